What follows belongs to an exercise in optimizing a design on an open flow for small area, a short achievable clock period and few clock cycles; a production flow would make more cautious choices.
Function was checked by simulation only, so behaviour that the tests miss may differ from the original.
Order is by start time. A run may have started before the one above it ended, and the first run may already hold edits.
Some runs may be left out. An edit can pass the tests and still lose a function that they never use.
Power figures rest on the tool's default switching activity, not on a simulated workload.

$ cat flow/config.mk
export PLATFORM = sky130hd
export DESIGN_NAME = arm
export DESIGN_NICKNAME = arm
export VERILOG_FILES = /design/flow/design.v
export SDC_FILE = /design/flow/constraint.sdc
export NUM_CORES = 4
export LEC_CHECK = 0
export CAP_MARGIN = 20
export CORE_MARGIN = 2
export CORE_UTILIZATION = 40
export SLEW_MARGIN = 20
$ cat flow/constraint.sdc
create_clock -name core_clock -period 11.0 [get_ports {clk}]
set_input_delay 2.2000 -clock core_clock [delete_from_list [all_inputs] [get_ports {clk}]]
set_output_delay 2.2000 -clock core_clock [all_outputs]
set_load 0.01 [all_outputs]
$ cat flow/design.v
module ff_res #(parameter N = 8)
              (input clk, reset,
               input [N-1:0] d, 
               output reg [N-1:0] q);
always @(posedge clk, posedge reset)
    if (reset) q <= 0;
    else       q <= d;
endmodule
module ff_resen #(parameter N = 8)
                (input clk, reset, en,
                 input [N-1:0] d, 
                 output reg [N-1:0] q);
always @(posedge clk, posedge reset)
    if (reset)   
        q <= 0;
    else 
        if(en) 
            q <= d;
endmodule
module mux2 #(parameter N = 8)
             (input[N-1:0] a, b, 
              input sel, 
              output[N-1:0] y);
assign y = sel ? b : a; 
endmodule
module mux3 #(parameter WIDTH = 8)
             (input  [WIDTH-1:0] d0, d1, d2,
              input  [1:0]       sel, 
              output [WIDTH-1:0] y);
  assign y = sel[1] ? d2 : (sel[0] ? d1 : d0); 
endmodule
module alu(
    input [31:0] a, b,
    input [3:0] ctrl,
    output [31:0] res,
    output [3:0] flags  
);
wire [31:0] ares, lres;
wire [31:0] sumres, sb;
wire cout;
assign res = ctrl[2] ? lres : ares;
assign o1 = ~(ctrl[1] ^ (a[31] ^ b[31]));
assign o2 = (ares[31] ^ a[31]);
assign o3 = ~ctrl[2];
assign flags[0] = o1 & o2 & o3;
assign flags[1] = (~ctrl[2]) & cout;
assign flags[2] = ~(|res);
assign flags[3] = res[31];
assign sb = ctrl[1] ? ~b : b;
assign {cout, sumres} = a + sb + ctrl[1];
assign ares = ctrl[3] ? {31'b0, sumres[31]} : sumres;
assign lres = (ctrl[2:0] == 3'b100) ? a & b    :
              (ctrl[2:0] == 3'b101) ? a | b    :
              (ctrl[2:0] == 3'b110) ? a ^ b    :
              (ctrl[2:0] == 3'b111) ? ~(a | b) :
                                      32'b0    ;
endmodule
module extender(input  [23:0] x,
                input  [1:0]  src,
                output reg [31:0] y);
always @(*)
    case(src) 
        2'b00:   y = {24'b0, x[7:0]};  
        2'b01:   y = {20'b0, x[11:0]}; 
        2'b10:   y = {{6{x[23]}}, x[23:0], 2'b00}; 
        default: y = 32'bx;  
    endcase             
endmodule
module regs(input clk, reset, 
            input we3, 
            input  [3:0] ra1, ra2, wa3, 
            input  [31:0] wd3, r15,
            output [31:0] rd1, rd2);
reg [31:0] rf[14:0];
integer i;
always @(posedge clk, posedge reset)
  if (reset)   
    begin
      for(i = 0; i < 15; i=i+1) 
        begin
          rf[i] = 0;
        end
    end
  else if (we3) rf[wa3] <= wd3;	
assign rd1 = (ra1 == 4'b1111) ? r15 : rf[ra1];
assign rd2 = (ra2 == 4'b1111) ? r15 : rf[ra2];
endmodule
module datapath(input         clk, reset,
                output [31:0] Adr, WriteData,
                input  [31:0] ReadData,
                output [31:0] Instr,
                output [3:0]  ALUFlags,
                input         PCWrite, RegWrite,
                input         IRWrite,
                input         AdrSrc, 
                input  [1:0]  RegSrc, 
                input  [1:0]  ALUSrcA, ALUSrcB, ResultSrc,
                input  [1:0]  ImmSrc, 
                input  [3:0]  ALUControl);
    wire [31:0] PCNext, PC;
    wire [31:0] ExtImm, SrcA, SrcB, Result;
    wire [31:0] Data, RD1, RD2, A, ALUResult, ALUOut;
    wire [3:0]  RA1, RA2;
    ff_resen #(32) pcreg(.clk(clk), .reset(reset), .en(PCWrite), .d(Result), .q(PC));
    mux2 #(32)  pcmux(.a(PC), .b(Result), .sel(AdrSrc), .y(Adr));
    ff_resen #(32) instreg(.clk(clk), .reset(reset), .en(IRWrite), .d(ReadData), .q(Instr));
    ff_res #(32) datareg(.clk(clk), .reset(reset), .d(ReadData), .q(Data));
    mux2 #(4) ra1mux(.a(Instr[19:16]), .b(4'b1111), .sel(RegSrc[0]), .y(RA1));
    mux2 #(4) ra2mux(.a(Instr[3:0]), .b(Instr[15:12]), .sel(RegSrc[1]), .y(RA2));
    regs register_file(.clk(clk),
                       .reset(reset),
                       .we3(RegWrite),
                       .ra1(RA1),
                       .ra2(RA2),
                       .wa3(Instr[15:12]),
                       .wd3(Result),
                       .r15(Result),
                       .rd1(RD1),
                       .rd2(RD2));
    ff_res #(32) rd1reg(.clk(clk), .reset(reset), .d(RD1), .q(A));
    ff_res #(32) rd2reg(.clk(clk), .reset(reset), .d(RD2), .q(WriteData));
    extender ext(.x(Instr[23:0]), 
                 .src(ImmSrc), 
                 .y(ExtImm));
    mux3 #(32) alusrc1mux(.d0(A), 
                          .d1(PC), 
                          .d2(ALUOut), 
                          .sel(ALUSrcA), 
                          .y(SrcA));
    mux3 #(32) alusrc2mux(.d0(WriteData), 
                          .d1(ExtImm), 
                          .d2(32'd4), 
                          .sel(ALUSrcB), 
                          .y(SrcB));
    alu alu(.a(SrcA),  
            .b(SrcB),  
            .ctrl(ALUControl),  
            .res(ALUResult),  
            .flags(ALUFlags));  
    ff_res #(32) alureg(.clk(clk), .reset(reset), .d(ALUResult), .q(ALUOut));
    mux3 #(32) resmux(.d0(ALUOut), 
                          .d1(Data), 
                          .d2(ALUResult), 
                          .sel(ResultSrc), 
                          .y(Result));
endmodule
module condlogic(input        clk, reset,
                 input  [3:0] Cond,
                 input  [3:0] ALUFlags,
                 input  [1:0] FlagW,
                 input        PCS, NextPC, RegW, MemW,
                 output       PCWrite, RegWrite, MemWrite);
  wire [1:0] FlagWrite;
  wire [3:0] Flags;
  wire       CondEx, CondExR;
  assign FlagWrite = FlagW&{2{CondEx}};
  ff_resen #(2)flagreg1(.clk(clk), 
                       .reset(reset), 
                       .en(FlagWrite[1]), 
                       .d(ALUFlags[3:2]), 
                       .q(Flags[3:2]));
  ff_resen #(2)flagreg0(.clk(clk),
                       .reset(reset),
                       .en(FlagWrite[0]),
                       .d(ALUFlags[1:0]),
                       .q(Flags[1:0]));
  condcheck cc(Cond, Flags, CondEx);
  ff_res #(1)condexreg(clk, reset, CondEx, CondExR);
  assign RegWrite  = RegW   & CondExR;
  assign MemWrite  = MemW   & CondExR;
  assign PCWrite   = (PCS   & CondExR) | NextPC;
endmodule    
module condcheck(input  [3:0] Cond,
                 input  [3:0] Flags,
                 output reg   CondEx);
  wire neg, zero, carry, overflow, ge;
  assign {neg, zero, carry, overflow} = Flags;
  assign ge = (neg == overflow);
  always @(*)
    case(Cond)
      4'b0000: CondEx = zero;              
      4'b0001: CondEx = ~zero;             
      4'b0010: CondEx = carry;             
      4'b0011: CondEx = ~carry;            
      4'b0100: CondEx = neg;               
      4'b0101: CondEx = ~neg;              
      4'b0110: CondEx = overflow;          
      4'b0111: CondEx = ~overflow;         
      4'b1000: CondEx = carry & ~zero;     
      4'b1001: CondEx = ~(carry & ~zero);  
      4'b1010: CondEx = ge;                
      4'b1011: CondEx = ~ge;               
      4'b1100: CondEx = ~zero & ge;        
      4'b1101: CondEx = ~(~zero & ge);     
      4'b1110: CondEx = 1'b1;              
      default: CondEx = 1'bx;              
    endcase
endmodule
module mainfsm(input          clk,
               input          reset,
               input  [1:0]   Op,
               input  [5:0]   Funct,
               output         IRWrite,
               output         AdrSrc,
               output [1:0]   ALUSrcA, ALUSrcB, ResultSrc,
               output         NextPC, RegW, MemW, Branch, ALUOp);  
  localparam [3:0] FETCH = 4'd0,
                   DECODE = 4'd1,
                   MEMADR = 4'd2,
                   MEMRD = 4'd3,
                   MEMWB = 4'd4,
                   MEMWR = 4'd5,
                   EXECUTER = 4'd6,
                   EXECUTEI = 4'd7,
                   ALUWB = 4'd8,
                   BRANCH = 4'd9,
				   UNKNOWN = 4'd10;
  reg [3:0] state, nextstate;
  reg [12:0] controls;
  always @(posedge clk or posedge reset)
    if (reset) state <= FETCH;
    else state <= nextstate;
  always @(*)
    casex(state)
      FETCH:                    nextstate = DECODE;
      DECODE: case(Op)
                2'b00: 
                  if (Funct[5]) nextstate = EXECUTEI;
                  else          nextstate = EXECUTER;
                2'b01:          nextstate = MEMADR;
                2'b10:          nextstate = BRANCH;
                default:        nextstate = UNKNOWN;
              endcase
      EXECUTER:
                                nextstate = ALUWB;                  
      EXECUTEI:
                                nextstate = ALUWB;                  
      MEMADR: 
                if (Funct[0] == 1) 
                                nextstate = MEMRD;
                else
                                nextstate = MEMWR;
      MEMRD:
                                nextstate = MEMWB;                     
      default:                  nextstate = FETCH; 
    endcase
  always @(*)
    case(state)
      FETCH: 	controls = 13'b10001_010_01100; 
      DECODE:  	controls = 13'b00000_010_01100;      
      MEMADR:   controls = 13'b00000_000_00010;      
      MEMRD:    controls = 13'h0080;
      MEMWB:    controls = 13'h0220;
      MEMWR:    controls = 13'h0480;
      EXECUTER: controls = 13'h0001;
      EXECUTEI: controls = 13'h0003;
      ALUWB:    controls = 13'h0200;
      BRANCH:   controls = 13'h0852;
      default: 	controls = 13'bxxxxx_xxx_xxxxx;
    endcase
  assign {NextPC, Branch, MemW, RegW, IRWrite,
          AdrSrc, ResultSrc,   
          ALUSrcA, ALUSrcB, ALUOp} = controls;
endmodule
module decode(input        clk, reset,
              input  [1:0] Op,
              input  [5:0] Funct,
              input  [3:0] Rd,
              output reg [1:0] FlagW,
              output       PCS, NextPC, RegW, MemW,
              output       IRWrite, AdrSrc,
              output [1:0] ResultSrc, ALUSrcA, ALUSrcB, 
              output [1:0] ImmSrc, RegSrc, 
              output reg [3:0] ALUControl);
  wire Branch, ALUOp;
  mainfsm fsm(clk, reset, Op, Funct, 
              IRWrite, AdrSrc, 
              ALUSrcA, ALUSrcB, ResultSrc,
              NextPC, RegW, MemW, Branch, ALUOp);
  always @(*)
    if (ALUOp) begin                  
      case(Funct[4:1]) 
  	    4'b0100: ALUControl = 4'b0000;  
  	    4'b0010: ALUControl = 4'b0010;  
        4'b0000: ALUControl = 4'b0100;  
  	    4'b1100: ALUControl = 4'b0101;  
        4'b0001: ALUControl = 4'b0110;  
  	    default: ALUControl = 4'bx;   
      endcase
      FlagW[1] = Funct[0];  
      FlagW[0] = Funct[0] & 
                 (ALUControl == 4'b0000 | ALUControl == 4'b0010); 
    end else begin
      ALUControl = 4'b0000;  
      FlagW      = 2'b00;  
    end
  assign PCS = ((Rd == 4'b1111) & RegW) | Branch; 
  assign ImmSrc = Op;
  assign RegSrc = (Op == 2'b01) ? 2'b10 :
                  (Op == 2'b00) ? 2'b00 :
                                  2'b01 ;
endmodule
module controller(input          clk,
                  input          reset,
                  input  [31:12] Instr,
                  input  [3:0]   ALUFlags,
                  output         PCWrite,
                  output         MemWrite,
                  output         RegWrite,
                  output         IRWrite,
                  output         AdrSrc,
                  output [1:0]   RegSrc,
                  output [1:0]   ALUSrcA,
                  output [1:0]   ALUSrcB,
                  output [1:0]   ResultSrc,
                  output [1:0]   ImmSrc,
                  output [3:0]   ALUControl);
  wire [1:0] FlagW;
  wire       PCS, NextPC, RegW, MemW;
  decode dec(clk, reset, Instr[27:26], Instr[25:20], Instr[15:12],
             FlagW, PCS, NextPC, RegW, MemW,
             IRWrite, AdrSrc, ResultSrc, 
             ALUSrcA, ALUSrcB, ImmSrc, RegSrc, ALUControl);
  condlogic cl(clk, reset, Instr[31:28], ALUFlags,
               FlagW, PCS, NextPC, RegW, MemW,
               PCWrite, RegWrite, MemWrite);
endmodule
module arm(input         clk, reset,
           output        MemWrite,
           output [31:0] Adr, WriteData,
           input  [31:0] ReadData);
  wire [31:0] Instr;
  wire [3:0]  ALUFlags, ALUControl;
  wire        PCWrite, RegWrite, IRWrite;
  wire        AdrSrc;
  wire [1:0]  RegSrc, ALUSrcA, ALUSrcB, ImmSrc, ResultSrc;
  controller c(.clk(clk), 
               .reset(reset), 
               .Instr(Instr[31:12]), 
               .ALUFlags(ALUFlags), 
               .PCWrite(PCWrite), 
               .MemWrite(MemWrite), 
               .RegWrite(RegWrite), 
               .IRWrite(IRWrite), 
               .AdrSrc(AdrSrc), 
               .RegSrc(RegSrc), 
               .ALUSrcA(ALUSrcA), 
               .ALUSrcB(ALUSrcB), 
               .ResultSrc(ResultSrc), 
               .ImmSrc(ImmSrc), 
               .ALUControl(ALUControl));
  datapath dp(.clk(clk), 
              .reset(reset), 
              .Adr(Adr), 
              .WriteData(WriteData), 
              .ReadData(ReadData), 
              .Instr(Instr), 
              .ALUFlags(ALUFlags), 
              .PCWrite(PCWrite), 
              .RegWrite(RegWrite), 
              .IRWrite(IRWrite), 
              .AdrSrc(AdrSrc), 
              .RegSrc(RegSrc), 
              .ALUSrcA(ALUSrcA), 
              .ALUSrcB(ALUSrcB), 
              .ResultSrc(ResultSrc), 
              .ImmSrc(ImmSrc), 
              .ALUControl(ALUControl));
endmodule
$ cat flow/run.sh
#!/bin/bash
# synth_recipe.tcl (not shown) runs the flow's synth.tcl, then flattens the netlist and writes it again
# the make line also repeats each setting of config.mk as NAME=value (left out here)
make -C /OpenROAD-flow-scripts/flow DESIGN_CONFIG=/design/flow/config.mk WORK_HOME=/design/flow/orfs CLKGATE_MAP_FILE= SYNTH_SCRIPT=/design/flow/synth_recipe.tcl finish
==> results of run 1 <==
worst min-delay path, delay by kind of cell (launching register included):
family	cells	cell delay (ps)
AOI/OAI and AO/OA	1	60
DFF	1	350
and+or+nand+nor	1	50
worst max path at each step:
stage | startpoint | end | slack (ps) | depth (start not counted)
finish | dp.instreg.q[27]$_DFFE_PP0P_ | Adr[24] | 1440 | 22
global route | dp.instreg.q[27]$_DFFE_PP0P_ | Adr[24] | 1090 | 22
CTS | dp.instreg.q[27]$_DFFE_PP0P_ | Adr[24] | 1620 | 22
detailed placement | dp.instreg.q[27]$_DFFE_PP0P_ | Adr[24] | 2350 | 22
global placement | dp.instreg.q[27]$_DFFE_PP0P_ | Adr[24] | 2470 | 22
floorplan | reset | c.cl.condexreg.q$_DFF_PP0_ | -520 | 1
cells in the final DEF (no fill, tap or decap), drive strengths merged, types with 7 or more instances in the layout:
cell	n
o211ai	24
clkinv	9
a31oi	13
a22oi	265
o21a	37
mux2	29
nand2b	12
ha	102
o22ai	48
nand2	725
nor3	27
nand4b	13
or3	8
nand3	99
a22o	41
mux2i	68
nor2b	7
o22a	13
xnor2	42
buf	105
nand4	78
dfrtp	681
a222oi	42
a21o	15
or2	10
a221oi	55
bufinv	8
inv	90
xor2	12
a211oi	10
clkdlybuf4s50	98
o221ai	15
and3	12
clkbuf	107
nor2	106
a21oi	126
o31ai	9
o21ai	694
sequential cells by signal (all words and copies together) (netlist names):
name                 flops
c.cl.flagreg0.q          2
c.dec.fsm.state          4
c.cl.flagreg1.q          2
dp.instreg.q            32
dp.rd2reg.q             32
dp.datareg.q            32
dp.alureg.q             32
dp.pcreg.q              32
c.cl.condexreg.q         1
dp.rd1reg.q             32
dp.register_file.rf    480
through the flow:
stage	hold WS, ps	cells
floorplan	463	3930
global placement	480	4971
detailed placement	489	4971
CTS	501	5104
global route	532	5104
finish	501	5105
routing by layer:
metal | up-vias | GRT usage
li1 | 14200 | -
met1 | 15700 | 0.422
met2 | 1948 | 0.494
met3 | 501 | 0.0811
met4 | 6 | 0.145
met5 | - | 0
where the power goes:
part | internal, mW | leakage (nW) | switching [mW]
clock | 1.61 | 1.28 | 1.10
sequential | 3.49 | 9.01 | 0.900
combinational | 2.43 | 6.87 | 5.72
total | 7.53 | 17.2 | 7.72
final cells by class:
| cell class | count | share of cell area |
|---|---|---|
| clock buffer | 107 | 0.0552 |
| clock inverter | 26 | 0.00973 |
| multi-input combinational | 2835 | 0.426 |
| sequential | 681 | 0.421 |
| timing repair buffer | 203 | 0.0443 |
| inverter | 87 | 0.00816 |
| tap | 1165 | 0.0360 |
| antenna | 1 | 0.0000618 |
cells by family after synthesis:
| logic type | after synthesis | share of synthesized area |
|---|---|---|
| DFF | 681 | 0.479 |
| and+or+nand+nor | 1133 | 0.139 |
| muxes | 97 | 0.0283 |
| adders and majority gates | 103 | 0.0364 |
| buffers and inverters | 414 | 0.0451 |
| AOI/OAI and AO/OA | 1448 | 0.258 |
| xor gates and xnor gates | 54 | 0.0133 |
==> summary.txt, run 1 <==
Power
  • Total power after layout: 15.2 mW
  • Peak VDD IR: 0.237 mV
  • LEAKAGE: 17.2 nW
  • PwrDens: 376 mW/mm^2

Floorplanning
  • # IOs: 99
  • Die Span X: 302 um
  • Core ar.: 0.0882 mm^2
  • Row count: 109
  • Die Footprint: 0.0913 mm^2
  • Die height: 302 um
  • Starting Density: 0.403

Global route
  • First-pass GRT wire length: 215000 um
  • Number of global-route vias before repair: 31.2k
  • Total track usage: 0.319
  • Grt ovf: 0
  • Initial antenna violation count: 5
  • Largest net degree at the start of global routing: 170

Worst setup path
  • Critical Path Slowest Stage Cell: ha_1
  • Critical Path Start Type: register
  • WP buf/inv: 4
  • CP Data Required Time: 8800 ps
  • Arr. time, crit path: 7360 ps
  • Largest stage delay, worst path: 710 ps
  • Flop2flop setup slack: 4310 ps
  • CP max FO: 22
  • CP Class: reg2out
  • CP most frequent cell: nor2_1
  • Largest delay share family, worst path: compound AO/OA/AOI/OAI gates
  • FF-to-FF End: c.cl.flagreg1.q[0]$_DFFE_PP0P_
  • RR Startpoint: dp.instreg.q[27]$_DFFE_PP0P_
  • R2R depth: 21
  • Crit. End Element: primary output
  • Critical-path cell list: inv_1, ha_1, nand2b_1, a21boi_0, nor2_1, or2_1, inv_2, nor2_1, a21oi_1, fa_1, nand2b_1, a211o_1, a2111o_1, and3_1, nor2_1, a311oi_1, o21ai_1, nor2_1, a31oi_1, inv_1, o21ai_0, clkdlybuf4s50_1

Routing
  • Drt wl/cell: 28.8 um
  • DRT iter0 DRCs: 4316
  • DR pass1 iterations: 6
  • Number of nets with antenna violations after routing: 0
  • Wire length on met1: 58400 um
  • Routed wl met3: 15900 um
  • DR WL met2: 65200 um
  • Max Used Layer: met5
  • # DRC: 0
  • Final Routed Wirelength: 147000 um
  • Vias: 32.3k
  • DR vias/cell: 6.33

Logic synthesis
  • Gate Count Post-Synth: 3930
  • Dominant synthesized flop cell: dfrtp_1
  • Post-synth top area share: 0.479
  • Most frequent cells after synthesis: nand2_1 (725), dfrtp_1 (681), o21ai_0 (646)
  • Area leader, netlist: dfrtp_1
  • EDFF count, synth: 0
  • Mean Syn Cell Area: 9.05 um^2
  • Most area-consuming cells after synthesis: dfrtp_1 (48%), o21ai_0 (9.1%), nand2_1 (7.7%)
  • Number of synthesized register bits: 681
  • Synth Warn #: 13
  • Ys async rst share: 1.00
  • Unique masters post-synth: 83
  • Synthesized cell area: 0.0356 mm^2
  • Mapped Nets: 4067
  • Post-synthesis sequential area ratio: 0.479
  • Most common cell in the netlist: nand2_1

Placed design
  • I/O Buffers: 98
  • Area after DPL: 0.0379 mm^2
  • Dpl ws: 2350 ps
  • Hpwl dp: 87700 um
  • Gp weighted congestion: 0.978

Clock network
  • Hold Buf Count CTS: 0
  • H-tree levels: 3
  • Worst-skew pair later-pin latency: 640 ps
  • Cts repair resizes: 0
  • Setup Fix Bufs, Post-CTS: 0
  • Total CTS buffers: 73
  • CTS Root Cell: clkbuf_16
  • Clk buf depth: 3
  • CTS sink count: 681
  • Clock slew at reported path FFs: 70 ps
  • CTS tree: done

Final layout
  • Fillers: 8374
  • Final Util: 0.459
  • Layout cells sized above 1: 0.0904
  • Design Area, Final: 0.0405 mm^2
  • Multi-input logic area: 0.0172 mm^2
  • Fin nets: 4018
  • Area Growth Syn to Fin: 13.9%
  • Reg area: 0.0170 mm^2

STA
  • Worst Skew: 26.1 ps
  • Max Fclk: 105 MHz
  • Slew Limit Headroom: 0.239
  • Final hold violation count: 0
  • Pins Over Slew Limit: 0
  • Fin crit period: 9560 ps
  • RSZ-0062 raised after global routing: no
  • Crit share post-route: 0.869
  • Setup ws final: 1440 ps
  • Setup TNS: 0 ps
  • Worst Max-Slew Pin Slew: 1130 ps
  • Final setup viols: 0

Hold path
  • Hold crit path type: reg2reg
  • Hold Crit Depth: 2
  • Worst Hold Endpoint: dp.register_file.rf[0][5]$_DFFE_PP0P_
  • Hold Startpoint: dp.register_file.rf[0][5]$_DFFE_PP0P_

Run
  • Number of max-cap violations: 0

Outcome
  • Outcome: finished clean
Testbench counts, summed over its fixed seeds: cycles 87,193.
==> run 2: changes to the inputs <==
==> flow/design.v (replaced) <==
module arm(input         clk, reset,
           output        MemWrite,
           output [31:0] Adr, WriteData,
           input  [31:0] ReadData);
  reg  [31:2] pc;         
  reg  [31:0] ir;         
  reg         irv;        
  reg         mem;        
  reg         mst;        
  reg  [31:0] madr;       
  reg  [3:0]  mrd;        
  reg  [3:0]  flags;      
  wire [3:0] cond = ir[31:28];
  wire       n = flags[3], z = flags[2], c = flags[1], v = flags[0];
  wire       ge = (n == v);
  reg        condpass;
  always @(*)
    case (cond)
      4'b0000: condpass = z;
      4'b0001: condpass = ~z;
      4'b0010: condpass = c;
      4'b0011: condpass = ~c;
      4'b0100: condpass = n;
      4'b0101: condpass = ~n;
      4'b0110: condpass = v;
      4'b0111: condpass = ~v;
      4'b1000: condpass = c & ~z;
      4'b1001: condpass = ~(c & ~z);
      4'b1010: condpass = ge;
      4'b1011: condpass = ~ge;
      4'b1100: condpass = ~z & ge;
      4'b1101: condpass = ~(~z & ge);
      default: condpass = 1'b1;
    endcase
  wire ex    = irv & ~mem & condpass;
  wire isdp  = ~ir[27] & ~ir[26];
  wire ismem = ~ir[27] &  ir[26];
  wire isb   =  ir[27];
  wire [3:0] cmd = ir[24:21];
  wire       setf = ir[20];
  wire       ld   = ir[20];
  wire [3:0] rn = ir[19:16];
  wire [3:0] rd = ir[15:12];
  reg  [31:0] rf [0:14];
  wire [3:0]  ra1 = rn;
  wire [3:0]  ra2 = mem ? mrd : ir[3:0];
  wire [31:0] pc4 = {pc + 30'd1, 2'b00};    
  reg  [14:0] rv;
  wire [15:0] rv16 = {1'b0, rv};
  wire [31:0] rd1 = (ra1 == 4'd15) ? pc4 : rf[ra1] & {32{rv16[ra1]}};
  wire [31:0] rd2 = (ra2 == 4'd15) ? (mem ? {pc, 2'b00} : pc4) : rf[ra2] & {32{rv16[ra2]}};
  wire        useimm = ir[25] | ir[26];
  wire [31:0] b     = useimm ? {20'b0, ir[11:0]} : rd2;
  wire        sub   = ~ir[26] & cmd[1];
  wire        arith = ir[26] | (cmd[2] & ~cmd[3]) | cmd[1];
  wire [31:0] bx    = sub ? ~b : b;
  wire [32:0] sum   = {1'b0, rd1} + {1'b0, bx} + {32'b0, sub};
  wire [31:0] lres = cmd[3] ? (rd1 | b) : cmd[0] ? (rd1 ^ b) : (rd1 & b);
  wire [31:0] res   = arith ? sum[31:0] : lres;
  wire        fz    = ~|res;
  wire        fv    = (rd1[31] ^ b[31] ^ ~sub) & (sum[31] ^ rd1[31]);
  wire dpwr   = ex & isdp;
  wire jump   = dpwr & (rd == 4'd15);
  wire br     = ex & isb;
  wire memgo  = ex & ismem;
  wire ldpc   = mem & ~mst & (mrd == 4'd15);
  wire [31:2] brt = pc + 30'd1 + {{6{ir[23]}}, ir[23:0]};
  wire        we  = (mem & ~mst) | dpwr;
  wire [3:0]  wa  = mem ? mrd : rd;
  wire [31:0] wd  = mem ? ReadData : res;
  integer i;
  always @(posedge clk)
    for (i = 0; i < 15; i = i + 1)
      if (we && wa == i) rf[i] <= wd;
  always @(posedge clk, posedge reset)
    if (reset) rv <= 15'b0;
    else
      for (i = 0; i < 15; i = i + 1)
        if (we && wa == i) rv[i] <= 1'b1;
  always @(posedge clk, posedge reset)
    if (reset) flags <= 4'b0;
    else if (dpwr & setf) begin
      flags[3] <= res[31];
      flags[2] <= fz;
      if (arith) begin
        flags[1] <= sum[32];
        flags[0] <= fv;
      end
    end
  always @(posedge clk, posedge reset)
    if (reset) begin
      pc  <= 30'b0;
      irv <= 1'b0;
    end else if (mem) begin
      if (ldpc) begin
        pc  <= ReadData[31:2];
        irv <= 1'b0;
      end
    end else if (jump) begin
      pc  <= res[31:2];
      irv <= 1'b0;
    end else if (br) begin
      pc  <= brt;
      irv <= 1'b0;
    end else begin
      pc  <= pc + 30'd1;
      irv <= 1'b1;
    end
  always @(posedge clk)
    if (~mem) ir <= ReadData;
  always @(posedge clk, posedge reset)
    if (reset) begin
      mem <= 1'b0;
      mst <= 1'b0;
    end else begin
      mem <= memgo;
      mst <= memgo & ~ld;
    end
  always @(posedge clk)
    if (memgo) begin
      madr <= sum[31:0];
      mrd  <= rd;
    end
  assign Adr       = mem ? madr : {pc, 2'b00};
  assign MemWrite  = mst;
  assign WriteData = rd2;
endmodule
==> run 2 against run 1 <==
Net effect: still clean on timing, DRC and antenna; sequential cell count fell by 81; critical path depth rose by 2; cell area fell by 4.9%; worst hold slack got worse by 6.4 ps; largest cell class is now sequential cells; clock skew rose by 14 ps.
==> summary.txt, run 2 <==
Logic synthesis
  • Post-synth top area share: 0.488
  • Largest family of logic cells by synthesized area: compound AO/OA/AOI/OAI gates
  • Gate Count Post-Synth: 3043
  • Most frequent cells after synthesis: edfxtp_1 (548), a22oi_1 (296), nor2_1 (221)
  • Mean Syn Cell Area: 11.1 um^2
  • Post-synthesis sequential area ratio: 0.527
  • Ys async rst share: 0.0867
  • EDFF count, synth: 548
  • Most common cell in the netlist: edfxtp_1
  • Synth Warn #: 2
  • Adder-cell share of the synthesized area: 0.0476
  • Synthesized cell area: 0.0337 mm^2
  • Synth Area in Simple Gates: 0.111
  • Most area-consuming cells after synthesis: edfxtp_1 (49%), a22oi_1 (6.6%), ha_1 (4.6%)
  • Unique masters post-synth: 89
  • Synth Area in Compound Gates: 0.205
  • Number of synthesized register bits: 600
  • Mapped Nets: 3204
  • Dominant synthesized flop cell: edfxtp_1
  • Mux contribution to synthesized area: 0.0386
  • XOR/XNOR Fraction of Synth Area: 0.0314
  • Area leader, netlist: edfxtp_1

Hold path
  • Hold Startpoint: rv[6]$_DFFE_PP0P_
  • Hold crit path type: reg2reg
  • Hold Crit Depth: 1
  • Worst Hold Endpoint: rv[6]$_DFFE_PP0P_

Floorplanning
  • Die Span X: 294 um
  • Core ar.: 0.0836 mm^2
  • Starting Density: 0.404
  • Row count: 106
  • # IOs: 99
  • Die Footprint: 0.0866 mm^2
  • Die height: 294 um

Worst setup path
  • RR Startpoint: mem$_DFF_PP0_
  • Flop2flop setup slack: 1850 ps
  • CP max FO: 37
  • Critical Path Start Type: register
  • Arr. time, crit path: 9730 ps
  • CP Data Required Time: 11580 ps
  • CP Class: reg2reg
  • FF-to-FF End: flags[2]$_DFFE_PP0P_
  • R2R depth: 24
  • Crit. End Element: register

Final layout
  • Commonest non-fill, non-tap cells in the layout: edfxtp_1 (548), a22oi_1 (296), nor2_1 (176), nand2_1 (175), a21oi_1 (171)
  • Fillers: 7565
  • Largest regs: rf (480), ir (32), madr (32)
  • Max reg flops: 480
  • Commonest non-fill, non-tap cell in the layout: edfxtp_1
  • Area Growth Syn to Fin: 14.2%
  • Layout cells sized above 1: 0.115
  • Ant diodes: 0
  • Register with the most flip-flops: rf
  • Fin nets: 3250

STA
  • Setup TNS: 0 ps
  • Fin crit period: 9150 ps
  • Pins Over Slew Limit: 0
  • RSZ-0062 raised after global routing: no
  • Worst Skew: 40.0 ps
  • Max Fclk: 109 MHz
  • Slew Limit Headroom: 0.214
  • Crit share post-route: 0.832
  • Worst Max-Slew Pin Slew: 1160 ps
  • Final setup viols: 0
  • Final hold violation count: 0
  • Worst hold slack: 494 ps

Power
  • PwrDens: 303 mW/mm^2
  • LEAKAGE: 14.0 nW
  • Total power after layout: 11.7 mW
  • Peak VDD IR: 0.146 mV

Placed design
  • Gp weighted congestion: 0.995
  • Hpwl dp: 85500 um
  • I/O Buffers: 98

Clock network
  • CTS sink count: 600
  • CTS Root Cell: clkbuf_16
  • H-tree levels: 2
  • CTS tree: done
  • Clk buf depth: 3
  • Hold Buf Count CTS: 0
  • Total CTS buffers: 61
  • Worst-skew pair later-pin latency: 680 ps
  • Cts repair resizes: 0
  • Setup Fix Bufs, Post-CTS: 0
  • Clock slew at reported path FFs: 70 ps

Routing
  • Final Routed Wirelength: 135000 um
  • Drt wl/cell: 31.9 um
  • Vias: 28.8k
  • DR vias/cell: 6.82
  • Number of nets with antenna violations after routing: 0
  • DRT iter0 DRCs: 5199
  • # DRC: 0
  • DR pass1 iterations: 10

Run
  • Number of max-cap violations: 0

Outcome
  • Outcome: finished clean

Global route
  • Number of global-route vias before repair: 28.1k
  • Total track usage: 0.303
  • Grt ovf: 0
  • Initial antenna violation count: 2
  • First-pass GRT wire length: 192000 um
  • Largest net degree at the start of global routing: 70
==> run 2: cell count changes in the layout (fill, tap and decap cells not counted), sizes merged, moves of 45 or more <==
cell / before / now
o22ai: 48 / 3
edfxtp: 0 / 548
inv: 90 / 150
a21oi: 126 / 180
nand2: 725 / 175
nor2: 106 / 221
dfrtp: 681 / 52
a211oi: 10 / 66
o21ai: 694 / 86
==> run 2: cells by family (layout without fill, tap and decap cells) <==
kind of cell,after synthesis,in the layout
AND/OR/NAND/NOR,769,769
XOR/XNOR,121,121
buffers and inverters,353,452
multiplexers,117,117
flip-flops,600,600
adder cells (fa/ha/maj),127,127
AO/OA/AOI/OAI,956,956
==> run 2: area by class of cell <==
| class | instances | area, um^2 | share of cell area |
|---|---|---|---|
| Clock inverter | 47 | 556 | 0.0144 |
| Multi-Input combinational cell | 2090 | 15000 | 0.390 |
| Inverter | 149 | 563 | 0.0146 |
| Clock buffer | 69 | 1620 | 0.0421 |
| Tap cell | 1080 | 1350 | 0.0351 |
| Sequential cell | 600 | 17800 | 0.461 |
| Timing Repair Buffer | 187 | 1650 | 0.0428 |
==> run 2: through the flow <==
stage	setup slack, ps	cells	util	area, um^2
final	1850	4222	0.461	38500
after global routing	1680	4222	0.461	38500
after CTS	1870	4222	0.460	38500
after detailed placement	1860	4106	0.434	36300
after global placement	1960	4106	0.434	36300
after floorplan	5000	3043	-	33700
==> run 2: routing by layer <==
metal	share of wire	wire length, um	global-route usage	vias to the layer above
met1	0.37	49800	0.389	13800
met2	0.44	59200	0.468	2402
li1	-	-	-	12000
met4	0.062	8410	0.165	2
met3	0.13	17500	0.0790	616
met5	0.000074	10	0	-
==> run 2: critical path, cell delays in order (launching register included) <==
cell and delay [ps]:
dfrtp_4 670, buf_4 350, and3_1 200, a31oi_2 530
or2_2 300, nand2_1 440, buf_4 460, a2111oi_0 490
a31oi_1 230, a21oi_1 280, nor2_1 60, a21oi_1 270
xor2_1 140, ha_1 410, nand2_1 100, o21ai_0 440
nor2_1 150, nor3_1 840, nand3_1 240, o21a_1 290
o311ai_1 960, o2111ai_1 300, nor4_2 470, nand4_1 180
o31ai_2 240
==> run 2: report_power, final <==
group | switching (mW) | internal (mW) | total (mW)
clock | 0.962 | 1.28 | 2.25
combinational | 3.75 | 1.89 | 5.65
sequential | 0.307 | 3.46 | 3.77
==> run 2: worst max-delay path by stage <==
stage / startpoint / to / slack, ps / cells after the start
finish: mem$_DFF_PP0_ / flags[2]$_DFFE_PP0P_ / 1850 / 24
global route: mem$_DFF_PP0_ / flags[2]$_DFFE_PP0P_ / 1680 / 27
CTS: mem$_DFF_PP0_ / flags[2]$_DFFE_PP0P_ / 1870 / 24
detailed placement: mem$_DFF_PP0_ / flags[2]$_DFFE_PP0P_ / 1860 / 24
global placement: mem$_DFF_PP0_ / flags[2]$_DFFE_PP0P_ / 1960 / 24
floorplan: mrd[0]$_DFFE_PP_ / rf[0][30]$_DFFE_PP_ / 5000 / 27
Testbench counts for the RTL of run 2, summed over its fixed seeds: cycles 28,710.
==> run 3: changes to the inputs <==
--- a/flow/design.v
+++ b/flow/design.v
@@ -12,2 +12,3 @@
   reg  [3:0]  flags;      
+  reg  [3:0]  ra2;        
   wire [3:0] cond = ir[31:28];
@@ -45,3 +46,2 @@
   wire [3:0]  ra1 = rn;
-  wire [3:0]  ra2 = mem ? mrd : ir[3:0];
   wire [31:0] pc4 = {pc + 30'd1, 2'b00};    
@@ -49,8 +49,9 @@
   wire [15:0] rv16 = {1'b0, rv};
-  wire [31:0] rd1 = (ra1 == 4'd15) ? pc4 : rf[ra1] & {32{rv16[ra1]}};
+  wire [31:0] rd1 = (ra1 == 4'd15 || isb) ? pc4 : rf[ra1] & {32{rv16[ra1]}};
   wire [31:0] rd2 = (ra2 == 4'd15) ? (mem ? {pc, 2'b00} : pc4) : rf[ra2] & {32{rv16[ra2]}};
   wire        useimm = ir[25] | ir[26];
-  wire [31:0] b     = useimm ? {20'b0, ir[11:0]} : rd2;
-  wire        sub   = ~ir[26] & cmd[1];
-  wire        arith = ir[26] | (cmd[2] & ~cmd[3]) | cmd[1];
+  wire [31:0] b     = isb ? {{6{ir[23]}}, ir[23:0], 2'b00} :
+                      useimm ? {20'b0, ir[11:0]} : rd2;
+  wire        sub   = isdp & cmd[1];
+  wire        arith = ~isdp | (cmd[2] & ~cmd[3]) | cmd[1];
   wire [31:0] bx    = sub ? ~b : b;
@@ -59,3 +60,4 @@
   wire [31:0] res   = arith ? sum[31:0] : lres;
-  wire        fz    = ~|res;
+  wire [31:0] zk    = {rd1[30:0] | bx[30:0], sub};
+  wire        fz    = arith ? &(~(rd1 ^ bx ^ zk)) : ~|lres;
   wire        fv    = (rd1[31] ^ b[31] ^ ~sub) & (sum[31] ^ rd1[31]);
@@ -66,3 +68,2 @@
   wire ldpc   = mem & ~mst & (mrd == 4'd15);
-  wire [31:2] brt = pc + 30'd1 + {{6{ir[23]}}, ir[23:0]};
   wire        we  = (mem & ~mst) | dpwr;
@@ -98,7 +99,4 @@
       end
-    end else if (jump) begin
+    end else if (jump | br) begin
       pc  <= res[31:2];
-      irv <= 1'b0;
-    end else if (br) begin
-      pc  <= brt;
       irv <= 1'b0;
@@ -118,7 +116,7 @@
     end
-  always @(posedge clk)
-    if (memgo) begin
-      madr <= sum[31:0];
-      mrd  <= rd;
-    end
+  always @(posedge clk) begin
+    madr <= sum[31:0];
+    mrd  <= rd;
+    ra2  <= memgo ? rd : mem ? ir[3:0] : ReadData[3:0];
+  end
   assign Adr       = mem ? madr : {pc, 2'b00};
--- a/flow/config.mk
+++ b/flow/config.mk
@@ -7,2 +7,3 @@
 export LEC_CHECK = 0
+export ABC_CLOCK_PERIOD_IN_PS = 5000
 export CAP_MARGIN = 20
@@ -10,2 +11,3 @@
 export CORE_UTILIZATION = 40
+export SETUP_SLACK_MARGIN = 5
 export SLEW_MARGIN = 20
==> run 3 against run 2 <==
Net effect: still clean on timing, DRC and antenna; non-clock buffer count rose by 37; maximum frequency rose by 49%; critical path depth fell by 7; combinational power rose by 22%; cell count fell by 2.2%; count of clock-buffer cells in the layout rose by 10; total power rose by 14%; routed wire length rose by 3.4%; synthesized cell count fell by 3.4%; highest routed layer unchanged.
==> summary.txt, run 3 <==
Outcome
  • Outcome: finished clean

Final layout
  • Design Area, Final: 0.0387 mm^2
  • Max reg flops: 480
  • Largest regs: rf (480), ir (32), madr (32)
  • Area Growth Syn to Fin: 17.8%
  • Commonest non-fill, non-tap cells in the layout: edfxtp_1 (512), a22oi_1 (323), a21oi_1 (173), nand2_1 (153), nor2_1 (152)
  • Commonest non-fill, non-tap cell in the layout: edfxtp_1
  • Final instance count without filler cells: 4129
  • Fin nets: 3164
  • Layout cells sized above 1: 0.160
  • Final Util: 0.474
  • Register with the most flip-flops: rf

Floorplanning
  • Die Footprint: 0.0844 mm^2
  • Die Span X: 291 um
  • Starting Density: 0.402
  • Die height: 291 um
  • # IOs: 99
  • Core ar.: 0.0817 mm^2
  • Row count: 105

Routing
  • DR pass1 iterations: 11
  • DRT iter0 DRCs: 5341
  • Vias: 27.9k
  • Number of nets with antenna violations after routing: 0
  • # DRC: 0
  • Drt wl/cell: 33.8 um
  • Final Routed Wirelength: 139000 um
  • DR vias/cell: 6.75

Clock network
  • Hold Buf Count CTS: 0
  • Clock slew at reported path FFs: 60 ps
  • H-tree levels: 3
  • Clk buf depth: 3
  • Total CTS buffers: 67
  • CTS sink count: 604
  • Worst-skew pair later-pin latency: 640 ps
  • CTS tree: done
  • CTS Root Cell: clkbuf_16

STA
  • Worst Max-Slew Pin Slew: 1160 ps
  • Worst hold slack: 510 ps
  • Crit share post-route: 0.557
  • Pins Over Slew Limit: 0
  • Final setup viols: 0
  • RSZ-0062 raised after global routing: yes
  • Setup ws final: 4880 ps
  • Max Fclk: 163 MHz
  • Fin crit period: 6120 ps
  • Worst Skew: 37.2 ps
  • Setup TNS: 0 ps
  • Final hold violation count: 0
  • Slew Limit Headroom: 0.223

Logic synthesis
  • Mux contribution to synthesized area: 0.0292
  • Dominant synthesized flop cell: edfxtp_1
  • Post-synthesis sequential area ratio: 0.532
  • Mapped Nets: 3101
  • Most common cell in the netlist: edfxtp_1
  • Synth Area in Compound Gates: 0.195
  • Synth Warn #: 2
  • Most frequent cells after synthesis: edfxtp_1 (512), a22oi_1 (323), nor2_1 (190)
  • Largest family of logic cells by synthesized area: compound AO/OA/AOI/OAI gates
  • Synth Area in Simple Gates: 0.108
  • Post-synth top area share: 0.468
  • Unique masters post-synth: 95
  • XOR/XNOR Fraction of Synth Area: 0.0423
  • Mean Syn Cell Area: 11.2 um^2
  • Synthesized cell area: 0.0329 mm^2
  • Number of synthesized register bits: 604
  • Gate Count Post-Synth: 2939
  • Area leader, netlist: edfxtp_1
  • Most area-consuming cells after synthesis: edfxtp_1 (47%), a22oi_1 (7.4%), ha_1 (4.8%)
  • Adder-cell share of the synthesized area: 0.0490
  • EDFF count, synth: 512
  • Ys async rst share: 0.0861

Worst setup path
  • Critical-path cell list: buf_4, nand2b_1, nor3_4, buf_6, a22oi_1, nand4_1, nor2_1, o32ai_1, inv_1, ha_1, mux2_2, o21ai_0, nor4b_1, nand2_1, nor3_1, a31oi_1, o21ai_0
  • CP Class: reg2reg
  • Critical Path Slowest Stage Cell: nor4b_1
  • Largest stage delay, worst path: 770 ps
  • CP Data Required Time: 11540 ps
  • Crit. End Element: register
  • CP most frequent cell: o21ai_0
  • CP max FO: 26
  • Critical Path Start Type: register
  • WP buf/inv: 3
  • Largest delay share family, worst path: simple AND/OR/NAND/NOR gates
  • Arr. time, crit path: 6660 ps

Power
  • Total power after layout: 13.3 mW
  • Peak VDD IR: 0.180 mV
  • LEAKAGE: 13.5 nW
  • PwrDens: 344 mW/mm^2

Hold path
  • Hold crit path type: reg2reg

Run
  • Number of max-cap violations: 0

Global route
  • Total track usage: 0.317
  • First-pass GRT wire length: 194000 um
  • Initial antenna violation count: 6
  • Largest net degree at the start of global routing: 53
  • Number of global-route vias before repair: 26.6k
  • Grt ovf: 0

Placed design
  • Area after DPL: 0.0351 mm^2
  • I/O Buffers: 98
  • Dpl ws: 2820 ps
  • Placed cells: 3957
  • Gp weighted congestion: 1.02
  • Hpwl dp: 86400 um
==> run 3: area by class of cell <==
class,count,area [um^2]
clock inverter,44,644
clock buffer,79,1750
tap,1070,1340
antenna,3,7.51
fill,7217,43000
sequential,604,17500
inverter,123,467
multi-input combinational,1982,14900
timing repair buffer,224,2130
==> run 3: cells by family after synthesis <==
| family | after synthesis |
|---|---|
| mux | 85 |
| flops | 604 |
| buf+inv | 354 |
| fa+ha+maj | 128 |
| simple gates | 714 |
| compound gates | 897 |
| xor+xnor | 157 |
==> run 3: final timing paths <==
check                                  start                   end  slack [ps]  cells after the start
hold / removal             rv[1]$_DFFE_PP0P_     rv[1]$_DFFE_PP0P_         510                      1
min in group asynchronous              reset     pc[6]$_DFFE_PP0P_        2160                      3
setup reg to reg            ir[16]$_DFFE_PN_  flags[2]$_DFFE_PP0P_        4880                     17
max in group asynchronous              reset    pc[17]$_DFFE_PP0P_        8160                      3
hold reg to reg            rv[1]$_DFFE_PP0P_     rv[1]$_DFFE_PP0P_         510                      1
setup / recovery            ir[16]$_DFFE_PN_  flags[2]$_DFFE_PP0P_        4880                     17
==> run 3: routing by layer <==
layer	vias to the layer above	GRT usage	share of wire
li1	11500	-	-
met3	463	0.0853	0.13
met4	10	0.159	0.052
met2	2265	0.479	0.44
met1	13700	0.420	0.38
met5	-	0	0.00046
==> run 3: report_power, final <==
group	switching [mW]	leakage, nW	internal [mW]
sequential	0.312	5.60	3.67
clock	0.999	1.17	1.45
combinational	4.57	6.75	2.32
total	5.88	13.5	7.44
==> run 3: repair_timing <==
action / 4_1_cts / 5_1_grt
gates resized for setup: 83 / 90
buffers inserted: 23 / 19
cloned: 2 / 2
pin swaps: 13 / 19
endpoints found under the setup margin: 465 / 346
Testbench counts for the RTL of run 3, summed over its fixed seeds: cycles 28,710.
==> run 4: changes to the inputs <==
--- a/flow/config.mk
+++ b/flow/config.mk
@@ -7,3 +7,2 @@
 export LEC_CHECK = 0
-export ABC_CLOCK_PERIOD_IN_PS = 5000
 export CAP_MARGIN = 20
==> run 4 against run 3 <==
Net effect: highest routed layer unchanged; cell area is the same; worst hold slack unchanged; synthesized area stayed put; cell count did not move; utilization did not move; routed wire length stayed put; count of clock-buffer cells in the layout stayed put; setup slack unchanged; sequential power barely moved; sequential share of layout area unchanged; total power is the same; maximum frequency stayed put.
==> summary.txt, run 4 <==
Worst setup path
  • CP Launch Point: ir[16]$_DFFE_PN_
  • Critical Path Start Type: register
  • CP Class: reg2reg
  • FF-to-FF End: flags[2]$_DFFE_PP0P_
  • CP Capture Point: flags[2]$_DFFE_PP0P_
  • RR Startpoint: ir[16]$_DFFE_PN_
  • CP Data Required Time: 11540 ps
  • R2R depth: 17
  • Crit. End Element: register
  • Arr. time, crit path: 6660 ps
  • CP max FO: 26
  • Flop2flop setup slack: 4880 ps

Floorplanning
  • Die Span X: 291 um
  • Die Footprint: 0.0844 mm^2
  • Starting Density: 0.402
  • Core ar.: 0.0817 mm^2
  • Die height: 291 um
  • Row count: 105
  • # IOs: 99

Placed design
  • I/O Buffers: 98
  • Hpwl dp: 86400 um
  • Placed cells: 3957
  • Area after DPL: 0.0351 mm^2
  • Dpl ws: 2820 ps
  • Gp weighted congestion: 1.02

Global route
  • Total track usage: 0.317
  • Largest net degree at the start of global routing: 53
  • First-pass GRT wire length: 194000 um
  • Grt ovf: 0
  • Number of global-route vias before repair: 26.6k
  • Initial antenna violation count: 6

STA
  • Crit share post-route: 0.557
  • Max Fclk: 163 MHz
  • Worst Max-Slew Pin Slew: 1160 ps
  • Slew Limit Headroom: 0.223
  • Setup TNS: 0 ps
  • Final hold violation count: 0
  • Setup ws final: 4880 ps
  • RSZ-0062 raised after global routing: yes
  • Worst Skew: 37.2 ps
  • Final setup viols: 0
  • Pins Over Slew Limit: 0
  • Fin crit period: 6120 ps

Outcome
  • Outcome: finished clean

Logic synthesis
  • Post-synthesis sequential area ratio: 0.532
  • Synth Warn #: 2
  • Ys async rst share: 0.0861
  • Most common cell in the netlist: edfxtp_1
  • Area leader, netlist: edfxtp_1
  • Mapped Nets: 3101
  • Most area-consuming cells after synthesis: edfxtp_1 (47%), a22oi_1 (7.4%), ha_1 (4.8%)
  • Mean Syn Cell Area: 11.2 um^2
  • Synthesized cell area: 0.0329 mm^2
  • Dominant synthesized flop cell: edfxtp_1
  • EDFF count, synth: 512
  • Unique masters post-synth: 95
  • Gate Count Post-Synth: 2939
  • Most frequent cells after synthesis: edfxtp_1 (512), a22oi_1 (323), nor2_1 (190)
  • Number of synthesized register bits: 604
  • Post-synth top area share: 0.468

Clock network
  • CTS Root Cell: clkbuf_16
  • CTS sink count: 604
  • Clock slew at reported path FFs: 60 ps
  • Clk buf depth: 3
  • Total CTS buffers: 67
  • CTS tree: done
  • H-tree levels: 3
  • Worst-skew pair later-pin latency: 640 ps

Final layout
  • Register with the most flip-flops: rf
  • Layout cells sized above 1: 0.160
  • Commonest non-fill, non-tap cells in the layout: edfxtp_1 (512), a22oi_1 (323), a21oi_1 (173), nand2_1 (153), nor2_1 (152)
  • Area Growth Syn to Fin: 17.8%
  • Largest regs: rf (480), ir (32), madr (32)
  • Max reg flops: 480
  • Multi-input logic area: 0.0149 mm^2
  • Design Area, Final: 0.0387 mm^2
  • Fillers: 7217
  • Commonest non-fill, non-tap cell in the layout: edfxtp_1
  • Fin nets: 3164
  • Reg area: 0.0175 mm^2
  • Final instance count without filler cells: 4129

Power
  • Peak VDD IR: 0.180 mV
  • Pint: 7.44 mW
  • Reg power frac: 0.299
  • Logic pwr share: 0.517
  • LEAKAGE: 13.5 nW
  • PwrDens: 344 mW/mm^2
  • NetSw: 5.88 mW
  • Sw Share: 0.441
  • Clock network power share: 0.184

Routing
  • Final Routed Wirelength: 139000 um
  • DRT iter0 DRCs: 5341
  • Drt wl/cell: 33.8 um
  • DR vias/cell: 6.75
  • DR pass1 iterations: 11
  • # DRC: 0
  • Vias: 27.9k
  • Number of nets with antenna violations after routing: 0

Hold path
  • Hold crit path type: reg2reg

Run
  • Number of max-cap violations: 0
## run 4: cell counts in the layout (fill, tap and decap cells not counted)
No cell type changed its count.
## run 4: through the flow
step | hold slack, ps | power [mW] | utilization
after floorplan | 429 | 7.42 | -
after global placement | 488 | 9.95 | 0.430
after detailed placement | 490 | 10.0 | 0.430
after CTS | 502 | 12.7 | 0.466
after global routing | 519 | 13.8 | 0.474
final | 510 | 13.3 | 0.474
## run 4: layout make-up
cell class / instances / area share
Sequential cell: 604 / 0.452
Multi-Input combinational cell: 1982 / 0.384
Timing Repair Buffer: 224 / 0.0550
Clock buffer: 79 / 0.0453
Tap cell: 1070 / 0.0346
Clock inverter: 44 / 0.0166
Inverter: 123 / 0.0121
Antenna cell: 3 / 0.000194
## run 4: worst min-delay path by stage
stage | start | to | cells past startpoint | slack (ps)
after global routing | rv[1]$_DFFE_PP0P_ | rv[1]$_DFFE_PP0P_ | 1 | 520
after floorplan | ir[13]$_DFFE_PN_ | mrd[1]$_DFF_P_ | 0 | 430
after detailed placement | rv[1]$_DFFE_PP0P_ | rv[1]$_DFFE_PP0P_ | 1 | 490
after global placement | rv[7]$_DFFE_PP0P_ | rv[7]$_DFFE_PP0P_ | 1 | 490
final | rv[1]$_DFFE_PP0P_ | rv[1]$_DFFE_PP0P_ | 1 | 510
after CTS | rv[1]$_DFFE_PP0P_ | rv[1]$_DFFE_PP0P_ | 1 | 500
## run 4: kinds of logic after synthesis
| logic type | count (synthesis) | synth area share |
|---|---|---|
| xor gates and xnor gates | 157 | 0.0423 |
| and+or+nand+nor | 714 | 0.108 |
| muxes | 85 | 0.0292 |
| adders and majority gates | 128 | 0.0490 |
| buffers and inverters | 354 | 0.0439 |
| DFF | 604 | 0.532 |
| AOI/OAI and AO/OA | 897 | 0.195 |
## run 4: what timing repair did
action                     CTS  global route
gates resized for setup     83            90
hold buffers                 0             0
pin swaps                   13            19
setup endpoints to repair  465           346
setup buffers               23            19
cloned                       2             2
## run 4: power by group through the flow
stage | Sequential (mW) | Combinational (mW) | Clock, mW
floorplan | 3.83 | 3.58 | 0
CTS | 3.97 | 6.30 | 2.46
global placement | 4.02 | 5.93 | 0
finish | 3.98 | 6.89 | 2.45
detailed placement | 4.02 | 6.02 | 0
global route | 4.00 | 7.20 | 2.56
## run 4: metal layers
layer | vias up | part of all wire | GRT usage
li1 | 11500 | - | -
met5 | - | 0.00046 | 0
met1 | 13700 | 0.38 | 0.420
met4 | 10 | 0.052 | 0.159
met3 | 463 | 0.13 | 0.0853
met2 | 2265 | 0.44 | 0.479
## run 4: critical path, cell delays in order, from the launching register on
cell and delay, ps:
edfxtp_1 360, buf_4 260, nand2b_1 360, nor3_4 450, buf_6 420, a22oi_1 150
nand4_1 140, nor2_1 140, o32ai_1 720, inv_1 160, ha_1 320, mux2_2 260
o21ai_0 740, nor4b_1 770, nand2_1 110, nor3_1 220, a31oi_1 160, o21ai_0 250
==> run 5: changes to the inputs <==
--- a/flow/design.v
+++ b/flow/design.v
@@ -7,2 +7,3 @@
   reg         irv;        
+  reg  [31:0] ra, rb;     
   reg         mem;        
@@ -12,3 +13,2 @@
   reg  [3:0]  flags;      
-  reg  [3:0]  ra2;        
   wire [3:0] cond = ir[31:28];
@@ -42,14 +42,6 @@
   wire       ld   = ir[20];
-  wire [3:0] rn = ir[19:16];
   wire [3:0] rd = ir[15:12];
-  reg  [31:0] rf [0:14];
-  wire [3:0]  ra1 = rn;
-  wire [31:0] pc4 = {pc + 30'd1, 2'b00};    
-  reg  [14:0] rv;
-  wire [15:0] rv16 = {1'b0, rv};
-  wire [31:0] rd1 = (ra1 == 4'd15 || isb) ? pc4 : rf[ra1] & {32{rv16[ra1]}};
-  wire [31:0] rd2 = (ra2 == 4'd15) ? (mem ? {pc, 2'b00} : pc4) : rf[ra2] & {32{rv16[ra2]}};
   wire        useimm = ir[25] | ir[26];
   wire [31:0] b     = isb ? {{6{ir[23]}}, ir[23:0], 2'b00} :
-                      useimm ? {20'b0, ir[11:0]} : rd2;
+                      useimm ? {20'b0, ir[11:0]} : rb;
   wire        sub   = isdp & cmd[1];
@@ -57,14 +49,23 @@
   wire [31:0] bx    = sub ? ~b : b;
-  wire [32:0] sum   = {1'b0, rd1} + {1'b0, bx} + {32'b0, sub};
-  wire [31:0] lres = cmd[3] ? (rd1 | b) : cmd[0] ? (rd1 ^ b) : (rd1 & b);
-  wire [31:0] res   = arith ? sum[31:0] : lres;
-  wire [31:0] zk    = {rd1[30:0] | bx[30:0], sub};
-  wire        fz    = arith ? &(~(rd1 ^ bx ^ zk)) : ~|lres;
-  wire        fv    = (rd1[31] ^ b[31] ^ ~sub) & (sum[31] ^ rd1[31]);
+  wire [32:0] sum   = {1'b0, ra} + {1'b0, bx} + {32'b0, sub};
+  wire        sor   = ~arith & cmd[3];
+  wire        sxor  = ~arith & ~cmd[3] & cmd[0];
+  wire        sand  = ~arith & ~cmd[3] & ~cmd[0];
+  wire [31:0] lres  = ({32{sor}} & (ra | b)) | ({32{sxor}} & (ra ^ b)) |
+                      ({32{sand}} & (ra & b));
+  wire [31:0] res   = ({32{arith}} & sum[31:0]) | lres;
+  wire [31:0] zk    = {ra[30:0] | bx[30:0], sub};
+  wire        fz    = arith ? &(~(ra ^ bx ^ zk)) : ~|lres;
+  wire        fv    = (ra[31] ^ b[31] ^ ~sub) & (sum[31] ^ ra[31]);
   wire dpwr   = ex & isdp;
-  wire jump   = dpwr & (rd == 4'd15);
+  wire rdpc   = (rd == 4'd15);
+  wire jump   = dpwr & rdpc;
   wire br     = ex & isb;
   wire memgo  = ex & ismem;
-  wire ldpc   = mem & ~mst & (mrd == 4'd15);
-  wire        we  = (mem & ~mst) | dpwr;
+  wire ldw    = mem & ~mst;             
+  wire ldpc   = ldw & (mrd == 4'd15);
+  reg  [31:0] rf [0:14];
+  reg  [14:0] rv;
+  wire [15:0] rv16 = {1'b0, rv};
+  wire        we  = ldw | dpwr;
   wire [3:0]  wa  = mem ? mrd : rd;
@@ -80,2 +81,16 @@
         if (we && wa == i) rv[i] <= 1'b1;
+  wire [31:0] fi  = mem ? ir : ReadData;
+  wire        fb  = fi[27];
+  wire [3:0]  ra1 = fi[19:16];
+  wire [3:0]  ra2 = fi[26] ? fi[15:12] : fi[3:0];
+  wire [31:2] r15 = pc + (mem ? 30'd1 : 30'd2);    
+  wire [31:0] rd1 = (ra1 == 4'd15 || fb) ? {r15, 2'b00} : rf[ra1] & {32{rv16[ra1]}};
+  wire [31:0] rd2 = (ra2 == 4'd15) ? {r15, 2'b00} : rf[ra2] & {32{rv16[ra2]}};
+  wire        wf  = mem ? ldw : (dpwr & ~rdpc);
+  wire        f1  = wf & (ra1 == wa) & ~fb;
+  wire        f2  = wf & (ra2 == wa);
+  always @(posedge clk) begin
+    ra <= f1 ? wd : rd1;
+    if (~memgo) rb <= f2 ? wd : rd2;
+  end
   always @(posedge clk, posedge reset)
@@ -119,3 +134,2 @@
     mrd  <= rd;
-    ra2  <= memgo ? rd : mem ? ir[3:0] : ReadData[3:0];
   end
@@ -123,3 +137,3 @@
   assign MemWrite  = mst;
-  assign WriteData = rd2;
+  assign WriteData = rb;
 endmodule
==> flow/flow/run.sh (new file) <==
#!/bin/bash
set -euo pipefail
export SETUP_SLACK_MARGIN=${REPAIR_MARGIN:-7}
export TNS_END_PERCENT=0
bash standard.sh > standard_make.log 2>&1
==> flow/standard.sh (new file) <==
#!/bin/bash
# synth_recipe.tcl (not shown) runs the flow's synth.tcl, then flattens the netlist and writes it again
# the make line also repeats each setting of config.mk as NAME=value (left out here)
make -C /OpenROAD-flow-scripts/flow DESIGN_CONFIG=/design/flow/config.mk WORK_HOME=/design/flow/orfs CLKGATE_MAP_FILE= SYNTH_SCRIPT=/design/flow/synth_recipe.tcl "${@:-finish}"
--- a/flow/config.mk
+++ b/flow/config.mk
@@ -10,3 +10,2 @@
 export CORE_UTILIZATION = 40
-export SETUP_SLACK_MARGIN = 5
 export SLEW_MARGIN = 20
removed: flow/run.sh
==> run 5 against run 4 <==
Net effect: setup slack improved by 1600 ps; highest routed layer unchanged; still clean; largest cell class unchanged; largest power group unchanged; combinational power fell by 7.1%; die area rose by 10%; first-iteration DRC count rose by 11%; clock skew fell by 7.1 ps; clock power rose by 7%; synthesized area rose by 10%; non-clock buffer count rose by 70.
==> summary.txt, run 5 <==
Clock network
  • H-tree levels: 3
  • Clock slew at reported path FFs: 60 ps
  • Hold Buf Count CTS: 0
  • CTS Root Cell: clkbuf_16
  • CTS tree: done
  • Clk buf depth: 3
  • Worst-skew pair later-pin latency: 650 ps
  • CTS sink count: 664
  • Total CTS buffers: 75

Worst setup path
  • CP Class: in2reg
  • Arr. time, crit path: 5040 ps
  • Critical Path Start Type: input port
  • Flop2flop setup slack: 6520 ps
  • CP max FO: 32
  • Crit. End Element: register
  • CP Data Required Time: 11480 ps

Routing
  • DRT iter0 DRCs: 5937
  • # DRC: 0
  • Final Routed Wirelength: 160000 um
  • DR pass1 iterations: 9
  • Vias: 31.5k
  • Drt wl/cell: 34.9 um
  • DR vias/cell: 6.88
  • Number of nets with antenna violations after routing: 0

Logic synthesis
  • Post-synthesis sequential area ratio: 0.521
  • Mean Syn Cell Area: 11.3 um^2
  • Mapped Nets: 3380
  • Most area-consuming cells after synthesis: edfxtp_1 (44%), a22oi_1 (5.6%), dfxtp_1 (4.5%)
  • Synth Warn #: 2
  • Most frequent cells after synthesis: edfxtp_1 (530), a22oi_1 (271), nand2_1 (193)
  • Post-synth top area share: 0.440
  • Ys async rst share: 0.0783
  • Number of synthesized register bits: 664
  • Synthesized cell area: 0.0362 mm^2
  • Area leader, netlist: edfxtp_1
  • Most common cell in the netlist: edfxtp_1
  • Gate Count Post-Synth: 3215
  • Dominant synthesized flop cell: edfxtp_1
  • Unique masters post-synth: 99
  • EDFF count, synth: 530

Power
  • Total power after layout: 13.3 mW
  • LEAKAGE: 15.5 nW
  • Peak VDD IR: 0.135 mV
  • PwrDens: 306 mW/mm^2

Final layout
  • Max reg flops: 480
  • Area Growth Syn to Fin: 20.6%
  • Final instance count without filler cells: 4585
  • Register with the most flip-flops: rf
  • Commonest non-fill, non-tap cell in the layout: edfxtp_1
  • Fin nets: 3511
  • Layout cells sized above 1: 0.198
  • Commonest non-fill, non-tap cells in the layout: edfxtp_1 (530), a22oi_1 (263), nand2_1 (188), inv_1 (130)

Global route
  • First-pass GRT wire length: 223000 um
  • Number of global-route vias before repair: 30.2k
  • Largest net degree at the start of global routing: 53
  • Grt ovf: 0
  • Total track usage: 0.333
  • Initial antenna violation count: 6

Floorplanning
  • Die Footprint: 0.0929 mm^2
  • Starting Density: 0.403
  • Row count: 110
  • # IOs: 99
  • Core ar.: 0.0899 mm^2
  • Die height: 305 um
  • Die Span X: 305 um

Placed design
  • I/O Buffers: 98
  • Gp weighted congestion: 1.00
  • Hpwl dp: 98600 um
  • Dpl ws: 4590 ps
  • Placed cells: 4340

STA
  • Worst Max-Slew Pin Slew: 1240 ps
  • Pins Over Slew Limit: 0
  • RSZ-0062 raised after global routing: yes
  • Setup ws final: 6440 ps
  • Fin crit period: 4560 ps
  • Slew Limit Headroom: 0.176
  • Max Fclk: 220 MHz
  • Worst hold slack: 493 ps
  • Final setup viols: 0
  • Worst Skew: 30.2 ps
  • Crit share post-route: 0.414
  • Final hold violation count: 0
  • Setup TNS: 0 ps

Run
  • Number of max-cap violations: 0

Outcome
  • Outcome: finished clean

Hold path
  • Hold crit path type: reg2reg
## run 5: changes by cell type in the layout (fill, tap and decap cells not counted), moves of 30 or more
cell	change
nand2_1	+35
o22ai_1	+38
clkdlybuf4s50_1	-36
nor2_1	-30
a21oi_1	-53
o21ai_0	+38
mux2i_1	+51
a22oi_1	-60
a32oi_1	+30
dfxtp_1	+45
## run 5: kinds of logic after synthesis
kind of cell / Yosys count / synth area share
multiplexers: 165 / 0.0501
buffers and inverters: 388 / 0.0449
AO/OA/AOI/OAI: 986 / 0.199
AND/OR/NAND/NOR: 741 / 0.105
adder cells (fa/ha/maj): 131 / 0.0457
XOR/XNOR: 140 / 0.0343
flip-flops: 664 / 0.521
## run 5: critical path, stage by stage
cell	delay, ps
clkdlybuf4s15_1	400
nand3b_1	220
and2_2	320
a21oi_4	120
buf_4	610
a222oi_1	230
nand3_1	170
o22a_1	220
a211oi_1	120
a221oi_2	410
## run 5: area by class of cell
class                      count  area, um^2
tap                         1176        1470
clock inverter                52         552
inverter                     143         559
multi-input combinational   2165       17100
clock buffer                  86        2000
fill                        7965       46200
timing repair inverter         3        22.5
sequential                   664       18900
timing repair buffer         294        3080
antenna                        2        5.00
## run 5: worst paths after layout
check | from | end | cells after the start
hold / removal | rv[0]$_DFFE_PP0P_ | rv[0]$_DFFE_PP0P_ | 1
max in group asynchronous | reset | pc[10]$_DFFE_PP0P_ | 3
hold reg to reg | rv[0]$_DFFE_PP0P_ | rv[0]$_DFFE_PP0P_ | 1
min in group asynchronous | reset | flags[2]$_DFFE_PP0P_ | 3
setup reg to reg | rb[0]$_DFFE_PN_ | ra[4]$_DFF_P_ | 12
setup / recovery | ReadData[19] | ra[31]$_DFF_P_ | 10
## run 5: metrics by stage
| stage | util | area (um^2) |
|---|---|---|
| floorplan | - | 36200 |
| global placement | 0.430 | 38600 |
| detailed placement | 0.430 | 38600 |
| CTS | 0.482 | 43300 |
| global route | 0.486 | 43700 |
| finish | 0.486 | 43700 |
## run 5: layer usage
layer	vias to the layer above	share of wire	GRT usage
met1	15200	0.35	0.408
met2	2729	0.43	0.500
met3	734	0.14	0.111
met5	-	0.00085	0.00672
met4	8	0.078	0.216
li1	12800	-	-
## run 5: power by group
part	internal, mW	leakage, nW	switching [mW]
sequential	3.82	6.22	0.503
clock	1.51	1.25	1.11
combinational	2.30	8.08	4.10
total	7.63	15.5	5.72
## run 5: what timing repair did
| item | in CTS | in global routing |
|---|---|---|
| pin swaps | 46 | 16 |
| buffers inserted | 84 | 10 |
| endpoints found under the setup margin | 1072 | 1072 |
| hold endpoints to repair | 0 | 0 |
| resized for setup | 386 | 40 |
| cloned | 9 | 2 |
Testbench counts for the RTL of run 5, summed over its fixed seeds: cycles 28,710.
==> run 6: changes to the inputs <==
--- a/flow/design.v
+++ b/flow/design.v
@@ -10,3 +10,3 @@
   reg         mst;        
-  reg  [31:0] madr;       
+  reg  [31:0] adr;        
   reg  [3:0]  mrd;        
@@ -35,6 +35,4 @@
     endcase
+  reg  isdp, ismem, isb, useimm, sub, arith, sor, sxor, sand;
   wire ex    = irv & ~mem & condpass;
-  wire isdp  = ~ir[27] & ~ir[26];
-  wire ismem = ~ir[27] &  ir[26];
-  wire isb   =  ir[27];
   wire [3:0] cmd = ir[24:21];
@@ -43,12 +41,6 @@
   wire [3:0] rd = ir[15:12];
-  wire        useimm = ir[25] | ir[26];
   wire [31:0] b     = isb ? {{6{ir[23]}}, ir[23:0], 2'b00} :
                       useimm ? {20'b0, ir[11:0]} : rb;
-  wire        sub   = isdp & cmd[1];
-  wire        arith = ~isdp | (cmd[2] & ~cmd[3]) | cmd[1];
   wire [31:0] bx    = sub ? ~b : b;
   wire [32:0] sum   = {1'b0, ra} + {1'b0, bx} + {32'b0, sub};
-  wire        sor   = ~arith & cmd[3];
-  wire        sxor  = ~arith & ~cmd[3] & cmd[0];
-  wire        sand  = ~arith & ~cmd[3] & ~cmd[0];
   wire [31:0] lres  = ({32{sor}} & (ra | b)) | ({32{sxor}} & (ra ^ b)) |
@@ -84,6 +76,10 @@
   wire [3:0]  ra1 = fi[19:16];
-  wire [3:0]  ra2 = fi[26] ? fi[15:12] : fi[3:0];
-  wire [31:2] r15 = pc + (mem ? 30'd1 : 30'd2);    
-  wire [31:0] rd1 = (ra1 == 4'd15 || fb) ? {r15, 2'b00} : rf[ra1] & {32{rv16[ra1]}};
-  wire [31:0] rd2 = (ra2 == 4'd15) ? {r15, 2'b00} : rf[ra2] & {32{rv16[ra2]}};
+  wire [3:0]  ra2 = memgo ? ir[15:12] : fi[3:0];
+  wire [31:3] pcinc = pc[31:3] + 29'd1;
+  wire [31:2] pc1   = pc[2] ? {pcinc, 1'b0} : {pc[31:3], 1'b1};
+  wire [31:2] pc2   = {pcinc, pc[2]};
+  wire [31:2] r15a  = mem ? pc1 : pc2;                 
+  wire [31:2] r15b  = (mem | memgo) ? pc1 : pc2;
+  wire [31:0] rd1 = (ra1 == 4'd15 || fb) ? {r15a, 2'b00} : rf[ra1] & {32{rv16[ra1]}};
+  wire [31:0] rd2 = (ra2 == 4'd15) ? {r15b, 2'b00} : rf[ra2] & {32{rv16[ra2]}};
   wire        wf  = mem ? ldw : (dpwr & ~rdpc);
@@ -91,5 +87,15 @@
   wire        f2  = wf & (ra2 == wa);
+  wire        fdp = ~fi[27] & ~fi[26];
   always @(posedge clk) begin
     ra <= f1 ? wd : rd1;
-    if (~memgo) rb <= f2 ? wd : rd2;
+    rb <= f2 ? wd : rd2;
+    isdp   <= fdp;
+    ismem  <= ~fi[27] & fi[26];
+    isb    <= fi[27];
+    useimm <= fi[25] | fi[26];
+    sub    <= fdp & fi[22];
+    arith  <= ~fdp | (fi[23] & ~fi[24]) | fi[22];
+    sor    <= fdp & ~(fi[23] & ~fi[24]) & ~fi[22] & fi[24];
+    sxor   <= fdp & ~(fi[23] & ~fi[24]) & ~fi[22] & ~fi[24] & fi[21];
+    sand   <= fdp & ~(fi[23] & ~fi[24]) & ~fi[22] & ~fi[24] & ~fi[21];
   end
@@ -105,2 +111,4 @@
     end
+  wire [31:2] pcnext = mem ? (ldpc ? ReadData[31:2] : pc) :
+                       (jump | br) ? res[31:2] : pc1;
   always @(posedge clk, posedge reset)
@@ -108,14 +116,11 @@
       pc  <= 30'b0;
-      irv <= 1'b0;
-    end else if (mem) begin
-      if (ldpc) begin
-        pc  <= ReadData[31:2];
-        irv <= 1'b0;
-      end
-    end else if (jump | br) begin
-      pc  <= res[31:2];
+      adr <= 32'b0;
       irv <= 1'b0;
     end else begin
-      pc  <= pc + 30'd1;
-      irv <= 1'b1;
+      pc  <= pcnext;
+      adr <= memgo ? sum[31:0] : {pcnext, 2'b00};
+      if (mem) begin
+        if (ldpc) irv <= 1'b0;
+      end else
+        irv <= ~(jump | br);
     end
@@ -132,6 +137,5 @@
   always @(posedge clk) begin
-    madr <= sum[31:0];
     mrd  <= rd;
   end
-  assign Adr       = mem ? madr : {pc, 2'b00};
+  assign Adr       = adr;
   assign MemWrite  = mst;
==> flow/flow/run.sh (replaced) <==
#!/bin/bash
set -euo pipefail
export SETUP_SLACK_MARGIN=${REPAIR_MARGIN:-8}
export TNS_END_PERCENT=0
bash standard.sh > standard_make.log 2>&1
--- a/flow/config.mk
+++ b/flow/config.mk
@@ -9,3 +9,3 @@
 export CORE_MARGIN = 2
-export CORE_UTILIZATION = 40
+export CORE_UTILIZATION = 60
 export SLEW_MARGIN = 20
==> run 6 against run 5 <==
Net effect: still clean on timing, DRC and antenna; global-route usage rose by 17 points; cell area fell by 0.49%; routed wire length shrank 3.9%; critical path depth grew 1; clock power hardly changed; cell count decreased by 8.9%; register-to-register slack improved by 370 ps; count of clock-buffer cells in the layout decreased by 6; synthesized cell count down 1.2%; critical path type unchanged; critical endpoint is now rb[29]$_DFF_P_.
==> summary.txt, run 6 <==
Outcome
  • Outcome: finished clean

Global route
  • Initial antenna violation count: 6
  • Largest net degree at the start of global routing: 52
  • First-pass GRT wire length: 217000 um
  • Grt ovf: 0
  • Total track usage: 0.500
  • Number of global-route vias before repair: 30.9k

Floorplanning
  • Starting Density: 0.604
  • Row count: 89
  • Die Span X: 247 um
  • Die Footprint: 0.0610 mm^2
  • Die height: 247 um
  • Core ar.: 0.0587 mm^2
  • # IOs: 99

STA
  • Crit share post-route: 0.375
  • RSZ-0062 raised after global routing: yes
  • Slew Limit Headroom: 0.300
  • Worst Skew: 20.2 ps
  • Pins Over Slew Limit: 0
  • Final hold violation count: 0
  • Setup TNS: 0 ps
  • Worst Max-Slew Pin Slew: 1040 ps
  • Setup ws final: 6880 ps
  • Fin crit period: 4120 ps
  • Max Fclk: 243 MHz
  • Final setup viols: 0
  • Worst hold slack: 479 ps

Final layout
  • Area Growth Syn to Fin: 22.6%
  • Register with the most flip-flops: rf
  • Commonest non-fill, non-tap cell in the layout: edfxtp_1
  • Fillers: 3880
  • Layout cells sized above 1: 0.216
  • Final Util: 0.740
  • Final instance count without filler cells: 4175
  • Commonest non-fill, non-tap cells in the layout: edfxtp_1 (497), a22oi_1 (359), nand2_1 (184), buf_4 (151), inv_1 (125)
  • Max reg flops: 480
  • Design Area, Final: 0.0434 mm^2
  • Fin nets: 3501

Placed design
  • Hpwl dp: 89100 um
  • Area after DPL: 0.0377 mm^2
  • I/O Buffers: 98
  • Dpl ws: 4940 ps
  • Gp weighted congestion: 1.04
  • Placed cells: 3887

Logic synthesis
  • Most frequent cells after synthesis: edfxtp_1 (497), a22oi_1 (372), nand2_1 (187)
  • Area leader, netlist: edfxtp_1
  • Synth Warn #: 2
  • Post-synthesis sequential area ratio: 0.532
  • Ys async rst share: 0.125
  • Mean Syn Cell Area: 11.2 um^2
  • Unique masters post-synth: 88
  • Most area-consuming cells after synthesis: edfxtp_1 (42%), a22oi_1 (7.9%), dfrtp_1 (5.9%)
  • Dominant synthesized flop cell: edfxtp_1
  • Mapped Nets: 3337
  • Gate Count Post-Synth: 3175
  • Most common cell in the netlist: edfxtp_1
  • Number of synthesized register bits: 672
  • Synthesized cell area: 0.0354 mm^2
  • EDFF count, synth: 497
  • Post-synth top area share: 0.421

Routing
  • DR pass1 iterations: 10
  • # DRC: 0
  • DRT iter0 DRCs: 6955
  • Number of nets with antenna violations after routing: 0
  • DR vias/cell: 7.67
  • Drt wl/cell: 36.9 um
  • Vias: 32.0k
  • Final Routed Wirelength: 154000 um

Worst setup path
  • Critical-path cell list: dlygate4sd2_1, mux2i_4, inv_1, nor2_2, nand2_1, mux2i_4, buf_6, a211oi_1, nand4_1, o22ai_1, o211ai_2
  • CP most frequent cell: mux2i_4
  • Critical Path Start Type: input port
  • Arr. time, crit path: 4680 ps
  • CP Data Required Time: 11560 ps
  • Largest stage delay, worst path: 440 ps
  • Critical Path Slowest Stage Cell: buf_6
  • CP Class: in2reg
  • Crit. End Element: register
  • CP max FO: 32

Power
  • Total power after layout: 13.6 mW
  • LEAKAGE: 15.5 nW
  • Peak VDD IR: 0.229 mV
  • PwrDens: 312 mW/mm^2

Clock network
  • Total CTS buffers: 72
  • Clock slew at reported path FFs: 60 ps
  • Hold Buf Count CTS: 0
  • H-tree levels: 3
  • CTS tree: done
  • CTS Root Cell: clkbuf_16
  • Worst-skew pair later-pin latency: 650 ps
  • CTS sink count: 672
  • Clk buf depth: 3

Hold path
  • Hold crit path type: reg2reg

Run
  • Number of max-cap violations: 0
## run 6: cell types whose count changed in the layout (fill, tap and decap cells not counted), sizes merged, moves of 22 or more
cell           change
nand3             +27
nor3              -22
dfrtp             +32
a32oi             -27
xnor2             +43
o221ai            +41
a22oi            +101
a22o              -26
o22ai             -49
clkdlybuf4s50     +31
edfxtp            -33
o21ai             +27
mux2i             -27
## run 6: where the power goes
| group | switching [mW] | total, mW | leakage (nW) | internal [mW] |
|---|---|---|---|---|
| clock | 1.11 | 2.66 | 1.25 | 1.56 |
| combinational | 4.08 | 6.56 | 7.96 | 2.48 |
| sequential | 0.551 | 4.33 | 6.31 | 3.78 |
| total | 5.73 | 13.6 | 15.5 | 7.82 |
## run 6: critical path, delay by kind of cell
| family | cells | cell delay [ps] |
|---|---|---|
| compound gates | 3 | 530 |
| simple gates | 3 | 540 |
| buf+inv | 3 | 950 |
| mux | 2 | 430 |
## run 6: what timing repair did
action                                   CTS  global route
gates cloned                              13             3
buffers inserted                         112            23
pin swaps                                 65            38
endpoints found under the setup margin  1228          1225
endpoints found under the hold margin      0             0
resized for setup                        308            84
## run 6: logic make-up (layout without fill, tap and decap cells)
| kind of cell | Yosys count | in the layout | share of synthesized area |
|---|---|---|---|
| fa+ha+maj | 128 | 128 | 0.0454 |
| xor+xnor | 185 | 185 | 0.0457 |
| mux | 129 | 129 | 0.0390 |
| buf+inv | 389 | 610 | 0.0433 |
| simple gates | 686 | 688 | 0.0932 |
| compound gates | 986 | 987 | 0.202 |
| flops | 672 | 672 | 0.532 |
| other cells | 0 | 3 | 0 |
## run 6: cell type report
type / instances / area (um^2) / share of cell area
Multi-Input combinational cell: 2117 / 16900 / 0.390
Sequential cell: 672 / 18900 / 0.434
Timing Repair inverter: 6 / 45.0 / 0.00104
Inverter: 145 / 573 / 0.0132
Clock inverter: 54 / 721 / 0.0166
Tap cell: 773 / 967 / 0.0223
Timing Repair Buffer: 325 / 3440 / 0.0793
Clock buffer: 80 / 1870 / 0.0431
Antenna cell: 3 / 7.51 / 0.000173
## run 6: layer usage
| layer | share of wire | track usage | up-vias |
|---|---|---|---|
| met5 | 0.00015 | 0 | - |
| met2 | 0.40 | 0.694 | 3293 |
| li1 | - | - | 12600 |
| met4 | 0.085 | 0.328 | 4 |
| met3 | 0.18 | 0.242 | 967 |
| met1 | 0.33 | 0.618 | 15200 |
## run 6: worst paths after layout
check,cells past startpoint,slack (ps),endpoint,from
max,11,6880,rb[29]$_DFF_P_,ReadData[3]
min,1,480,ir[25]$_DFF_P_,ir[25]$_DFF_P_
max reg2reg,16,6890,ra[27]$_DFF_P_,useimm$_DFF_P_
min reg2reg,1,480,ir[25]$_DFF_P_,ir[25]$_DFF_P_
max in group asynchronous,3,7600,mem$_DFF_PP0_,reset
min in group asynchronous,2,2090,flags[1]$_DFFE_PP0P_,reset
Testbench counts for the RTL of run 6, summed over its fixed seeds: cycles 28,710.
==> run 7: changes to the inputs <==
--- a/flow/design.v
+++ b/flow/design.v
@@ -45,7 +45,9 @@
   wire [32:0] sum   = {1'b0, ra} + {1'b0, bx} + {32'b0, sub};
-  wire [31:0] lres  = ({32{sor}} & (ra | b)) | ({32{sxor}} & (ra ^ b)) |
-                      ({32{sand}} & (ra & b));
+  wire [31:0] pg    = ra ^ bx;
+  wire [31:0] gg    = ra & bx;
+  wire [31:0] lres  = ({32{sor}} & (pg | gg)) | ({32{sxor}} & pg) |
+                      ({32{sand}} & gg);
   wire [31:0] res   = ({32{arith}} & sum[31:0]) | lres;
-  wire [31:0] zk    = {ra[30:0] | bx[30:0], sub};
-  wire        fz    = arith ? &(~(ra ^ bx ^ zk)) : ~|lres;
+  wire [31:0] zk    = {pg[30:0] | gg[30:0], sub};
+  wire        fz    = arith ? &(~(pg ^ zk)) : ~|lres;
   wire        fv    = (ra[31] ^ b[31] ^ ~sub) & (sum[31] ^ ra[31]);
==> run 7 against run 6 <==
Net effect: maximum frequency down 4.3%; die area down 2.2%; combinational power up 5.2%; cell area down 4.5%; clock power down 6%; largest power group unchanged.
==> summary.txt, run 7 <==
Final layout
  • Register with the most flip-flops: rf
  • Final instance count without filler cells: 4075
  • Layout cells sized above 1: 0.183
  • Fin nets: 3345
  • Area Growth Syn to Fin: 19.7%
  • Commonest non-fill, non-tap cell in the layout: edfxtp_1
  • Commonest non-fill, non-tap cells in the layout: edfxtp_1 (497), a22oi_1 (366), nand2_1 (187), a21oi_1 (152)
  • Fillers: 3954
  • Max reg flops: 480

Global route
  • Largest net degree at the start of global routing: 69
  • Grt ovf: 0
  • Number of global-route vias before repair: 29.8k
  • Total track usage: 0.483
  • First-pass GRT wire length: 207000 um
  • Initial antenna violation count: 4

Clock network
  • Clock slew at reported path FFs: 60 ps
  • H-tree levels: 3
  • Total CTS buffers: 72
  • CTS sink count: 672
  • CTS Root Cell: clkbuf_16
  • Clk buf depth: 3
  • Worst-skew pair later-pin latency: 640 ps
  • Hold Buf Count CTS: 0
  • CTS tree: done

Floorplanning
  • Die Span X: 244 um
  • Die height: 244 um
  • Die Footprint: 0.0597 mm^2
  • Starting Density: 0.604
  • Row count: 88
  • # IOs: 99
  • Core ar.: 0.0574 mm^2

STA
  • Worst Skew: 33.0 ps
  • Crit share post-route: 0.391
  • Max Fclk: 232 MHz
  • Fin crit period: 4310 ps
  • Pins Over Slew Limit: 0
  • Setup TNS: 0 ps
  • Final hold violation count: 0
  • RSZ-0062 raised after global routing: yes
  • Worst Max-Slew Pin Slew: 1180 ps
  • Final setup viols: 0
  • Slew Limit Headroom: 0.211

Logic synthesis
  • Most area-consuming cells after synthesis: edfxtp_1 (43%), a22oi_1 (8.0%), dfrtp_1 (6.1%)
  • Most frequent cells after synthesis: edfxtp_1 (497), a22oi_1 (371), nand2_1 (191)
  • EDFF count, synth: 497
  • Number of synthesized register bits: 672
  • Post-synth top area share: 0.431
  • Mapped Nets: 3221
  • Gate Count Post-Synth: 3121
  • Post-synthesis sequential area ratio: 0.544
  • Most common cell in the netlist: edfxtp_1
  • Synthesized cell area: 0.0346 mm^2
  • Area leader, netlist: edfxtp_1
  • Unique masters post-synth: 82
  • Mean Syn Cell Area: 11.1 um^2
  • Dominant synthesized flop cell: edfxtp_1
  • Ys async rst share: 0.125
  • Synth Warn #: 2

Worst setup path
  • Largest delay share family, worst path: compound AO/OA/AOI/OAI gates
  • CP max FO: 32
  • Critical-path cell list: dlygate4sd2_1, inv_1, o22ai_2, and2_1, a21oi_1, mux2i_4, buf_6, a21oi_1, nand4_1, o22ai_1, o221ai_2
  • Largest stage delay, worst path: 470 ps
  • CP Class: in2reg
  • Critical Path Start Type: input port
  • Crit. End Element: register
  • RR Startpoint: ir[2]$_DFF_P_
  • WP buf/inv: 3
  • Arr. time, crit path: 4810 ps
  • Critical Path Slowest Stage Cell: o22ai_1
  • CP Launch Point: ReadData[0]
  • CP most frequent cell: a21oi_1
  • CP Data Required Time: 11500 ps

Routing
  • Drt wl/cell: 36.1 um
  • DRT iter0 DRCs: 5899
  • DR pass1 iterations: 10
  • Final Routed Wirelength: 147000 um
  • Vias: 31.1k
  • # DRC: 0
  • Number of nets with antenna violations after routing: 0
  • DR vias/cell: 7.64

Placed design
  • I/O Buffers: 98
  • Gp weighted congestion: 1.06
  • Placed cells: 3826
  • Hpwl dp: 84200 um

Run
  • Number of max-cap violations: 0

Hold path
  • Hold Startpoint: ir[25]$_DFF_P_
  • Hold crit path type: reg2reg

Outcome
  • Outcome: finished clean

Power
  • Peak VDD IR: 0.200 mV
  • PwrDens: 333 mW/mm^2
  • LEAKAGE: 14.6 nW
==> run 7: cell types whose count changed after synthesis, sizes merged, moves of 18 or more <==
cell | before | now
xnor2 | 119 | 101
o22ai | 39 | 60
ha | 127 | 65
a211oi | 39 | 12
xor2 | 66 | 84
inv | 144 | 125
a21o | 23 | 49
a21oi | 149 | 171
==> run 7: cells by family after synthesis <==
group | Yosys count | share of synthesized area
compound gates | 1019 | 0.211
xor+xnor | 185 | 0.0468
fa+ha+maj | 66 | 0.0241
buf+inv | 371 | 0.0424
flops | 672 | 0.544
mux | 121 | 0.0367
simple gates | 687 | 0.0947
==> run 7: area by class of cell <==
type / instances / area, um^2 / area share
clock inverter: 34 / 364 / 0.00878
inverter: 126 / 536 / 0.0129
tap: 765 / 957 / 0.0231
multi-input combinational: 2083 / 15800 / 0.382
timing repair inverter: 6 / 45.0 / 0.00109
sequential: 672 / 18900 / 0.455
timing repair buffer: 284 / 2800 / 0.0675
clock buffer: 99 / 2060 / 0.0496
antenna: 6 / 15.0 / 0.000362
==> run 7: per-layer routing <==
layer | GRT usage | wire length (um)
met4 | 0.327 | 12500
met5 | 0.0253 | 201
met2 | 0.690 | 60800
met3 | 0.205 | 24800
met1 | 0.593 | 48600
==> run 7: worst paths after layout <==
check / endpoint / slack [ps] / cells after the start
setup / recovery: rb[2]$_DFF_P_ / 6690 / 11
hold reg to reg: ir[25]$_DFF_P_ / 470 / 1
max in group asynchronous: mem$_DFF_PP0_ / 7670 / 3
hold / removal: ir[25]$_DFF_P_ / 470 / 1
setup reg to reg: rf[14][24]$_DFFE_PP_ / 6770 / 17
min in group asynchronous: adr[30]$_DFF_PP0_ / 2090 / 2
==> run 7: worst register-to-register path, cell delays in order, from the launching register on <==
cell	delay, ps
dfxtp_1	730
mux2i_1	180
nor2_1	120
a21oi_1	60
xnor2_1	220
inv_1	120
ha_4	330
nor2b_1	150
o21a_1	200
o21ai_4	90
a21bo_2	270
a21oi_2	290
a21oi_2	130
xnor2_1	180
a21oi_1	260
a21o_2	320
clkinvlp_4	130
buf_4	190
==> run 7: power by group <==
| group | switching [mW] | total (mW) | internal (mW) |
|---|---|---|---|
| combinational | 4.51 | 6.90 | 2.39 |
| sequential | 0.478 | 4.40 | 3.93 |
| clock | 1.04 | 2.49 | 1.44 |
| total | 6.03 | 13.8 | 7.76 |
==> run 7: stage by stage <==
stage	hold slack, ps	util	total power [mW]	cell area, um^2	setup WS, ps
2_1_floorplan	385	-	7.64	34700	6780
3_3_place_gp	450	0.640	9.74	36700	4860
3_5_place_dp	463	0.640	9.85	36700	4810
4_1_cts	476	0.716	13.2	41100	6900
5_1_grt	505	0.723	14.1	41500	6690
6_report	473	0.723	13.8	41500	6690
==> run 7: timing repair <==
item | 4_1_cts | 5_1_grt
endpoints found under the setup margin | 1223 | 1217
cloned | 14 | 3
buffers inserted | 74 | 19
pin swaps | 41 | 21
resized for setup | 272 | 34
Testbench counts for the RTL of run 7, summed over its fixed seeds: cycles 28,710.
==> run 8: changes to the inputs <==
--- a/flow/design.v
+++ b/flow/design.v
@@ -8,2 +8,4 @@
   reg  [31:0] ra, rb;     
+  reg         fwa, fwb;   
+  reg  [31:0] lastw;      
   reg         mem;        
@@ -35,3 +37,3 @@
     endcase
-  reg  isdp, ismem, isb, useimm, sub, arith, sor, sxor, sand;
+  reg  isdp, ismem, isb, sub, arith, sor, sxor, sand;
   wire ex    = irv & ~mem & condpass;
@@ -41,8 +43,8 @@
   wire [3:0] rd = ir[15:12];
-  wire [31:0] b     = isb ? {{6{ir[23]}}, ir[23:0], 2'b00} :
-                      useimm ? {20'b0, ir[11:0]} : rb;
+  wire [31:0] a     = fwa ? lastw : ra;
+  wire [31:0] b     = fwb ? lastw : rb;
   wire [31:0] bx    = sub ? ~b : b;
-  wire [32:0] sum   = {1'b0, ra} + {1'b0, bx} + {32'b0, sub};
-  wire [31:0] pg    = ra ^ bx;
-  wire [31:0] gg    = ra & bx;
+  wire [32:0] sum   = {1'b0, a} + {1'b0, bx} + {32'b0, sub};
+  wire [31:0] pg    = a ^ bx;
+  wire [31:0] gg    = a & bx;
   wire [31:0] lres  = ({32{sor}} & (pg | gg)) | ({32{sxor}} & pg) |
@@ -52,3 +54,3 @@
   wire        fz    = arith ? &(~(pg ^ zk)) : ~|lres;
-  wire        fv    = (ra[31] ^ b[31] ^ ~sub) & (sum[31] ^ ra[31]);
+  wire        fv    = (a[31] ^ b[31] ^ ~sub) & (sum[31] ^ a[31]);
   wire dpwr   = ex & isdp;
@@ -87,8 +89,13 @@
   wire        wf  = mem ? ldw : (dpwr & ~rdpc);
+  wire        fuseimm = fi[25] | fi[26] | fi[27];
   wire        f1  = wf & (ra1 == wa) & ~fb;
-  wire        f2  = wf & (ra2 == wa);
+  wire        f2  = wf & (ra2 == wa) & (memgo | ~fuseimm);
+  wire [31:0] fimm = fi[27] ? {{6{fi[23]}}, fi[23:0], 2'b00} : {20'b0, fi[11:0]};
   wire        fdp = ~fi[27] & ~fi[26];
   always @(posedge clk) begin
-    ra <= f1 ? wd : rd1;
-    rb <= f2 ? wd : rd2;
+    ra <= rd1;
+    rb <= (fuseimm & ~memgo) ? fimm : rd2;
+    fwa <= f1;
+    fwb <= f2;
+    lastw <= wd;
     isdp   <= fdp;
@@ -96,3 +103,2 @@
     isb    <= fi[27];
-    useimm <= fi[25] | fi[26];
     sub    <= fdp & fi[22];
--- a/flow/flow/run.sh
+++ b/flow/flow/run.sh
@@ -4,2 +4,3 @@
 export TNS_END_PERCENT=0
+export BUFFER_PORTS_ARGS="-buffer_cell sky130_fd_sc_hd__buf_1"
 bash standard.sh > standard_make.log 2>&1
--- a/flow/config.mk
+++ b/flow/config.mk
@@ -9,3 +9,5 @@
 export CORE_MARGIN = 2
-export CORE_UTILIZATION = 60
+export CORE_UTILIZATION = 45
+export CTS_CLUSTER_DIAMETER = 100
+export CTS_CLUSTER_SIZE = 20
 export SLEW_MARGIN = 20
==> run 8 against run 7 <==
Net effect: total power decreased by 6.8%; synthesized cell count decreased by 2.2%; count of clock-buffer cells in the layout fell by 29; setup slack gained 190 ps; synthesized area rose by 0.92%; register-to-register slack improved by 170 ps; sequential cell count is 33 higher; routed wire length grew 1.2%; sequential share of layout area rose by 3.4 points; worst hold slack gained 31 ps; critical endpoint is now rb[28]$_DFF_P_.
==> summary.txt, run 8 <==
Floorplanning
  • Die Footprint: 0.0799 mm^2
  • Die height: 283 um
  • Starting Density: 0.453
  • # IOs: 99
  • Die Span X: 283 um
  • Core ar.: 0.0772 mm^2
  • Row count: 102

Worst setup path
  • CP max FO: 32
  • WP buf/inv: 3
  • Arr. time, crit path: 4670 ps
  • Largest stage delay, worst path: 500 ps
  • Crit. End Element: register
  • CP Class: in2reg
  • Largest delay share family, worst path: compound AO/OA/AOI/OAI gates
  • CP Launch Point: ReadData[0]
  • Critical Path Slowest Stage Cell: o32ai_2
  • Critical-path cell list: buf_1, inv_1, o32ai_2, nand2_1, mux2i_4, buf_8, a22oi_1, nand3_1, o22ai_1, o221ai_2
  • Flop2flop setup slack: 6940 ps
  • RR Startpoint: fwb$_DFF_P_
  • Critical Path Start Type: input port
  • CP Data Required Time: 11560 ps

Logic synthesis
  • Post-synthesis sequential area ratio: 0.554
  • Mean Syn Cell Area: 11.5 um^2
  • Synthesized cell area: 0.0350 mm^2
  • Most area-consuming cells after synthesis: edfxtp_1 (42%), dfxtp_1 (7.8%), a22oi_1 (7.5%)
  • Most common cell in the netlist: edfxtp_1
  • Dominant synthesized flop cell: edfxtp_1
  • Post-synth top area share: 0.416
  • EDFF count, synth: 484
  • Mapped Nets: 3151
  • Unique masters post-synth: 82
  • Gate Count Post-Synth: 3051
  • Ys async rst share: 0.119
  • Synth Warn #: 2
  • Most frequent cells after synthesis: edfxtp_1 (484), a22oi_1 (349), nand2_1 (200)
  • Area leader, netlist: edfxtp_1
  • Number of synthesized register bits: 705

Clock network
  • Total CTS buffers: 43
  • Clock slew at reported path FFs: 90 ps
  • H-tree levels: 2
  • CTS tree: done
  • CTS sink count: 705
  • CTS Root Cell: clkbuf_16
  • Clk buf depth: 3
  • Worst-skew pair later-pin latency: 640 ps

Hold path
  • Hold crit path type: reg2reg
  • Hold Startpoint: ir[11]$_DFF_P_

Global route
  • First-pass GRT wire length: 205000 um
  • Total track usage: 0.364
  • Initial antenna violation count: 6
  • Grt ovf: 0
  • Number of global-route vias before repair: 27.7k
  • Largest net degree at the start of global routing: 67

STA
  • Slew Limit Headroom: 0.219
  • Setup TNS: 0 ps
  • Final hold violation count: 0
  • Final setup viols: 0
  • Worst Skew: 21.9 ps
  • Worst Max-Slew Pin Slew: 1160 ps
  • RSZ-0062 raised after global routing: yes
  • Crit share post-route: 0.374
  • Worst hold slack: 504 ps
  • Pins Over Slew Limit: 0
  • Fin crit period: 4110 ps
  • Max Fclk: 243 MHz

Placed design
  • Gp weighted congestion: 0.984
  • I/O Buffers: 98
  • Hpwl dp: 88900 um

Routing
  • Vias: 29.3k
  • DR pass1 iterations: 7
  • DRT iter0 DRCs: 5595
  • DR vias/cell: 7.01
  • Final Routed Wirelength: 149000 um
  • Drt wl/cell: 35.6 um
  • # DRC: 0
  • Number of nets with antenna violations after routing: 0

Final layout
  • Max reg flops: 480
  • Commonest non-fill, non-tap cell in the layout: edfxtp_1
  • Layout cells sized above 1: 0.153
  • Register with the most flip-flops: rf
  • Commonest non-fill, non-tap cells in the layout: edfxtp_1 (484), a22oi_1 (349), nand2_1 (196), dfxtp_1 (134), a21oi_1 (119)
  • Fin nets: 3202
  • Area Growth Syn to Fin: 13.5%

Outcome
  • Outcome: finished clean

Power
  • Reg power frac: 0.364
  • LEAKAGE: 13.4 nW
  • Logic pwr share: 0.502
  • Clock network power share: 0.133
  • Peak VDD IR: 0.176 mV
  • NetSw: 5.79 mW
  • PwrDens: 324 mW/mm^2
  • Pint: 7.06 mW
  • Sw Share: 0.450
  • Total power after layout: 12.9 mW

Run
  • Number of max-cap violations: 0
==> run 8: cell count changes after synthesis, sizes merged, moves of 10 or more <==
cell    before  now
a21o        49   39
a21oi      171  144
a22oi      371  349
clkbuf     188  176
dfxtp       91  137
edfxtp     497  484
inv        125  109
mux2        47   65
mux2i       74   96
nor2       173  139
o21ai      126  109
o221ai      63   74
o22ai       60   36
==> run 8: power groups by stage <==
| stage | logic, mW | registers, mW | clock network, mW |
|---|---|---|---|
| floorplan | 3.38 | 4.45 | 0 |
| global placement | 5.38 | 4.70 | 0 |
| detailed placement | 5.45 | 4.70 | 0 |
| CTS | 6.09 | 4.64 | 1.72 |
| global route | 6.70 | 4.70 | 1.81 |
| finish | 6.45 | 4.68 | 1.72 |
==> run 8: stage by stage <==
stage	area, um^2	utilization	std cells	setup slack [ps]
after floorplan	35100	-	3051	6990
after global placement	36800	0.477	4037	5550
after detailed placement	36800	0.477	4037	5420
after CTS	39400	0.510	4166	7020
after global routing	39700	0.514	4175	6820
final	39700	0.514	4178	6890
==> run 8: cell type report <==
type	instances	area, um^2
multi-input combinational	2007	15500
tap	1040	1300
clock buffer	70	1190
timing repair buffer	236	1800
fill	6735	37500
sequential	705	19400
inverter	109	418
clock inverter	8	113
antenna	3	7.51
==> run 8: cell families (layout without fill, tap and decap cells) <==
kind of cell,count (synthesis),after routing,synth area share
flip-flops,705,705,0.554
multiplexers,162,164,0.0491
buffers and inverters,342,423,0.0388
adder cells (fa/ha/maj),66,66,0.0238
AND/OR/NAND/NOR,648,649,0.0886
XOR/XNOR,186,186,0.0466
other,0,3,0
AO/OA/AOI/OAI,942,942,0.199
==> run 8: worst paths after layout <==
| path | cells after the start | endpoint |
|---|---|---|
| worst max register to register | 16 | rf[10][25]$_DFFE_PP_ |
| min in group asynchronous | 2 | mst$_DFF_PP0_ |
| worst max-delay path | 10 | rb[28]$_DFF_P_ |
| worst min-delay path | 1 | ir[11]$_DFF_P_ |
| worst min register to register | 1 | ir[11]$_DFF_P_ |
| max in group asynchronous | 3 | adr[24]$_DFF_PP0_ |
==> run 8: repair_timing <==
item,CTS,global route
hold endpoints to repair,0,0
gates resized for setup,150,35
setup buffers,45,8
pin swaps,34,17
hold buffers,0,0
gates cloned,6,1
endpoints found under the setup margin,1203,1234
==> run 8: per-layer routing <==
metal | global-route usage | part of all wire
met3 | 0.0956 | 0.14
met2 | 0.555 | 0.43
met4 | 0.199 | 0.066
met5 | 0 | 0.00026
met1 | 0.473 | 0.36
Testbench counts for the RTL of run 8, summed over its fixed seeds: cycles 28,710.
==> run 9: changes to the inputs <==
--- a/flow/design.v
+++ b/flow/design.v
@@ -8,4 +8,2 @@
   reg  [31:0] ra, rb;     
-  reg         fwa, fwb;   
-  reg  [31:0] lastw;      
   reg         mem;        
@@ -37,3 +35,3 @@
     endcase
-  reg  isdp, ismem, isb, sub, arith, sor, sxor, sand;
+  reg  isdp, ismem, isb, useimm, sub, arith, sor, sxor, sand;
   wire ex    = irv & ~mem & condpass;
@@ -43,8 +41,8 @@
   wire [3:0] rd = ir[15:12];
-  wire [31:0] a     = fwa ? lastw : ra;
-  wire [31:0] b     = fwb ? lastw : rb;
+  wire [31:0] b     = isb ? {{6{ir[23]}}, ir[23:0], 2'b00} :
+                      useimm ? {20'b0, ir[11:0]} : rb;
   wire [31:0] bx    = sub ? ~b : b;
-  wire [32:0] sum   = {1'b0, a} + {1'b0, bx} + {32'b0, sub};
-  wire [31:0] pg    = a ^ bx;
-  wire [31:0] gg    = a & bx;
+  wire [32:0] sum   = {1'b0, ra} + {1'b0, bx} + {32'b0, sub};
+  wire [31:0] pg    = ra ^ bx;
+  wire [31:0] gg    = ra & bx;
   wire [31:0] lres  = ({32{sor}} & (pg | gg)) | ({32{sxor}} & pg) |
@@ -54,3 +52,3 @@
   wire        fz    = arith ? &(~(pg ^ zk)) : ~|lres;
-  wire        fv    = (a[31] ^ b[31] ^ ~sub) & (sum[31] ^ a[31]);
+  wire        fv    = (ra[31] ^ b[31] ^ ~sub) & (sum[31] ^ ra[31]);
   wire dpwr   = ex & isdp;
@@ -89,13 +87,8 @@
   wire        wf  = mem ? ldw : (dpwr & ~rdpc);
-  wire        fuseimm = fi[25] | fi[26] | fi[27];
   wire        f1  = wf & (ra1 == wa) & ~fb;
-  wire        f2  = wf & (ra2 == wa) & (memgo | ~fuseimm);
-  wire [31:0] fimm = fi[27] ? {{6{fi[23]}}, fi[23:0], 2'b00} : {20'b0, fi[11:0]};
+  wire        f2  = wf & (ra2 == wa);
   wire        fdp = ~fi[27] & ~fi[26];
   always @(posedge clk) begin
-    ra <= rd1;
-    rb <= (fuseimm & ~memgo) ? fimm : rd2;
-    fwa <= f1;
-    fwb <= f2;
-    lastw <= wd;
+    ra <= f1 ? wd : rd1;
+    rb <= f2 ? wd : rd2;
     isdp   <= fdp;
@@ -103,2 +96,3 @@
     isb    <= fi[27];
+    useimm <= fi[25] | fi[26];
     sub    <= fdp & fi[22];
==> run 9 against run 8 <==
Net effect: still clean on timing, DRC and antenna; count of clock-buffer cells in the layout shrank 2; non-clock buffer count increased by 34; first-iteration DRC count is 3.2% higher; combinational power rose by 5.7%; utilization increased by 1.3 points; die area is 0.90% lower; clock power hardly changed; critical endpoint is now rb[26]$_DFF_P_; largest power group unchanged.
==> summary.txt, run 9 <==
Outcome
  • Outcome: finished clean

Power
  • Total power after layout: 12.9 mW
  • Peak VDD IR: 0.142 mV
  • LEAKAGE: 13.7 nW
  • PwrDens: 322 mW/mm^2

Worst setup path
  • RR Startpoint: useimm$_DFF_P_
  • Crit. End Element: register
  • Critical Path Start Type: input port
  • CP Data Required Time: 11540 ps
  • CP max FO: 32
  • Flop2flop setup slack: 6840 ps
  • CP Capture Point: rb[26]$_DFF_P_
  • R2R depth: 19
  • FF-to-FF End: rb[26]$_DFF_P_
  • Arr. time, crit path: 4800 ps
  • CP Class: in2reg
  • CP Launch Point: ReadData[1]

STA
  • Slew Limit Headroom: 0.223
  • Pins Over Slew Limit: 0
  • Setup TNS: 0 ps
  • Final setup viols: 0
  • Fin crit period: 4250 ps
  • Final hold violation count: 0
  • Max Fclk: 235 MHz
  • Setup ws final: 6750 ps
  • RSZ-0062 raised after global routing: yes
  • Worst Skew: 42.7 ps
  • Crit share post-route: 0.386
  • Worst Max-Slew Pin Slew: 1160 ps

Routing
  • Number of nets with antenna violations after routing: 0
  • Vias: 30.3k
  • DR vias/cell: 7.09
  • DRT iter0 DRCs: 5776
  • Final Routed Wirelength: 151000 um
  • Drt wl/cell: 35.4 um
  • # DRC: 0
  • DR pass1 iterations: 15

Logic synthesis
  • Most common cell in the netlist: edfxtp_1
  • Gate Count Post-Synth: 3121
  • Most frequent cells after synthesis: edfxtp_1 (497), a22oi_1 (371), nand2_1 (191)
  • EDFF count, synth: 497
  • Number of synthesized register bits: 672
  • Synth Warn #: 2
  • Mean Syn Cell Area: 11.1 um^2
  • Ys async rst share: 0.125
  • Unique masters post-synth: 82
  • Post-synthesis sequential area ratio: 0.544
  • Dominant synthesized flop cell: edfxtp_1
  • Most area-consuming cells after synthesis: edfxtp_1 (43%), a22oi_1 (8.0%), dfrtp_1 (6.1%)
  • Synthesized cell area: 0.0346 mm^2
  • Post-synth top area share: 0.431
  • Area leader, netlist: edfxtp_1
  • Mapped Nets: 3221

Final layout
  • Fillers: 6572
  • Max reg flops: 480
  • Commonest non-fill, non-tap cell in the layout: edfxtp_1
  • Area Growth Syn to Fin: 15.8%
  • Register with the most flip-flops: rf
  • Layout cells sized above 1: 0.170
  • Fin nets: 3300
  • Design Area, Final: 0.0401 mm^2
  • Final instance count without filler cells: 4266
  • Commonest non-fill, non-tap cells in the layout: edfxtp_1 (497), a22oi_1 (364), nand2_1 (183), a21oi_1 (153), nor2_1 (133)

Run
  • Number of max-cap violations: 0

Floorplanning
  • Die Footprint: 0.0792 mm^2
  • # IOs: 99
  • Die Span X: 281 um
  • Starting Density: 0.455
  • Row count: 101
  • Die height: 281 um
  • Core ar.: 0.0761 mm^2

Clock network
  • CTS sink count: 672
  • Clk buf depth: 3
  • CTS tree: done
  • H-tree levels: 2
  • Clock slew at reported path FFs: 90 ps
  • Total CTS buffers: 42
  • CTS Root Cell: clkbuf_16
  • Worst-skew pair later-pin latency: 650 ps

Global route
  • First-pass GRT wire length: 208000 um
  • Initial antenna violation count: 3
  • Grt ovf: 0
  • Total track usage: 0.367
  • Largest net degree at the start of global routing: 62
  • Number of global-route vias before repair: 29.1k

Placed design
  • Dpl ws: 5110 ps
  • Hpwl dp: 87900 um
  • Gp weighted congestion: 0.993
  • I/O Buffers: 98
  • Placed cells: 4091
  • Area after DPL: 0.0365 mm^2

Hold path
  • Hold crit path type: reg2reg
## run 9: timing repair
action | in CTS | in global routing
pin swaps | 27 | 56
setup buffers | 37 | 41
gates cloned | 8 | 9
hold buffers | 0 | 0
resized for setup | 157 | 157
endpoints found under the setup margin | 1179 | 1236
## run 9: cell type report
cell class              instances  area (um^2)  share of cell area
well taps                    1030         1290              0.0321
multi-input cells            2081        16000               0.398
clock inverters                10          151             0.00377
flip-flops and latches        672        18900               0.470
repair buffers                270         2070              0.0515
diodes                          2         5.00            0.000125
repair inverters                7         51.3             0.00128
inverters                     126          547              0.0136
clock buffers                  68         1170              0.0292
## run 9: kinds of logic (layout without fill, tap and decap cells)
| logic type | count (synthesis) | count (layout) | share of synthesized area |
|---|---|---|---|
| XOR/XNOR | 185 | 185 | 0.0468 |
| AND/OR/NAND/NOR | 687 | 690 | 0.0947 |
| AO/OA/AOI/OAI | 1019 | 1019 | 0.211 |
| adder cells (fa/ha/maj) | 66 | 66 | 0.0241 |
| flip-flops | 672 | 672 | 0.544 |
| buffers and inverters | 371 | 481 | 0.0424 |
| other | 0 | 2 | 0 |
| multiplexers | 121 | 121 | 0.0367 |
## run 9: worst min path at each step
stage               slack (ps)  cells after the start              to              from
floorplan                  390                      0  mrd[3]$_DFF_P_  ir[15]$_DFFE_PN_
global placement           450                      1  ir[25]$_DFF_P_    ir[25]$_DFF_P_
detailed placement         470                      1  ir[25]$_DFF_P_    ir[25]$_DFF_P_
CTS                        490                      1  ir[25]$_DFF_P_    ir[25]$_DFF_P_
global route               510                      1  ir[25]$_DFF_P_    ir[25]$_DFF_P_
finish                     490                      1  ir[25]$_DFF_P_    ir[25]$_DFF_P_
## run 9: per-layer routing
layer | vias up | global-route usage | wire length (um)
li1 | 12200 | - | -
met1 | 14700 | 0.468 | 53900
met2 | 2678 | 0.545 | 64300
met3 | 639 | 0.125 | 22100
met4 | 2 | 0.209 | 10900
met5 | - | 0 | 11
## run 9: metrics by stage
step / utilization / hold WS [ps]
6_report: 0.527 / 488
3_5_place_dp: 0.479 / 466
3_3_place_gp: 0.479 / 452
2_1_floorplan: - / 385
4_1_cts: 0.511 / 485
5_1_grt: 0.527 / 506
## run 9: report_power, final
part	leakage (nW)	internal (mW)	total, mW	switching (mW)
logic	6.73	2.33	6.82	4.49
clock network	0.623	0.758	1.69	0.931
registers	6.31	3.92	4.40	0.482
total	13.7	7.00	12.9	5.90
## run 9: critical path, cell delays in order
cell and delay [ps]:
buf_1 270, nand2_1 230, o22ai_1 490, nand2_1 170
mux2i_4 170, buf_6 480, a22oi_1 200, nand3_1 160
o22ai_2 180, o221ai_2 210
Testbench counts for the RTL of run 9, summed over its fixed seeds: cycles 28,710.
==> run 10: changes to the inputs <==
--- a/flow/design.v
+++ b/flow/design.v
@@ -8,2 +8,4 @@
   reg  [31:0] ra, rb;     
+  reg         fwa, fwb;   
+  reg  [31:0] lastw;      
   reg         mem;        
@@ -35,3 +37,3 @@
     endcase
-  reg  isdp, ismem, isb, useimm, sub, arith, sor, sxor, sand;
+  reg  isdp, ismem, isb, sub, arith, sor, sxor, sand;
   wire ex    = irv & ~mem & condpass;
@@ -41,8 +43,8 @@
   wire [3:0] rd = ir[15:12];
-  wire [31:0] b     = isb ? {{6{ir[23]}}, ir[23:0], 2'b00} :
-                      useimm ? {20'b0, ir[11:0]} : rb;
+  wire [31:0] a     = fwa ? lastw : ra;
+  wire [31:0] b     = fwb ? lastw : rb;
   wire [31:0] bx    = sub ? ~b : b;
-  wire [32:0] sum   = {1'b0, ra} + {1'b0, bx} + {32'b0, sub};
-  wire [31:0] pg    = ra ^ bx;
-  wire [31:0] gg    = ra & bx;
+  wire [32:0] sum   = {1'b0, a} + {1'b0, bx} + {32'b0, sub};
+  wire [31:0] pg    = a ^ bx;
+  wire [31:0] gg    = a & bx;
   wire [31:0] lres  = ({32{sor}} & (pg | gg)) | ({32{sxor}} & pg) |
@@ -52,3 +54,3 @@
   wire        fz    = arith ? &(~(pg ^ zk)) : ~|lres;
-  wire        fv    = (ra[31] ^ b[31] ^ ~sub) & (sum[31] ^ ra[31]);
+  wire        fv    = (a[31] ^ b[31] ^ ~sub) & (sum[31] ^ a[31]);
   wire dpwr   = ex & isdp;
@@ -87,8 +89,13 @@
   wire        wf  = mem ? ldw : (dpwr & ~rdpc);
+  wire        fuseimm = fi[25] | fi[26] | fi[27];
   wire        f1  = wf & (ra1 == wa) & ~fb;
-  wire        f2  = wf & (ra2 == wa);
+  wire        f2  = wf & (ra2 == wa) & (memgo | ~fuseimm);
+  wire [31:0] fimm = fi[27] ? {{6{fi[23]}}, fi[23:0], 2'b00} : {20'b0, fi[11:0]};
   wire        fdp = ~fi[27] & ~fi[26];
   always @(posedge clk) begin
-    ra <= f1 ? wd : rd1;
-    rb <= f2 ? wd : rd2;
+    ra <= rd1;
+    rb <= (fuseimm & ~memgo) ? fimm : rd2;
+    fwa <= f1;
+    fwb <= f2;
+    lastw <= wd;
     isdp   <= fdp;
@@ -96,3 +103,2 @@
     isb    <= fi[27];
-    useimm <= fi[25] | fi[26];
     sub    <= fdp & fi[22];
--- a/flow/config.mk
+++ b/flow/config.mk
@@ -12,2 +12,3 @@
 export CTS_CLUSTER_SIZE = 20
+export PLACE_DENSITY = 0.75
 export SLEW_MARGIN = 20
==> run 10 against run 9 <==
Net effect: register-to-register slack gained 50 ps; first-iteration DRC count grew 8.9%; combinational power shrank 6.5%; sequential power grew 6.4%; count of clock-buffer cells in the layout grew 3; critical path depth grew 4; non-clock buffer count shrank 31; die area grew 0.91%; sequential cell count grew 33; total power shrank 1.9%; cell count shrank 2.0%.
==> summary.txt, run 10 <==
Global route
  • First-pass GRT wire length: 189000 um
  • Largest net degree at the start of global routing: 56
  • Grt ovf: 0
  • Number of global-route vias before repair: 27.9k
  • Initial antenna violation count: 9
  • Total track usage: 0.327

Worst setup path
  • CP Data Required Time: 11340 ps
  • Flop2flop setup slack: 6890 ps
  • CP max FO: 16
  • Worst path depth: 14
  • Largest stage delay, worst path: 510 ps
  • FF-to-FF End: rf[1][22]$_DFFE_PP_
  • Critical Path Slowest Stage Cell: a21oi_4
  • R2R depth: 14
  • WP buf/inv: 4
  • Arr. time, crit path: 4450 ps
  • Crit. End Element: register
  • CP Class: reg2reg
  • Critical Path Start Type: register
  • Critical-path cell list: buf_12, buf_16, mux2i_2, xnor2_1, ha_2, buf_4, a21o_1, a221o_1, a2111oi_4, buf_4, o31ai_1, xnor2_1, a21oi_2, a21oi_4
  • RR Startpoint: fwb$_DFF_P_
  • Largest delay share family, worst path: compound AO/OA/AOI/OAI gates

Power
  • Total power after layout: 12.7 mW
  • NetSw: 5.60 mW
  • Logic pwr share: 0.504
  • Pint: 7.07 mW
  • LEAKAGE: 13.4 nW
  • Reg power frac: 0.369
  • Peak VDD IR: 0.183 mV
  • Sw Share: 0.442
  • Clock network power share: 0.127
  • PwrDens: 319 mW/mm^2

Logic synthesis
  • Area leader, netlist: edfxtp_1
  • Most frequent cells after synthesis: edfxtp_1 (484), a22oi_1 (349), nand2_1 (200)
  • Adder-cell share of the synthesized area: 0.0238
  • XOR/XNOR Fraction of Synth Area: 0.0466
  • Synth Area in Compound Gates: 0.199
  • Mean Syn Cell Area: 11.5 um^2
  • Post-synthesis sequential area ratio: 0.554
  • Mapped Nets: 3151
  • Synthesized cell area: 0.0350 mm^2
  • Ys async rst share: 0.119
  • Mux contribution to synthesized area: 0.0491
  • Largest family of logic cells by synthesized area: compound AO/OA/AOI/OAI gates
  • Post-synth top area share: 0.416
  • Gate Count Post-Synth: 3051
  • Number of synthesized register bits: 705
  • Most area-consuming cells after synthesis: edfxtp_1 (42%), dfxtp_1 (7.8%), a22oi_1 (7.5%)
  • Synth Area in Simple Gates: 0.0886
  • Unique masters post-synth: 82
  • Dominant synthesized flop cell: edfxtp_1
  • EDFF count, synth: 484
  • Most common cell in the netlist: edfxtp_1
  • Synth Warn #: 2

Floorplanning
  • Die height: 283 um
  • Die Footprint: 0.0799 mm^2
  • Die Span X: 283 um
  • # IOs: 99
  • Core ar.: 0.0772 mm^2
  • Row count: 102
  • Starting Density: 0.453

Clock network
  • Worst-skew pair later-pin latency: 630 ps
  • Total CTS buffers: 41
  • CTS tree: done
  • Hold Buf Count CTS: 0
  • H-tree levels: 2
  • Clock slew at reported path FFs: 90 ps
  • CTS Root Cell: clkbuf_16
  • CTS sink count: 705
  • Clk buf depth: 3

Routing
  • DR vias/cell: 7.07
  • Final Routed Wirelength: 136000 um
  • Vias: 29.6k
  • # DRC: 0
  • DRT iter0 DRCs: 6291
  • Drt wl/cell: 32.4 um
  • DR pass1 iterations: 11
  • Number of nets with antenna violations after routing: 0

Hold path
  • Hold Crit Depth: 1
  • Worst Hold Endpoint: ir[25]$_DFF_P_
  • Hold Startpoint: ir[25]$_DFF_P_
  • Hold crit path type: reg2reg

Final layout
  • Area Growth Syn to Fin: 13.6%
  • Multi-input logic area: 0.0155 mm^2
  • Fillers: 6505
  • Commonest non-fill, non-tap cells in the layout: edfxtp_1 (484), a22oi_1 (349), nand2_1 (193), dfxtp_1 (134), a21oi_1 (120)
  • Fin nets: 3201
  • Reg area: 0.0194 mm^2
  • Max reg flops: 480
  • Register with the most flip-flops: rf
  • Final Util: 0.514
  • Layout cells sized above 1: 0.156
  • Commonest non-fill, non-tap cell in the layout: edfxtp_1

STA
  • Crit share post-route: 0.373
  • Final hold violation count: 0
  • Pins Over Slew Limit: 0
  • Max Fclk: 243 MHz
  • Setup TNS: 0 ps
  • Fin crit period: 4110 ps
  • RSZ-0062 raised after global routing: yes
  • Slew Limit Headroom: 0.210
  • Worst Skew: 27.3 ps
  • Worst Max-Slew Pin Slew: 1170 ps
  • Setup ws final: 6890 ps
  • Final setup viols: 0

Placed design
  • Gp weighted congestion: 1.09
  • I/O Buffers: 98
  • Hpwl dp: 80100 um
  • Dpl ws: 5850 ps

Outcome
  • Outcome: finished clean

Run
  • Number of max-cap violations: 0
## run 10: what timing repair did
| item | 4_1_cts | 5_1_grt |
|---|---|---|
| gates resized for setup | 105 | 92 |
| setup endpoints to repair | 1218 | 1250 |
| pin swaps | 20 | 29 |
| buffers inserted | 30 | 23 |
| cloned | 4 | 5 |
## run 10: cells by family (layout without fill, tap and decap cells)
family / after synthesis / after routing
AOI/OAI and AO/OA: 942 / 942
xor gates and xnor gates: 186 / 186
adders and majority gates: 66 / 66
buffers and inverters: 342 / 422
DFF: 705 / 705
muxes: 162 / 163
other: 0 / 9
and+or+nand+nor: 648 / 648
## run 10: layout make-up
| cell class | instances | area share |
|---|---|---|
| well taps | 1040 | 0.0328 |
| clock buffers | 71 | 0.0289 |
| diodes | 9 | 0.000567 |
| multi-input cells | 2005 | 0.392 |
| inverters | 109 | 0.0105 |
| repair buffers | 239 | 0.0465 |
| flip-flops and latches | 705 | 0.488 |
| clock inverters | 3 | 0.000851 |
## run 10: how the worst max path moves through the flow
stage,start,endpoint
after floorplan,ReadData[16],ra[11]$_DFF_P_
final,fwb$_DFF_P_,rf[1][22]$_DFFE_PP_
after CTS,fwb$_DFF_P_,rf[10][30]$_DFFE_PP_
after detailed placement,ReadData[19],ra[30]$_DFF_P_
after global routing,fwb$_DFF_P_,rf[10][30]$_DFFE_PP_
after global placement,ReadData[19],ra[30]$_DFF_P_
## run 10: stage by stage
step           cell area [um^2]  instances  hold WS, ps
6_report                  39700       4181          479
2_1_floorplan             35100       3051          329
3_3_place_gp              36800       4036          456
3_5_place_dp              36800       4036          459
4_1_cts                   38900       4144          479
5_1_grt                   39700       4172          502
## run 10: power by group through the flow
stage | combinational [mW] | clock (mW) | sequential [mW]
floorplan | 3.38 | 0 | 4.45
global placement | 5.13 | 0 | 4.68
detailed placement | 5.19 | 0 | 4.68
CTS | 5.64 | 1.60 | 4.62
global route | 6.58 | 1.70 | 4.69
finish | 6.38 | 1.61 | 4.68
## run 10: metal layers
metal / GRT usage / share of wire
met5: 0 / 0.00095
met4: 0.202 / 0.079
met3: 0.127 / 0.17
met2: 0.487 / 0.42
met1: 0.398 / 0.33
Testbench counts for the RTL of run 10, summed over its fixed seeds: cycles 28,710.
==> run 11: changes to the inputs <==
--- a/flow/config.mk
+++ b/flow/config.mk
@@ -11,3 +11,3 @@
 export CTS_CLUSTER_DIAMETER = 100
-export CTS_CLUSTER_SIZE = 20
+export CTS_CLUSTER_SIZE = 24
 export PLACE_DENSITY = 0.75
==> run 11 against run 10 <==
Net effect: still clean on timing, DRC and antenna; global-route usage is 0.11 points lower; sequential share of layout area increased by 1.0 points; sequential power about the same; maximum frequency fell by 2.8%; synthesized cell count unchanged; synthesized area stayed put.
==> summary.txt, run 11 <==
Logic synthesis
  • Area leader, netlist: edfxtp_1
  • Most frequent cells after synthesis: edfxtp_1 (484), a22oi_1 (349), nand2_1 (200)
  • Number of synthesized register bits: 705
  • Synth Warn #: 2
  • Unique masters post-synth: 82
  • Synthesized cell area: 0.0350 mm^2
  • Mapped Nets: 3151
  • EDFF count, synth: 484
  • Most area-consuming cells after synthesis: edfxtp_1 (42%), dfxtp_1 (7.8%), a22oi_1 (7.5%)
  • Post-synthesis sequential area ratio: 0.554
  • Mean Syn Cell Area: 11.5 um^2
  • Dominant synthesized flop cell: edfxtp_1
  • Post-synth top area share: 0.416
  • Most common cell in the netlist: edfxtp_1
  • Ys async rst share: 0.119
  • Gate Count Post-Synth: 3051

Routing
  • DRT iter0 DRCs: 6498
  • Vias: 29.3k
  • DR vias/cell: 7.07
  • Final Routed Wirelength: 133000 um
  • Drt wl/cell: 32.2 um
  • DR pass1 iterations: 12
  • Number of nets with antenna violations after routing: 0
  • # DRC: 0

Global route
  • Grt ovf: 0
  • Number of global-route vias before repair: 27.7k
  • First-pass GRT wire length: 189000 um
  • Largest net degree at the start of global routing: 56
  • Total track usage: 0.326
  • Initial antenna violation count: 6

Worst setup path
  • CP Data Required Time: 11540 ps
  • R2R depth: 14
  • CP max FO: 32
  • Arr. time, crit path: 4770 ps
  • Critical-path cell list: buf_1, nand2_1, o22ai_1, nand2_1, o21ai_4, buf_4, a22oi_1, nand4_1, o22ai_1, o221ai_1
  • Largest stage delay, worst path: 570 ps
  • Crit. End Element: register
  • CP Class: in2reg
  • Critical Path Start Type: input port
  • Flop2flop setup slack: 6800 ps
  • Critical Path Slowest Stage Cell: buf_4

STA
  • Worst Max-Slew Pin Slew: 1180 ps
  • Final setup viols: 0
  • Final hold violation count: 0
  • Crit share post-route: 0.384
  • Max Fclk: 237 MHz
  • Slew Limit Headroom: 0.206
  • Fin crit period: 4230 ps
  • Setup TNS: 0 ps
  • Pins Over Slew Limit: 0
  • RSZ-0062 raised after global routing: yes
  • Worst Skew: 37.6 ps

Power
  • Total power after layout: 12.2 mW
  • Peak VDD IR: 0.186 mV
  • PwrDens: 313 mW/mm^2
  • LEAKAGE: 13.1 nW

Floorplanning
  • # IOs: 99
  • Row count: 102
  • Die Footprint: 0.0799 mm^2
  • Die Span X: 283 um
  • Core ar.: 0.0772 mm^2
  • Die height: 283 um
  • Starting Density: 0.453

Clock network
  • Total CTS buffers: 35
  • Hold Buf Count CTS: 0
  • H-tree levels: 2
  • Clk buf depth: 3
  • CTS tree: done
  • CTS sink count: 705
  • CTS Root Cell: clkbuf_16
  • Clock slew at reported path FFs: 100 ps
  • Worst-skew pair later-pin latency: 620 ps

Final layout
  • Register with the most flip-flops: rf
  • Max reg flops: 480
  • Area Growth Syn to Fin: 11.2%
  • Fillers: 6583
  • Commonest non-fill, non-tap cells in the layout: edfxtp_1 (484), a22oi_1 (349), nand2_1 (196), dfxtp_1 (134), a21oi_1 (122)
  • Commonest non-fill, non-tap cell in the layout: edfxtp_1
  • Fin nets: 3167
  • Layout cells sized above 1: 0.133

Placed design
  • Gp weighted congestion: 1.09
  • Hpwl dp: 80100 um
  • I/O Buffers: 98

Hold path
  • Hold Crit Depth: 1
  • Hold crit path type: reg2reg

Run
  • Number of max-cap violations: 0

Outcome
  • Outcome: finished clean
run 11: power by group:
part           leakage, nW  switching [mW]  internal, mW
combinational         6.02            4.07          1.93
clock                0.500           0.860         0.649
sequential            6.56           0.484          4.18
run 11: per-stage QoR:
step / utilization / instances / worst slack, ps / hold WS [ps] / instance area, um^2
after floorplan: - / 3051 / 6990 / 329 / 35100
after global placement: 0.477 / 4036 / 5910 / 456 / 36800
after detailed placement: 0.477 / 4036 / 5850 / 459 / 36800
after CTS: 0.502 / 4128 / 7000 / 483 / 38800
after global routing: 0.503 / 4131 / 6740 / 506 / 38900
final: 0.503 / 4137 / 6770 / 484 / 38900
run 11: final cells by class:
type	instances	area [um^2]	share of cell area
inverter	109	415	0.0107
timing repair buffer	212	1520	0.0391
antenna	6	15.0	0.000386
multi-input combinational	2004	15200	0.391
tap	1040	1300	0.0335
clock inverter	4	66.3	0.00171
sequential	705	19400	0.499
clock buffer	57	980	0.0252
run 11: worst max-delay path, delay by kind of cell:
family,cells,cell delay (ps)
AND/OR/NAND/NOR,3,440
buffers and inverters,2,880
AO/OA/AOI/OAI,5,1210
run 11: worst paths after layout:
path / startpoint / end
worst max-delay path: ReadData[3] / rb[12]$_DFF_P_
worst min-delay path: ir[25]$_DFF_P_ / ir[25]$_DFF_P_
worst max register to register: fwb$_DFF_P_ / rf[10][21]$_DFFE_PP_
worst min register to register: ir[25]$_DFF_P_ / ir[25]$_DFF_P_
max in group asynchronous: reset / mem$_DFF_PP0_
min in group asynchronous: reset / adr[3]$_DFF_PP0_
run 11: repair_timing:
| action | 4_1_cts | 5_1_grt |
|---|---|---|
| pin swaps | 19 | 7 |
| resized for setup | 111 | 7 |
| gates cloned | 4 | 0 |
| setup buffers | 27 | 3 |
| endpoints found under the setup margin | 1209 | 1238 |
run 11: kinds of logic (layout without fill, tap and decap cells):
group,Yosys count,in the layout,synth area share
compound gates,942,942,0.199
flops,705,705,0.554
simple gates,648,648,0.0886
buf+inv,342,382,0.0388
xor+xnor,186,186,0.0466
mux,162,162,0.0491
fa+ha+maj,66,66,0.0238
other cells,0,6,0
run 11: metal layers:
layer / part of all wire / vias to the layer above / GRT usage
li1: - / 11800 / -
met3: 0.17 / 737 / 0.122
met1: 0.34 / 13800 / 0.403
met5: 0.00032 / - / 0
met4: 0.077 / 4 / 0.199
met2: 0.42 / 2900 / 0.483

-- re-timing with driven ports --
Ports are ideal in the flow. The routed layouts listed here were re-timed in OpenROAD.
Step 1: set_driving_cell puts a clkbuf_16 on clk and a buf_2 on each other input, an assumption about the parent block.
Step 2 moves the port delays by t, midway between the first and last clock arrival at a register: inputs arrive t later, outputs are due t later. That takes back most of the time a late clock gives input paths.
Three values: no drivers, after step 1, after step 2; two values: the first two.
run | shift t [ns] | setup slack, ns | hold slack, ns | worst register clock-pin slew, ns | worst data-port slew with drivers (ns)
run 1 | 0.693 | 1.439 / 1.375 / 2.067 | 0.501 / 0.501 / 0.501 | 0.07 / 0.07 | 0.07
run 2 | 0.726 | 1.850 / 1.850 / 1.850 | 0.494 / 0.494 / 0.494 | 0.08 / 0.08 | 0.05
run 3 | 0.699 | 4.877 / 4.877 / 4.877 | 0.510 / 0.510 / 0.510 | 0.07 / 0.07 | 0.05
run 4 | 0.699 | 4.877 / 4.877 / 4.877 | 0.510 / 0.510 / 0.510 | 0.07 / 0.07 | 0.05
run 5 | 0.708 | 6.444 / 6.437 / 5.728 | 0.493 / 0.493 / 0.493 | 0.07 / 0.07 | 0.17
run 6 | 0.705 | 6.878 / 6.830 / 6.211 | 0.479 / 0.479 / 0.479 | 0.07 / 0.07 | 0.10
run 7 | 0.688 | 6.694 / 6.734 / 6.047 | 0.473 / 0.473 / 0.473 | 0.07 / 0.07 | 0.11
run 8 | 0.698 | 6.885 / 6.861 / 6.163 | 0.504 / 0.504 / 0.504 | 0.10 / 0.10 | 0.09
run 9 | 0.692 | 6.749 / 6.732 / 6.040 | 0.488 / 0.488 / 0.488 | 0.10 / 0.10 | 0.09
run 10 | 0.682 | 6.892 / 6.891 / 6.208 | 0.479 / 0.479 / 0.479 | 0.10 / 0.10 | 0.10
run 11 | 0.670 | 6.775 / 6.797 / 6.140 | 0.484 / 0.484 / 0.484 | 0.11 / 0.11 | 0.11
After both steps setup and hold are still met in every run listed. The setup slack of run 8, which loses most, moves by -0.024 ns with the drivers and by -0.722 ns with both steps.
